Background: an optimization exercise with open tools, aiming at small area, a short achievable clock period and few clock cycles. Do not read the settings as production practice.
In this exercise RTL edits were held to simulation tests only and were not proved equivalent to the original.
The runs stand in the order in which they began. Some may have run side by side, so a run need not build on the results above it, and the first need not be the original design.
The series may have gaps, and a smaller design here may also do less where the tests do not look.
Power is estimated from default activity; no workload was simulated.

## config.mk

```make
export PLATFORM = sky130hd
export DESIGN_NAME = LASER
export DESIGN_NICKNAME = LASER
export VERILOG_FILES = /design/flow/design.v
export SDC_FILE = /design/flow/constraint.sdc
export NUM_CORES = 4
export LEC_CHECK = 0
export CAP_MARGIN = 20
export CORE_MARGIN = 2
export CORE_UTILIZATION = 45
export GPL_ROUTABILITY_DRIVEN = 0
export GPL_TIMING_DRIVEN = 0
export SLEW_MARGIN = 20
```

## constraint.sdc

```tcl
create_clock -name core_clock -period 22.0 [get_ports {CLK}]
set_input_delay 4.4000 -clock core_clock [delete_from_list [all_inputs] [get_ports {CLK}]]
set_output_delay 4.4000 -clock core_clock [all_outputs]
set_load 0.01 [all_outputs]
```

## design.v

```verilog
module LASER (
    input CLK,
    input RST,
    input [3:0] X,
    input [3:0] Y,
    output reg [3:0] C1X,
    output reg [3:0] C1Y,
    output reg [3:0] C2X,
    output reg [3:0] C2Y,
    output reg DONE
);
    parameter READ = 'b0000_0001;
    parameter C0_LOOP = 'b0000_0010;
    parameter C1_LOOP = 'b0000_0100;
    parameter C0C1_LOOP = 'b0000_1000;
    parameter C1C0_LOOP = 'b0001_0000;
    parameter CHECK = 'b0010_0000;
    reg [5:0] read_cnt;
    reg [7:0] CurrState;
    reg [7:0] NextState;
    reg [7:0] PrevState;
    reg [3:0] x_pos[0:39];
    reg [3:0] y_pos[0:39];
    reg [3:0] C0_x;
    reg [3:0] C0_y;
    reg [3:0] C1_x;
    reg [3:0] C1_y;
    wire C0_LOOP_DONE;
    wire C1_LOOP_DONE;
    integer i;
    wire [5:0] C0_points;
    wire [5:0] C1_points;
    wire [5:0] Re_points;
    reg [5:0] Coverage;
    wire [39:0] IN0;
    wire [39:0] IN1;
    wire [39:0] IN_R;
    reg [5:0] max_Coverage;
    reg [3:0] C0_max_x_pos;
    reg [3:0] C0_max_y_pos;
    reg [3:0] C1_max_x_pos;
    reg [3:0] C1_max_y_pos;
    wire [7:0] C0_x_diff[0:39];
    wire [7:0] C0_y_diff[0:39];
    wire [8:0] C0_dis[0:39];
    wire [7:0] C1_x_diff[0:39];
    wire [7:0] C1_y_diff[0:39];
    wire [8:0] C1_dis[0:39];
    reg [3:0] C0_last_x;
    reg [3:0] C0_last_y;
    reg [3:0] C1_last_x;
    reg [3:0] C1_last_y;
    reg [3:0] last_x, last_y;
    always @(posedge CLK) begin
        if (RST) CurrState <= RST;
        else CurrState <= NextState;
    end
    always @(posedge CLK) PrevState <= CurrState;
    wire C0C1_DONE;
    wire C1C0_DONE;
    assign C0C1_DONE = (C0_last_x == C0_max_x_pos) && (C0_max_y_pos == C0_last_y) &&(C0_x==15)&&(C0_y==15);
    assign C1C0_DONE = (C1_last_x == C1_max_x_pos) && (C1_max_y_pos == C1_last_y) &&(C1_x==15)&&(C1_y==15);
    always @(*) begin
        case (CurrState)
            READ: begin
                if (read_cnt == 40) NextState <= C0_LOOP;
                else NextState <= READ;
            end
            C0_LOOP: begin
                if (C0_LOOP_DONE) NextState <= C1_LOOP;
                else NextState <= C0_LOOP;
            end
            C1_LOOP: begin
                if (C1_LOOP_DONE) NextState <= C0C1_LOOP;
                else NextState <= C1_LOOP;
            end
            C0C1_LOOP: begin
                if (C0C1_DONE) begin
                    NextState <= CHECK;
                end else begin
                    if (C0_LOOP_DONE) NextState <= C1C0_LOOP;
                    else NextState <= C0C1_LOOP;
                end
            end
            C1C0_LOOP: begin
                if (C1C0_DONE) begin
                    NextState <= CHECK;
                end else begin
                    if (C1_LOOP_DONE) NextState <= C0C1_LOOP;
                    else NextState <= C1C0_LOOP;
                end
            end
            CHECK: begin
                NextState <= READ;
            end
            default: NextState <= READ;
        endcase
    end
    always @(posedge CLK) begin
        if (RST | DONE) begin
            read_cnt <= 0;
        end else begin
            if (CurrState == CHECK) read_cnt <= 0;
            else begin
                if (read_cnt < 40) read_cnt <= read_cnt + 1;
            end
        end
    end
    assign C0_LOOP_DONE = (C0_x == 15) && (C0_y == 15);
    assign C1_LOOP_DONE = (C1_x == 15) && (C1_y == 15);
    always @(posedge CLK) begin
        case (CurrState)
            READ: begin
                DONE <= 0;
                C0_x <= 0;
                C0_y <= 0;
                C1_x <= 0;
                C1_y <= 0;
                C1X  <= 0;
                C1Y  <= 0;
                C2X  <= 0;
                C2Y  <= 0;
            end
            C0_LOOP: begin
                if (C0_x == 15) begin
                    C0_x <= 0;
                end else begin
                    C0_x <= C0_x + 1;
                end
                if ((C0_y == 15) && (C0_x == 15)) begin
                    C0_y <= 0;
                end else begin
                    if (C0_x == 15) C0_y <= C0_y + 1;
                end
            end
            C1_LOOP: begin
                C0_x <= C0_max_x_pos;
                C0_y <= C0_max_y_pos;
                if (C1_x == 15) begin
                    C1_x <= 0;
                end else begin
                    C1_x <= C1_x + 1;
                end
                if ((C1_y == 15) && (C1_x == 15)) begin
                    C1_y <= 0;
                end else begin
                    if (C1_x == 15) C1_y <= C1_y + 1;
                end
            end
            C0C1_LOOP: begin
                C1_x <= C1_max_x_pos;
                C1_y <= C1_max_y_pos;
                if (PrevState != C0C1_LOOP) begin
                    C0_x <= 0;
                    C0_y <= 0;
                end else begin
                    if (C0_x == 15) begin
                        C0_x <= 0;
                    end else begin
                        C0_x <= C0_x + 1;
                    end
                    if ((C0_y == 15) && (C0_x == 15)) begin
                        C0_y <= 0;
                    end else begin
                        if (C0_x == 15) C0_y <= C0_y + 1;
                    end
                end
            end
            C1C0_LOOP: begin
                C0_x <= C0_max_x_pos;
                C0_y <= C0_max_y_pos;
                if (PrevState != C1C0_LOOP) begin
                    C1_x <= 0;
                    C1_y <= 0;
                end else begin
                    if (C1_x == 15) begin
                        C1_x <= 0;
                    end else begin
                        C1_x <= C1_x + 1;
                    end
                    if ((C1_y == 15) && (C1_x == 15)) begin
                        C1_y <= 0;
                    end else begin
                        if (C1_x == 15) C1_y <= C1_y + 1;
                    end
                end
            end
            CHECK: begin
                DONE <= 1;
                C1X  <= C0_max_x_pos;
                C1Y  <= C0_max_y_pos;
                C2X  <= C1_max_x_pos;
                C2Y  <= C1_max_y_pos;
            end
            default: begin
                DONE <= 0;
                C0_x <= 0;
                C0_y <= 0;
                C1_x <= 0;
                C1_y <= 0;
                C1X  <= 0;
                C1Y  <= 0;
                C2X  <= 0;
                C2Y  <= 0;
            end
        endcase
    end
    integer k;
    always @(posedge CLK) begin
        if ((CurrState == READ) && (read_cnt < 40)) begin
            for (k = 0; k < 39; k = k + 1) begin
                x_pos[k] <= x_pos[k+1];
                y_pos[k] <= y_pos[k+1];
            end
            x_pos[39] <= X;
            y_pos[39] <= Y;
        end
    end
    genvar idx;
    generate
        for (idx = 0; idx < 40; idx = idx + 1) begin : distance
            assign C0_x_diff[idx]= (x_pos[idx]>C0_x) ? (x_pos[idx]-C0_x)*(x_pos[idx]-C0_x) :(C0_x-x_pos[idx])*(C0_x-x_pos[idx]);
            assign C0_y_diff[idx]= (y_pos[idx]>C0_y) ? (y_pos[idx]-C0_y)*(y_pos[idx]-C0_y) :(C0_y-y_pos[idx])*(C0_y-y_pos[idx]);
            assign C0_dis[idx] = C0_x_diff[idx] + C0_y_diff[idx];
            assign C1_x_diff[idx]= (x_pos[idx]>C1_x) ? (x_pos[idx]-C1_x)*(x_pos[idx]-C1_x) :(C1_x-x_pos[idx])*(C1_x-x_pos[idx]);
            assign C1_y_diff[idx]= (y_pos[idx]>C1_y) ? (y_pos[idx]-C1_y)*(y_pos[idx]-C1_y) :(C1_y-y_pos[idx])*(C1_y-y_pos[idx]);
            assign C1_dis[idx] = C1_x_diff[idx] + C1_y_diff[idx];
            assign IN0[idx] = (C0_dis[idx] <= 16);
            assign IN1[idx] = (C1_dis[idx] <= 16);
            assign IN_R[idx] = IN0[idx] && IN1[idx];
        end
    endgenerate
    assign Re_points =IN_R[0]+IN_R[1]+IN_R[2]+IN_R[3]+IN_R[4]+IN_R[5]+IN_R[6]+IN_R[7]+IN_R[8]+IN_R[9]+IN_R[10]+IN_R[11]+IN_R[12]+IN_R[13]+IN_R[14]+IN_R[15]+IN_R[16]+IN_R[17]+IN_R[18]+IN_R[19]+IN_R[20]+IN_R[21]+IN_R[22]+IN_R[23]+IN_R[24]+IN_R[25]+IN_R[26]+IN_R[27]+IN_R[28]+IN_R[29]+IN_R[30]+IN_R[31]+IN_R[32]+IN_R[33]+IN_R[34]+IN_R[35]+IN_R[36]+IN_R[37]+IN_R[38]+IN_R[39];
    assign C0_points =IN0[0]+IN0[1]+IN0[2]+IN0[3]+IN0[4]+IN0[5]+IN0[6]+IN0[7]+IN0[8]+IN0[9]+IN0[10]+IN0[11]+IN0[12]+IN0[13]+IN0[14]+IN0[15]+IN0[16]+IN0[17]+IN0[18]+IN0[19]+IN0[20]+IN0[21]+IN0[22]+IN0[23]+IN0[24]+IN0[25]+IN0[26]+IN0[27]+IN0[28]+IN0[29]+IN0[30]+IN0[31]+IN0[32]+IN0[33]+IN0[34]+IN0[35]+IN0[36]+IN0[37]+IN0[38]+IN0[39];
    assign C1_points =IN1[0]+IN1[1]+IN1[2]+IN1[3]+IN1[4]+IN1[5]+IN1[6]+IN1[7]+IN1[8]+IN1[9]+IN1[10]+IN1[11]+IN1[12]+IN1[13]+IN1[14]+IN1[15]+IN1[16]+IN1[17]+IN1[18]+IN1[19]+IN1[20]+IN1[21]+IN1[22]+IN1[23]+IN1[24]+IN1[25]+IN1[26]+IN1[27]+IN1[28]+IN1[29]+IN1[30]+IN1[31]+IN1[32]+IN1[33]+IN1[34]+IN1[35]+IN1[36]+IN1[37]+IN1[38]+IN1[39];
    always @(posedge CLK) begin
        if (RST || DONE) begin
            Coverage <= 0;
            Coverage <= 0;
            max_Coverage <= 0;
            C0_max_x_pos <= 0;
            C0_max_y_pos <= 0;
            C1_max_x_pos <= 0;
            C1_max_y_pos <= 0;
            last_x <= 0;
            last_y <= 0;
            C0_last_x <= 0;
            C0_last_y <= 0;
            C1_last_x <= 0;
            C1_last_y <= 0;
        end else begin
            case (CurrState)
                C0_LOOP, C0C1_LOOP: begin
                    last_x <= C0_x;
                    last_y <= C0_y;
                end
                C1_LOOP, C1C0_LOOP: begin
                    last_x <= C1_x;
                    last_y <= C1_y;
                end
            endcase
            Coverage <= C1_points + C0_points - Re_points;
            if ((CurrState != READ) && (Coverage > max_Coverage)) begin
                max_Coverage <= Coverage;
                case (CurrState)
                    C0_LOOP, C0C1_LOOP: begin
                        C0_max_x_pos <= last_x;
                        C0_max_y_pos <= last_y;
                        C0_last_x <= last_x;
                        C0_last_y <= last_y;
                    end
                    C1_LOOP, C1C0_LOOP: begin
                        C1_max_x_pos <= last_x;
                        C1_max_y_pos <= last_y;
                        C1_last_x <= last_x;
                        C1_last_y <= last_y;
                    end
                endcase
            end
        end
    end
endmodule
```

## run.sh

```bash
#!/bin/bash
# synth_recipe.tcl (not shown) runs the flow's synth.tcl, then flattens the netlist and writes it again
# the make line also repeats each setting of config.mk as NAME=value (left out here)
make -C /OpenROAD-flow-scripts/flow DESIGN_CONFIG=/design/flow/config.mk WORK_HOME=/design/flow/orfs CLKGATE_MAP_FILE= SYNTH_SCRIPT=/design/flow/synth_recipe.tcl finish
```

==> out/metrics.yaml, run 1 <==
status: "finished clean"
via_per_inst: 5.02
clock_sinks: 407
dp_hpwl_um: 519000
maxCapViolations: 0
cts_inserted_buffers: 74
syn_area_um2: 250000
criticalPathCategory: "reg2reg"
skew_ns: 0.0855
synth_ff_type: "edfxtp_1"
initial_core_util_pct: 45.2
io_pins: 27
post_drt_wl_per_cell_um: 17.0
num-fill-cells: 52988
cp-end-kind: "flip-flop"
slew_viol_final: 0
core_area_um2: 553000
yosysSeqAreaShare_pct: 4.67
start_kind: "flip-flop"
chipWidth_um: 750
vias: 180526
finalSetupTns_ns: 0
portBuffers: 26
clk_latency_ns: 0.86
path_buf_inv: 18
synth_top_area_share_pct: 29.7
final_nets: 36344
clockBufferDepth: 4
synthTopCellsByArea: "fa_1 (30%), ha_1 (20%), inv_1 (9.7%)"
cts_tree: "yes"
rows: 273
drt_iter0_drc: 8882
critPathMaxFanout: 30
synth-edff-count: 353
hold_buffers: 0
cellLeakagePower_nw: 137
synth-seq-cells: 407
final_layout_size_suffix_gt1_share_pct: 4.09
hold_path.class: "reg2reg"
rsz0062_at_grt: "false"
p_total_mw: 26.2
clk_pin_slew_worst_paths_ns: 0.07
grt_max_degree: 47
hold_viol_final: 0
max_stage_delay_ns: 0.80
fin_crit_ns: 15.50
cp.depth: 52
path_delay_family: "adder cells"
reg2regPathDepth: 52
critical_path_arrival_ns: 16.14
cts-resized-gates: 0
drt_first_pass_iters: 5
htree_levels: 3
worst_slew_pin_slew_ns: 1.04
synth.net_count: 36006
syn_area_per_cell_um2: 8.85
synthCells: 28257
regArea_um2: 11700
p_per_area_nw_per_um2: 98.5
grt_pass1_vias: 187688
slowest_stage: "fa_1"
synthDistinctLibCells: 72
min_period_over_period_pct: 70.5
syn2layout_area_growth_pct: 6.47
hold_depth: 0
whs_ns: 0.367
antenna_left: 0
multi_input_area_um2: 213000
fmax_ghz: 0.0645
synth.largest_area_cell: "fa_1"
cp.required_ns: 22.64
layoutNonFillerInstCount: 35939
drc: 0
grt_use_total_pct: 22.1
postCtsSetupBuffers: 0
grt_overflow_total: 0
peakVddDrop_mv: 1.21
wl_um: 610000
finalSetupViolations: 0
crit_top_cell: "fa_1"
relSlewSlack_pct: 30.4
die_area_um2: 562000
async_flop_share_pct: 0
die_h_um: 750
cts_root_buf: "clkbuf_16"
place_inst: 35806
grt_antenna_before_repair: 30
ys.warnings.count: 3
grt_pass1_wl_um: 1000000
-- power breakdown --
part	internal [mW]	switching, mW	total, mW
clock	0.690	0.538	1.23
combinational	10.4	13.6	24.0
sequential	0.918	0.0899	1.01
total	12.0	14.2	26.2
-- metrics by stage --
stage | utilization [%] | instance area, µm² | setup slack [ns]
after global routing | 48.1 | 266000 | 5.96
after detailed placement | 47.7 | 264000 | 6.56
after global placement | 46.9 | 260000 | -16.42
final | 48.1 | 266000 | 6.50
after CTS | 48.1 | 266000 | 6.45
after floorplan | - | 250000 | 4.33
-- worst paths after layout --
| kind | start | endpoint | slack, ns |
|---|---|---|---|
| max | C1_y[1] | Coverage[5] | 6.50 |
| min | CurrState[3] | PrevState[3] | 0.37 |
| max reg2reg | C1_y[1] | Coverage[5] | 6.50 |
| min reg2reg | CurrState[3] | PrevState[3] | 0.37 |
-- metal layers --
layer / wire (µm) / part of all wire [%] / vias to the layer above / track usage [%]
li1: - / - / 89084 / -
met1: 280000 / 46 / 88439 / 30.6
met2: 287000 / 47 / 2495 / 37.5
met3: 25900 / 4.3 / 508 / 2.01
met4: 16900 / 2.8 / 0 / 5.11
met5: 0 / 0 / - / 0
-- registers in the layout, indices dropped and copies added (netlist names) --
register      count
CurrState         6
DONE              1
C0_y              4
Coverage          6
C2Y               4
y_pos           160
PrevState         6
C1_y              4
C2X               4
last_x            4
last_y            4
C1_max_x_pos      4
read_cnt          6
C1X               4
x_pos           160
max_Coverage      6
C0_max_x_pos      4
C1_x              4
C1Y               4
C1_max_y_pos      4
C0_max_y_pos      4
C0_x              4
-- cell usage in the layout, fill, tap and decap left out, drive strengths merged, types with 353 or more instances in the layout --
cell type | synthesis | layout
xnor2 | 2144 | 2144
xor2 | 951 | 951
nor3 | 477 | 477
inv | 6536 | 6544
o21ai | 601 | 601
a21oi | 1287 | 1287
edfxtp | 353 | 353
nand2b | 496 | 496
nand2 | 1259 | 1259
and2 | 1171 | 1171
nor2 | 1396 | 1396
nor2b | 636 | 636
fa | 3707 | 3707
mux2i | 423 | 423
ha | 4032 | 4032
a21o | 991 | 991
-- synth_stat cells (all sizes together) (496+ instances only) --
master  number
a21o       991
a21oi     1287
and2      1171
fa        3707
ha        4032
inv       6536
nand2     1259
nand2b     496
nor2      1396
nor2b      636
o21ai      601
xnor2     2144
xor2       951
-- kinds of logic (layout without fill, tap and decap cells) --
group	after synthesis	after routing	synth area share [%]
and+or+nand+nor	6243	6243	13.0
other	0	6	0
AOI/OAI and AO/OA	3288	3288	8.66
DFF	407	407	4.67
xor gates and xnor gates	3095	3095	10.8
buffers and inverters	6837	7226	10.3
muxes	648	648	2.71
adders and majority gates	7739	7739	49.8
-- worst reg2reg max path, delay by kind of cell, from the launching register on --
| kind | cells | cell delay, ns |
|---|---|---|
| fa+ha+maj | 16 | 7.98 |
| xor+xnor | 4 | 0.94 |
| compound gates | 7 | 1.18 |
| buf+inv | 18 | 2.53 |
| mux | 1 | 0.22 |
| flops | 1 | 0.75 |
| simple gates | 6 | 1.69 |
-- area by class of cell --
type	count	share of cell area [%]
buffer	301	0.479
inverter	6536	9.26
clock buffer	94	0.747
sequential	407	4.39
antenna	6	0.00564
multi-input combinational	21013	79.9
tap	7287	3.42
timing repair buffer	262	1.67
clock inverter	33	0.126
Testbench counts, summed over its fixed seeds: cycles 103,928.
==> run 2: changes to the inputs <==
==> design.v (replaced) <==
module LASER (
    input CLK,
    input RST,
    input [3:0] X,
    input [3:0] Y,
    output reg [3:0] C1X,
    output reg [3:0] C1Y,
    output reg [3:0] C2X,
    output reg [3:0] C2Y,
    output reg DONE
);
    localparam P  = 16;               
    localparam NG = 256 / P;         
    localparam GW = 4;
    reg        loading;
    reg [5:0]  lcnt;
    reg        fc;                   
    reg        ev;                   
    reg        dr;                   
    reg [1:0]  sweep;
    reg [GW-1:0] g;
    reg          s1v;
    reg [GW-1:0] s1g;
    reg [5:0]    cnt [0:P-1];
    reg [5:0]    best;
    reg [3:0] px [0:39];
    reg [3:0] py [0:39];
    reg       fm [0:39];
    wire [3:0] fx = (sweep == 2'd1) ? 4'd0 : (sweep == 2'd2) ? C1X : C2X;
    wire [3:0] fy = (sweep == 2'd1) ? 4'd0 : (sweep == 2'd2) ? C1Y : C2Y;
    wire [7:0] gbase = {g, 4'd0};
    wire [3:0] cy = fc ? fy : g;
    wire [39:0] fnew;
    wire [15:0] hit [0:39];
    genvar i, j;
    generate
        for (i = 0; i < 40; i = i + 1) begin : pt
            lpt u (.px(px[i]), .py(py[i]), .fm(fm[i]), .cy(cy), .fx(fx), .hit(hit[i]), .fnew(fnew[i]));
        end
    endgenerate
    integer k;
    always @(posedge CLK) begin
        for (k = 0; k < 39; k = k + 1) begin
            px[k] <= px[k+1];
            py[k] <= py[k+1];
            fm[k] <= fc ? fnew[k+1] : fm[k+1];
        end
        px[39] <= loading ? X : px[0];
        py[39] <= loading ? Y : py[0];
        fm[39] <= fc ? fnew[0] : fm[0];
    end
    generate
        for (j = 0; j < P; j = j + 1) begin : pc
            wire [39:0] col;
            for (i = 0; i < 40; i = i + 1) begin : cb
                assign col[i] = hit[i][j];
            end
            wire [5:0] s;
            lpc u (.v(col), .s(s));
            always @(posedge CLK) cnt[j] <= s;
        end
    endgenerate
    wire [7:0] s1base = s1g * P;
    wire       lastg  = (s1g == NG - 1);
    reg        tv [0:2*P-2];
    reg [5:0]  tc [0:2*P-2];
    reg [7:0]  tp [0:2*P-2];
    integer n;
    always @(*) begin
        for (n = 0; n < P; n = n + 1) begin
            tc[P-1+n] = cnt[n];
            tp[P-1+n] = s1base + n;
            tv[P-1+n] = !((sweep == 2'd2) && (s1base + n == 0)) && !(s1base + n == 255);
        end
        for (n = P - 2; n >= 0; n = n - 1) begin
            if (tv[2*n+2] && (!tv[2*n+1] || tc[2*n+2] > tc[2*n+1])) begin
                tv[n] = 1'b1; tc[n] = tc[2*n+2]; tp[n] = tp[2*n+2];
            end else begin
                tv[n] = tv[2*n+1]; tc[n] = tc[2*n+1]; tp[n] = tp[2*n+1];
            end
        end
    end
    wire [5:0] c255 = cnt[P-1];
    wire wupd = s1v && tv[0] && (tc[0] > best);
    wire supd = s1v && lastg && (sweep != 2'd3) && (c255 > best) && (!tv[0] || c255 > tc[0]);
    always @(posedge CLK) begin
        if (RST) begin
            loading <= 1'b1;
            lcnt <= 6'd0;
            fc <= 1'b0; ev <= 1'b0; dr <= 1'b0; s1v <= 1'b0;
            DONE <= 1'b0;
        end else if (DONE) begin
            loading <= 1'b1;
            lcnt <= 6'd0;
            DONE <= 1'b0;
        end else begin
            if (loading) begin
                lcnt <= lcnt + 6'd1;
                if (lcnt == 6'd39) begin
                    loading <= 1'b0;
                    fc <= 1'b1;
                    sweep <= 2'd1;
                end
            end
            if (fc) begin
                fc <= 1'b0;
                ev <= 1'b1;
                g <= 0;
            end
            if (ev) begin
                g <= g + 1'b1;
                if (g == NG - 1) begin
                    ev <= 1'b0;
                    dr <= 1'b1;
                end
            end
            s1v <= ev;
            s1g <= g;
            if (dr) begin
                dr <= 1'b0;
                if (sweep == 2'd3) DONE <= 1'b1;
                else begin
                    sweep <= sweep + 2'd1;
                    fc <= 1'b1;
                end
            end
        end
    end
    always @(posedge CLK) begin
        if (fc && sweep == 2'd1) begin
            best <= 6'd0;
            C1X <= 4'd0; C1Y <= 4'd0; C2X <= 4'd0; C2Y <= 4'd0;
        end else begin
            if (wupd) begin
                best <= tc[0];
                if (sweep == 2'd2) begin C2X <= tp[0][3:0]; C2Y <= tp[0][7:4]; end
                else begin C1X <= tp[0][3:0]; C1Y <= tp[0][7:4]; end
            end
            if (supd) begin
                best <= c255;
                if (sweep == 2'd1) begin C2X <= 4'd15; C2Y <= 4'd15; end
                else begin C1X <= 4'd15; C1Y <= 4'd15; end
            end
        end
    end
endmodule
module lpc(input [39:0] v, output reg [5:0] s);
    integer m;
    always @(*) begin
        s = 6'd0;
        for (m = 0; m < 40; m = m + 1) s = s + v[m];
    end
endmodule
module lpt(input [3:0] px, input [3:0] py, input fm, input [3:0] cy, input [3:0] fx, output [15:0] hit, output fnew);
    genvar j;
    wire [4:0] d = {1'b0, py} - {1'b0, cy};
    reg v;
    reg [2:0] r;
    always @(*) begin
        v = 1'b1;
        case (d)
            5'd0: r = 3'd4;
            5'd1, 5'd2, 5'd31, 5'd30: r = 3'd3;
            5'd3, 5'd29: r = 3'd2;
            5'd4, 5'd28: r = 3'd0;
            default: begin r = 3'd0; v = 1'b0; end
        endcase
    end
    wire [4:0] hs = {1'b0, px} + {2'b00, r};
    wire [4:0] ls = {1'b0, px} - {2'b00, r};
    wire [3:0] hi = hs[4] ? 4'd15 : hs[3:0];
    wire [3:0] lo = ls[4] ? 4'd0 : ls[3:0];
    wire [15:0] th, tl;
    therm t0 (.x(hi), .t(th));
    therm t1 (.x(lo), .t(tl));
    wire [16:0] tl1 = {1'b0, tl};
    for (j = 0; j < 16; j = j + 1) begin : sl
        assign hit[j] = fm | (v & th[j] & ~tl1[j + 1]);
    end
    assign fnew = v & (fx <= hi) & (fx >= lo);
endmodule
module therm(input [3:0] x, output [15:0] t);
    genvar j;
    wire [1:0] a = x[3:2];
    wire [1:0] b = x[1:0];
    wire [3:0] bge = {b[1] & b[0], b[1], b[1] | b[0], 1'b1};
    wire [3:0] agt = {1'b0, a[1] & a[0], a[1], a[1] | a[0]};
    wire [3:0] aeq = {a[1] & a[0], a[1] & ~a[0], ~a[1] & a[0], ~a[1] & ~a[0]};
    for (j = 0; j < 16; j = j + 1) begin : tb
        assign t[j] = agt[j / 4] | (aeq[j / 4] & bge[j % 4]);
    end
endmodule
==> out/metrics.yaml, run 2 <==
status: "finished clean"
fin_crit_ns: 12.97
synthDistinctLibCells: 93
async_flop_share_pct: 0
worst_slack_ns: 9.03
grt_antenna_before_repair: 14
wl_um: 241000
io_pins: 27
grt_max_degree: 37
synth-edff-count: 10
dp_hpwl_um: 205000
grt_pass1_wl_um: 356000
initial_core_util_pct: 45.2
syn_area_um2: 67400
rows: 142
postCtsSetupBuffers: 0
cp-end-kind: "flip-flop"
synth.largest_area_cell: "ha_1"
drt_first_pass_iters: 6
syn_area_per_cell_um2: 8.32
cts_root_buf: "clkbuf_16"
min_period_over_period_pct: 59.0
slew_viol_final: 0
portBuffers: 26
fmax_ghz: 0.0771
die_area_um2: 153000
chipWidth_um: 391
finalSetupViolations: 0
synthCells: 8103
clock_sinks: 500
cts-resized-gates: 0
ys_top_cells_by_count: "inv_1 (1154), ha_1 (1106), a21oi_1 (877)"
rsz0062_at_grt: "false"
worst_slew_pin_slew_ns: 1.23
hold_viol_final: 0
clk_pin_slew_worst_paths_ns: 0.07
whs_ns: 0.351
final_layout_size_suffix_gt1_share_pct: 4.75
htree_levels: 3
post_drt_wl_per_cell_um: 23.6
ys.warnings.count: 17
clockBufferDepth: 3
syn2layout_area_growth_pct: 9.12
hold_path.class: "reg2reg"
via_per_inst: 5.80
synth-seq-cells: 500
yosysSeqAreaShare_pct: 15.0
dpl_cell_area_um2: 71200
crit_top_cell: "fa_1"
mostFrequentLayoutCells: "inv_1 (1154), ha_1 (1106), a21oi_1 (873)"
hold_buffers: 0
dp_worst_setup_slack_ns: 9.00
die_h_um: 391
cp.required_ns: 22.60
slowest_stage: "fa_1"
synth.net_count: 9795
critical_path_arrival_ns: 13.58
final_nets: 9931
cts_tree: "yes"
maxCapViolations: 0
max_stage_delay_ns: 0.68
criticalPathCategory: "reg2reg"
antenna_left: 0
vias: 59396
final_common_cell: "inv_1"
synth_top_area_share_pct: 20.5
finalSetupTns_ns: 0
drc: 0
synth_ff_type: "dfxtp_1"
skew_ns: 0.0471
synthTopCellsByArea: "ha_1 (21%), fa_1 (17%), dfxtp_1 (15%)"
start_kind: "flip-flop"
grt_overflow_total: 0
synth.most_common_cell: "inv_1"
clk_latency_ns: 0.70
grt_use_total_pct: 31.2
cts_inserted_buffers: 68
drt_iter0_drc: 6097
relSlewSlack_pct: 18.3
core_area_um2: 149000
grt_pass1_vias: 57146
critPathMaxFanout: 10
postLayoutCellArea_um2: 73600
[run 2: cell types whose count changed in the layout (fill, tap and decap cells not counted), sizes merged, moves of 436 or more]
cell,previous run,this run
ha,4032,1106
nor2b,636,152
dfxtp,54,490
nor2,1396,652
nand2,1259,496
inv,6544,1161
a21o,991,339
and2,1171,46
xor2,951,92
fa,3707,576
xnor2,2144,172
[run 2: cell type report]
cell class	instances	area (µm²)
fillers	14255	75600
multi-input cells	6252	52400
flip-flops and latches	500	10100
inverters	1155	4340
well taps	1944	2430
clock buffers	79	1830
repair buffers	66	1220
plain buffers	196	766
clock inverters	45	539
diodes	2	5.00
[run 2: worst max-delay path, delay by kind of cell (launching register included)]
family	cells	cell delay, ns
adders and majority gates	12	5.75
buffers and inverters	12	2.66
AOI/OAI and AO/OA	8	2.04
and+or+nand+nor	5	1.00
xor gates and xnor gates	3	0.49
DFF	1	0.47
muxes	1	0.33
[run 2: kinds of logic after synthesis]
logic type,share of synthesized area (%)
flops,15.0
xor+xnor,3.43
simple gates,13.6
buf+inv,7.53
fa+ha+maj,38.2
compound gates,20.9
mux,1.42
[run 2: through the flow]
step	std cells	util, %
3_5_place_dp	10113	47.7
4_1_cts	10237	49.3
6_report	10239	49.3
2_1_floorplan	8103	-
5_1_grt	10237	49.3
3_3_place_gp	10073	47.0
[run 2: worst paths after layout]
kind                                start         to  depth (start not counted)  slack (ns)
worst max-delay path            flip-flop  cnt[3][4]                         41        9.03
worst min-delay path            px[31][2]  px[30][2]                          0        0.35
worst min register to register  px[31][2]  px[30][2]                          0        0.35
worst max register to register  flip-flop  cnt[3][4]                         41        9.03
[run 2: per-layer routing]
layer	part of all wire, %	track usage [%]	up-vias	wire length [µm]
li1	-	-	27912	-
met1	41	40.0	28239	100000
met2	42	47.6	2637	102000
met3	9.2	6.88	604	22200
met4	7.1	19.4	4	17200
met5	0.0095	0.159	-	23
Testbench counts for the RTL of run 2, summed over its fixed seeds: cycles 12,152.
Power of run 2 is not shown: the default activity estimate is doubtful for this run.
==> run 3: changes to the inputs <==
==> design.v (replaced) <==
module LASER (
    input CLK,
    input RST,
    input [3:0] X,
    input [3:0] Y,
    output reg [3:0] C1X,
    output reg [3:0] C1Y,
    output reg [3:0] C2X,
    output reg [3:0] C2Y,
    output reg DONE
);
    reg        loading;
    reg [5:0]  lcnt;
    reg        fc;           
    reg        ev;           
    reg        dr;           
    reg        dr2;          
    reg [1:0]  sweep;
    reg [3:0]  g;
    reg [3:0]  off;
    reg        s1v;
    reg [3:0]  s1g;
    reg [5:0]  cnt [0:15];
    reg [5:0]  best;
    reg [3:0] px [0:39];
    reg [4:0] yr [0:39];
    reg       fm [0:39];
    wire [3:0] fx = (sweep == 2'd1) ? 4'd0 : (sweep == 2'd2) ? C1X : C2X;
    wire [3:0] fy = (sweep == 2'd2) ? C1Y : C2Y;
    wire [3:0] nrow = ev ? ((g == 4'd15) ? 4'd15 : g + 4'd1) :
                      dr2 ? fy :
                      (dr ? off : 4'd0);
    wire [4:0] delta = {1'b0, nrow} - {1'b0, off};
    wire [39:0] fnew;
    wire [15:0] hit [0:39];
    genvar i, j;
    generate
        for (i = 0; i < 40; i = i + 1) begin : pt
            lpt u (.px(px[i]), .d(yr[i]), .fm(fm[i]), .fx(fx), .hit(hit[i]), .fnew(fnew[i]));
        end
    endgenerate
    integer k;
    always @(posedge CLK) begin
        for (k = 0; k < 39; k = k + 1) begin
            px[k] <= px[k+1];
            yr[k] <= yr[k+1] - delta;
            fm[k] <= fc ? fnew[k+1] : fm[k+1];
        end
        px[39] <= loading ? X : px[0];
        yr[39] <= loading ? {1'b0, Y} : yr[0] - delta;
        fm[39] <= fc ? fnew[0] : fm[0];
    end
    generate
        for (j = 0; j < 16; j = j + 1) begin : pc
            wire [39:0] col;
            for (i = 0; i < 40; i = i + 1) begin : cb
                assign col[i] = hit[i][j];
            end
            wire [5:0] s;
            lpc u (.v(col), .s(s));
            always @(posedge CLK) cnt[j] <= s;
        end
    endgenerate
    reg        tv [0:30];
    reg [5:0]  tc [0:30];
    reg [3:0]  tp [0:30];
    integer n;
    always @(*) begin
        for (n = 0; n < 16; n = n + 1) begin
            tc[15+n] = cnt[n];
            tp[15+n] = n;
            tv[15+n] = !((sweep == 2'd2) && (s1g == 4'd0) && (n == 0)) && !((s1g == 4'd15) && (n == 15));
        end
        for (n = 14; n >= 0; n = n - 1) begin
            if (tv[2*n+2] && (!tv[2*n+1] || tc[2*n+2] > tc[2*n+1])) begin
                tv[n] = 1'b1; tc[n] = tc[2*n+2]; tp[n] = tp[2*n+2];
            end else begin
                tv[n] = tv[2*n+1]; tc[n] = tc[2*n+1]; tp[n] = tp[2*n+1];
            end
        end
    end
    wire [5:0] c255 = cnt[15];
    wire wupd = s1v && tv[0] && (tc[0] > best);
    wire supd = s1v && (s1g == 4'd15) && (sweep != 2'd3) && (c255 > best) && (!tv[0] || c255 > tc[0]);
    always @(posedge CLK) begin
        if (RST) begin
            loading <= 1'b1;
            lcnt <= 6'd0;
            fc <= 1'b0; ev <= 1'b0; dr <= 1'b0; dr2 <= 1'b0; s1v <= 1'b0;
            off <= 4'd0;
            DONE <= 1'b0;
        end else if (DONE) begin
            loading <= 1'b1;
            lcnt <= 6'd0;
            off <= 4'd0;
            DONE <= 1'b0;
        end else begin
            off <= nrow;
            if (loading) begin
                lcnt <= lcnt + 6'd1;
                if (lcnt == 6'd39) begin
                    loading <= 1'b0;
                    fc <= 1'b1;
                    sweep <= 2'd1;
                end
            end
            if (fc) begin
                fc <= 1'b0;
                ev <= 1'b1;
                g <= 4'd0;
            end
            if (ev) begin
                g <= g + 4'd1;
                if (g == 4'd15) begin
                    ev <= 1'b0;
                    dr <= 1'b1;
                end
            end
            s1v <= ev;
            s1g <= g;
            if (dr) begin
                dr <= 1'b0;
                if (sweep == 2'd3) DONE <= 1'b1;
                else begin
                    sweep <= sweep + 2'd1;
                    dr2 <= 1'b1;
                end
            end
            if (dr2) begin
                dr2 <= 1'b0;
                fc <= 1'b1;
            end
        end
    end
    always @(posedge CLK) begin
        if (fc && sweep == 2'd1) begin
            best <= 6'd0;
            C1X <= 4'd0; C1Y <= 4'd0; C2X <= 4'd0; C2Y <= 4'd0;
        end else begin
            if (wupd) begin
                best <= tc[0];
                if (sweep == 2'd2) begin C2X <= tp[0]; C2Y <= s1g; end
                else begin C1X <= tp[0]; C1Y <= s1g; end
            end
            if (supd) begin
                best <= c255;
                if (sweep == 2'd1) begin C2X <= 4'd15; C2Y <= 4'd15; end
                else begin C1X <= 4'd15; C1Y <= 4'd15; end
            end
        end
    end
endmodule
module lpt(input [3:0] px, input [4:0] d, input fm, input [3:0] fx, output [15:0] hit, output fnew);
    genvar j;
    reg v;
    reg [2:0] r;
    always @(*) begin
        v = 1'b1;
        case (d)
            5'd0: r = 3'd4;
            5'd1, 5'd2, 5'd31, 5'd30: r = 3'd3;
            5'd3, 5'd29: r = 3'd2;
            5'd4, 5'd28: r = 3'd0;
            default: begin r = 3'd0; v = 1'b0; end
        endcase
    end
    wire [4:0] hs = {1'b0, px} + {2'b00, r};
    wire [4:0] ls = {1'b0, px} - {2'b00, r};
    wire [3:0] hi = hs[4] ? 4'd15 : hs[3:0];
    wire [3:0] lo = ls[4] ? 4'd0 : ls[3:0];
    wire [15:0] th, tl;
    therm t0 (.x(hi), .t(th));
    therm t1 (.x(lo), .t(tl));
    wire [16:0] tl1 = {1'b0, tl};
    for (j = 0; j < 16; j = j + 1) begin : sl
        assign hit[j] = fm | (v & th[j] & ~tl1[j + 1]);
    end
    assign fnew = v & (fx <= hi) & (fx >= lo);
endmodule
module therm(input [3:0] x, output [15:0] t);
    genvar j;
    wire [1:0] a = x[3:2];
    wire [1:0] b = x[1:0];
    wire [3:0] bge = {b[1] & b[0], b[1], b[1] | b[0], 1'b1};
    wire [3:0] agt = {1'b0, a[1] & a[0], a[1], a[1] | a[0]};
    wire [3:0] aeq = {a[1] & a[0], a[1] & ~a[0], ~a[1] & a[0], ~a[1] & ~a[0]};
    for (j = 0; j < 16; j = j + 1) begin : tb
        assign t[j] = agt[j / 4] | (aeq[j / 4] & bge[j % 4]);
    end
endmodule
module lpc(input [39:0] v, output [5:0] s);
    wire w1 = v[0] ^ v[1] ^ v[2];
    wire w2 = (v[0] & v[1]) | (v[0] & v[2]) | (v[1] & v[2]);
    wire w3 = v[3] ^ v[4] ^ v[5];
    wire w4 = (v[3] & v[4]) | (v[3] & v[5]) | (v[4] & v[5]);
    wire w5 = v[6] ^ v[7] ^ v[8];
    wire w6 = (v[6] & v[7]) | (v[6] & v[8]) | (v[7] & v[8]);
    wire w7 = v[9] ^ v[10] ^ v[11];
    wire w8 = (v[9] & v[10]) | (v[9] & v[11]) | (v[10] & v[11]);
    wire w9 = v[12] ^ v[13] ^ v[14];
    wire w10 = (v[12] & v[13]) | (v[12] & v[14]) | (v[13] & v[14]);
    wire w11 = v[15] ^ v[16] ^ v[17];
    wire w12 = (v[15] & v[16]) | (v[15] & v[17]) | (v[16] & v[17]);
    wire w13 = v[18] ^ v[19] ^ v[20];
    wire w14 = (v[18] & v[19]) | (v[18] & v[20]) | (v[19] & v[20]);
    wire w15 = v[21] ^ v[22] ^ v[23];
    wire w16 = (v[21] & v[22]) | (v[21] & v[23]) | (v[22] & v[23]);
    wire w17 = v[24] ^ v[25] ^ v[26];
    wire w18 = (v[24] & v[25]) | (v[24] & v[26]) | (v[25] & v[26]);
    wire w19 = v[27] ^ v[28] ^ v[29];
    wire w20 = (v[27] & v[28]) | (v[27] & v[29]) | (v[28] & v[29]);
    wire w21 = v[30] ^ v[31] ^ v[32];
    wire w22 = (v[30] & v[31]) | (v[30] & v[32]) | (v[31] & v[32]);
    wire w23 = v[33] ^ v[34] ^ v[35];
    wire w24 = (v[33] & v[34]) | (v[33] & v[35]) | (v[34] & v[35]);
    wire w25 = v[36] ^ v[37] ^ v[38];
    wire w26 = (v[36] & v[37]) | (v[36] & v[38]) | (v[37] & v[38]);
    wire w27 = w1 ^ w3 ^ w5;
    wire w28 = (w1 & w3) | (w1 & w5) | (w3 & w5);
    wire w29 = w7 ^ w9 ^ w11;
    wire w30 = (w7 & w9) | (w7 & w11) | (w9 & w11);
    wire w31 = w13 ^ w15 ^ w17;
    wire w32 = (w13 & w15) | (w13 & w17) | (w15 & w17);
    wire w33 = w19 ^ w21 ^ w23;
    wire w34 = (w19 & w21) | (w19 & w23) | (w21 & w23);
    wire w35 = w2 ^ w4 ^ w6;
    wire w36 = (w2 & w4) | (w2 & w6) | (w4 & w6);
    wire w37 = w8 ^ w10 ^ w12;
    wire w38 = (w8 & w10) | (w8 & w12) | (w10 & w12);
    wire w39 = w14 ^ w16 ^ w18;
    wire w40 = (w14 & w16) | (w14 & w18) | (w16 & w18);
    wire w41 = w20 ^ w22 ^ w24;
    wire w42 = (w20 & w22) | (w20 & w24) | (w22 & w24);
    wire w43 = w27 ^ w29 ^ w31;
    wire w44 = (w27 & w29) | (w27 & w31) | (w29 & w31);
    wire w45 = w33 ^ w25 ^ v[39];
    wire w46 = (w33 & w25) | (w33 & v[39]) | (w25 & v[39]);
    wire w47 = w28 ^ w30 ^ w32;
    wire w48 = (w28 & w30) | (w28 & w32) | (w30 & w32);
    wire w49 = w34 ^ w35 ^ w37;
    wire w50 = (w34 & w35) | (w34 & w37) | (w35 & w37);
    wire w51 = w39 ^ w41 ^ w26;
    wire w52 = (w39 & w41) | (w39 & w26) | (w41 & w26);
    wire w53 = w36 ^ w38 ^ w40;
    wire w54 = (w36 & w38) | (w36 & w40) | (w38 & w40);
    wire w55 = w44 ^ w46 ^ w47;
    wire w56 = (w44 & w46) | (w44 & w47) | (w46 & w47);
    wire w57 = w48 ^ w50 ^ w52;
    wire w58 = (w48 & w50) | (w48 & w52) | (w50 & w52);
    wire w59 = w55 ^ w49 ^ w51;
    wire w60 = (w55 & w49) | (w55 & w51) | (w49 & w51);
    wire w61 = w56 ^ w57 ^ w53;
    wire w62 = (w56 & w57) | (w56 & w53) | (w57 & w53);
    wire w63 = w60 ^ w61 ^ w42;
    wire w64 = (w60 & w61) | (w60 & w42) | (w61 & w42);
    wire w65 = w62 ^ w58 ^ w54;
    wire w66 = (w62 & w58) | (w62 & w54) | (w58 & w54);
    wire [5:0] ra = {1'b0, w66, w64, w63, w59, w43};
    wire [5:0] rb = {1'b0, 1'b0, w65, 1'b0, 1'b0, w45};
    assign s = ra + rb;
endmodule
==> out/metrics.yaml, run 3 <==
status: "finished clean"
relSlewSlack_pct: 18.5
drt_iter0_drc: 5845
crit_top_cell: "o21a_1"
wl_um: 228000
largest_reg_flops: 200
finalSetupViolations: 0
syn_area_um2: 71400
synth_compound_area_share_pct: 16.8
io_pins: 27
async_flop_share_pct: 0
grt_antenna_before_repair: 7
syn2layout_area_growth_pct: 9.15
final_nets: 10327
clock_sinks: 701
fin_crit_ns: 11.34
post_drt_wl_per_cell_um: 21.0
clockBufferDepth: 3
ys.warnings.count: 16
chipWidth_um: 402
synth_ff_type: "dfxtp_1"
mostFrequentLayoutCells: "inv_1 (1414), ha_1 (942), nand2_1 (878)"
criticalPathCategory: "reg2reg"
synthDistinctLibCells: 95
critPathMaxFanout: 10
final_common_cell: "inv_1"
synthTopCellsByArea: "dfxtp_1 (19%), fa_1 (18%), ha_1 (17%)"
synthMuxAreaShare_pct: 1.36
cts_root_buf: "clkbuf_16"
critical_path_arrival_ns: 12.00
die_area_um2: 162000
grt_max_degree: 41
hold_viol_final: 0
htree_levels: 3
postCtsSetupBuffers: 0
max_stage_delay_ns: 0.72
clk_latency_ns: 0.73
wl_met3_um: 18100
cp-end-kind: "flip-flop"
die_h_um: 402
finalSetupTns_ns: 0
min_period_over_period_pct: 51.5
clk_pin_slew_worst_paths_ns: 0.07
routedLengthMet1_um: 99600
hold_buffers: 0
regMostFlops: "yr"
fmax_ghz: 0.0882
start_kind: "flip-flop"
synthAdderAreaFrac_pct: 34.7
routed.top_layer: "met5"
syn_area_per_cell_um2: 8.32
via_per_inst: 5.56
worst_slew_pin_slew_ns: 1.22
hold_path.class: "reg2reg"
synthCells: 8584
synth_simple_gate_area_share_pct: 15.1
grt_pass1_wl_um: 349000
synth_top_area_share_pct: 19.4
cts_inserted_buffers: 84
skew_ns: 0.0512
vias: 60420
synth.largest_area_cell: "dfxtp_1"
cts-resized-gates: 0
core_area_um2: 158000
cts_tree: "yes"
synth.net_count: 10185
final_layout_size_suffix_gt1_share_pct: 3.25
rsz0062_at_grt: "false"
rows: 146
yosysSeqAreaShare_pct: 19.8
antenna_left: 0
ys_top_cells_by_count: "inv_1 (1416), ha_1 (942), nand2_1 (878)"
synth.most_common_cell: "inv_1"
wl_met2_um: 99800
portBuffers: 26
synth_xor_area_share_pct: 3.89
grt_overflow_total: 0
initial_core_util_pct: 45.2
slew_viol_final: 0
maxCapViolations: 0
drt_first_pass_iters: 9
cp.required_ns: 22.66
slowest_stage: "o221ai_1"
synth-seq-cells: 701
synth_top_family_by_area: "adder cells"
grt_pass1_vias: 59448
drc: 0
synth-edff-count: 10
grt_use_total_pct: 28.0
dp_hpwl_um: 192000
## run 3: cell types whose count changed after synthesis, moves of 127 or more
cell | before | now
o21ai_0 | 299 | 441
a21oi_1 | 877 | 660
dfxtp_1 | 490 | 691
ha_1 | 1106 | 942
inv_1 | 1154 | 1416
a21o_1 | 339 | 209
nand3_1 | 96 | 223
nand2_1 | 495 | 878
## run 3: critical path, delay by kind of cell, from the launching register on
family | cells | cell delay, ns
muxes | 3 | 1.27
and+or+nand+nor | 5 | 0.84
adders and majority gates | 4 | 1.22
DFF | 1 | 0.35
AOI/OAI and AO/OA | 28 | 6.14
buffers and inverters | 7 | 1.47
## run 3: worst paths after layout
kind / startpoint / end / slack, ns / depth (start not counted)
setup / recovery: cnt[10][1] / best[5] / 10.66 / 47
hold / removal: px[16][3] / px[15][3] / 0.37 / 0
setup reg to reg: cnt[10][1] / best[5] / 10.66 / 47
hold reg to reg: px[16][3] / px[15][3] / 0.37 / 0
## run 3: cells by family after synthesis
| family | after synthesis |
|---|---|
| AND/OR/NAND/NOR | 2354 |
| AO/OA/AOI/OAI | 1945 |
| adder cells (fa/ha/maj) | 1593 |
| buffers and inverters | 1582 |
| flip-flops | 701 |
| XOR/XNOR | 316 |
| multiplexers | 93 |
## run 3: routing by layer
metal  GRT usage (%)  vias up
li1                -    28827
met1            37.7    28855
met2            44.0     2286
met3            5.40      444
met4            11.5        8
met5               0        -
## run 3: area by class of cell
class / count / area (µm²)
antenna: 1 / 2.50
buffer: 165 / 647
fill: 15038 / 80100
clock inverter: 44 / 427
clock buffer: 112 / 2440
sequential: 701 / 14100
inverter: 1417 / 5330
multi-input combinational: 6301 / 51400
tap: 2072 / 2590
timing repair buffer: 56 / 980
## run 3: metrics by stage
step           setup WS [ns]  utilization, %  hold slack (ns)  cell area [µm²]  std cells
6_report               10.66            49.3            0.369            77900      10869
3_5_place_dp           10.98            47.5            0.355            75100      10712
2_1_floorplan          12.92               -            0.329            71400       8584
5_1_grt                 9.84            49.3            0.374            77900      10868
3_3_place_gp            9.89            47.0            0.363            74300      10682
4_1_cts                10.96            49.3            0.373            77900      10868
Testbench counts for the RTL of run 3, summed over its fixed seeds: cycles 12,408.
Power of run 3 is not shown: default switching activity piles up to over one toggle a cycle in this logic, so the estimate is an artifact.
==> run 4: changes to the inputs <==
--- a/design.v
+++ b/design.v
@@ -32,11 +32,12 @@
                       (dr ? off : 4'd0);
     wire [4:0] delta = {1'b0, nrow} - {1'b0, off};
     wire [39:0] fnew;
+    wire [15:0] fxoh = 16'd1 << fx;
     wire [15:0] hit [0:39];
     genvar i, j;
     generate
         for (i = 0; i < 40; i = i + 1) begin : pt
-            lpt u (.px(px[i]), .d(yr[i]), .fm(fm[i]), .fx(fx), .hit(hit[i]), .fnew(fnew[i]));
+            lpt u (.px(px[i]), .d(yr[i]), .fm(fm[i]), .fxoh(fxoh), .hit(hit[i]), .fnew(fnew[i]));
         end
     endgenerate
     integer k;
@@ -61,32 +62,64 @@
             always @(posedge CLK) cnt[j] <= s;
         end
     endgenerate
-    reg        tv [0:30];
-    reg [5:0]  tc [0:30];
-    reg [3:0]  tp [0:30];
-    integer n;
-    always @(*) begin
-        for (n = 0; n < 16; n = n + 1) begin
-            tc[15+n] = cnt[n];
-            tp[15+n] = n;
-            tv[15+n] = !((sweep == 2'd2) && (s1g == 4'd0) && (n == 0)) && !((s1g == 4'd15) && (n == 15));
-        end
-        for (n = 14; n >= 0; n = n - 1) begin
-            if (tv[2*n+2] && (!tv[2*n+1] || tc[2*n+2] > tc[2*n+1])) begin
-                tv[n] = 1'b1; tc[n] = tc[2*n+2]; tp[n] = tp[2*n+2];
-            end else begin
-                tv[n] = tv[2*n+1]; tc[n] = tc[2*n+1]; tp[n] = tp[2*n+1];
-            end
-        end
-    end
-    wire [5:0] c255 = cnt[15];
-    wire wupd = s1v && tv[0] && (tc[0] > best);
-    wire supd = s1v && (s1g == 4'd15) && (sweep != 2'd3) && (c255 > best) && (!tv[0] || c255 > tc[0]);
+    function gt6(input [5:0] a, input [5:0] b);
+        reg [5:0] e, g;
+        begin
+            e = ~(a ^ b);
+            g = a & ~b;
+            gt6 = g[5] | (e[5] & g[4]) | (e[5] & e[4] & g[3]) | (e[5] & e[4] & e[3] & g[2]) |
+                  (e[5] & e[4] & e[3] & e[2] & g[1]) | (e[5] & e[4] & e[3] & e[2] & e[1] & g[0]);
+        end
+    endfunction
+    wire [15:0] cv;
+    genvar q;
+    generate
+        for (q = 0; q < 16; q = q + 1) begin : cvb
+            assign cv[q] = !((q == 0) && (sweep == 2'd2) && (s1g == 4'd0)) && !((q == 15) && (s1g == 4'd15));
+        end
+    endgenerate
+    function [3:0] first4(input [23:0] c, input [3:0] v);
+        reg [5:0] c0, c1, c2, c3;
+        reg g10, g20, g30, g21, g31, g32;
+        begin
+            c0 = c[5:0]; c1 = c[11:6]; c2 = c[17:12]; c3 = c[23:18];
+            g10 = gt6(c1, c0); g20 = gt6(c2, c0); g30 = gt6(c3, c0);
+            g21 = gt6(c2, c1); g31 = gt6(c3, c1); g32 = gt6(c3, c2);
+            first4[0] = v[0] & (~v[1] | ~g10) & (~v[2] | ~g20) & (~v[3] | ~g30);
+            first4[1] = v[1] & (~v[0] | g10) & (~v[2] | ~g21) & (~v[3] | ~g31);
+            first4[2] = v[2] & (~v[0] | g20) & (~v[1] | g21) & (~v[3] | ~g32);
+            first4[3] = v[3] & (~v[0] | g30) & (~v[1] | g31) & (~v[2] | g32);
+        end
+    endfunction
+    wire [3:0]  l1s [0:3];
+    wire [23:0] l2c;
+    wire [3:0]  l2v;
+    wire [7:0]  l2p;
+    generate
+        for (q = 0; q < 4; q = q + 1) begin : l1
+            assign l1s[q] = first4({cnt[4*q+3], cnt[4*q+2], cnt[4*q+1], cnt[4*q]}, cv[4*q+3:4*q]);
+            assign l2v[q] = |l1s[q];
+            assign l2c[6*q+5:6*q] = ({6{l1s[q][0]}} & cnt[4*q]) | ({6{l1s[q][1]}} & cnt[4*q+1]) |
+                                    ({6{l1s[q][2]}} & cnt[4*q+2]) | ({6{l1s[q][3]}} & cnt[4*q+3]);
+            assign l2p[2*q+1:2*q] = {l1s[q][3] | l1s[q][2], l1s[q][3] | l1s[q][1]};
+        end
+    endgenerate
+    wire [3:0] l2s = first4(l2c, l2v);
+    wire [3:0] wpos = {l2s[3] | l2s[2], l2s[3] | l2s[1],
+                       |(l2s & {l2p[7], l2p[5], l2p[3], l2p[1]}),
+                       |(l2s & {l2p[6], l2p[4], l2p[2], l2p[0]})};
+    wire [5:0] wcnt = ({6{l2s[0]}} & l2c[5:0]) | ({6{l2s[1]}} & l2c[11:6]) |
+                      ({6{l2s[2]}} & l2c[17:12]) | ({6{l2s[3]}} & l2c[23:18]);
+    wire wupd = s1v && (|l2v) && gt6(wcnt, best);
+    reg  [5:0] c255;
+    reg        s2v;
+    always @(posedge CLK) if (s1v && s1g == 4'd15) c255 <= cnt[15];
+    wire supd = s2v && gt6(c255, best);
     always @(posedge CLK) begin
         if (RST) begin
             loading <= 1'b1;
             lcnt <= 6'd0;
-            fc <= 1'b0; ev <= 1'b0; dr <= 1'b0; dr2 <= 1'b0; s1v <= 1'b0;
+            fc <= 1'b0; ev <= 1'b0; dr <= 1'b0; dr2 <= 1'b0; s1v <= 1'b0; s2v <= 1'b0;
             off <= 4'd0;
             DONE <= 1'b0;
         end else if (DONE) begin
@@ -117,6 +150,7 @@
                 end
             end
             s1v <= ev;
+            s2v <= dr && (sweep != 2'd3);
             s1g <= g;
             if (dr) begin
                 dr <= 1'b0;
@@ -138,32 +172,26 @@
             C1X <= 4'd0; C1Y <= 4'd0; C2X <= 4'd0; C2Y <= 4'd0;
         end else begin
             if (wupd) begin
-                best <= tc[0];
-                if (sweep == 2'd2) begin C2X <= tp[0]; C2Y <= s1g; end
-                else begin C1X <= tp[0]; C1Y <= s1g; end
+                best <= wcnt;
+                if (sweep == 2'd2) begin C2X <= wpos; C2Y <= s1g; end
+                else begin C1X <= wpos; C1Y <= s1g; end
             end
             if (supd) begin
                 best <= c255;
-                if (sweep == 2'd1) begin C2X <= 4'd15; C2Y <= 4'd15; end
+                if (sweep == 2'd2) begin C2X <= 4'd15; C2Y <= 4'd15; end
                 else begin C1X <= 4'd15; C1Y <= 4'd15; end
             end
         end
     end
 endmodule
-module lpt(input [3:0] px, input [4:0] d, input fm, input [3:0] fx, output [15:0] hit, output fnew);
+module lpt(input [3:0] px, input [4:0] d, input fm, input [15:0] fxoh, output [15:0] hit, output fnew);
     genvar j;
-    reg v;
-    reg [2:0] r;
-    always @(*) begin
-        v = 1'b1;
-        case (d)
-            5'd0: r = 3'd4;
-            5'd1, 5'd2, 5'd31, 5'd30: r = 3'd3;
-            5'd3, 5'd29: r = 3'd2;
-            5'd4, 5'd28: r = 3'd0;
-            default: begin r = 3'd0; v = 1'b0; end
-        endcase
-    end
+    wire a0 = (d == 5'd0);
+    wire a1 = (d == 5'd1) | (d == 5'd2) | (d == 5'd31) | (d == 5'd30);
+    wire a2 = (d == 5'd3) | (d == 5'd29);
+    wire a3 = (d == 5'd4) | (d == 5'd28);
+    wire v = a0 | a1 | a2 | a3;
+    wire [2:0] r = {a0, a1 | a2, a1};
     wire [4:0] hs = {1'b0, px} + {2'b00, r};
     wire [4:0] ls = {1'b0, px} - {2'b00, r};
     wire [3:0] hi = hs[4] ? 4'd15 : hs[3:0];
@@ -172,10 +200,12 @@
     therm t0 (.x(hi), .t(th));
     therm t1 (.x(lo), .t(tl));
     wire [16:0] tl1 = {1'b0, tl};
+    wire [15:0] win;
     for (j = 0; j < 16; j = j + 1) begin : sl
-        assign hit[j] = fm | (v & th[j] & ~tl1[j + 1]);
-    end
-    assign fnew = v & (fx <= hi) & (fx >= lo);
+        assign win[j] = v & th[j] & ~tl1[j + 1];
+        assign hit[j] = fm | win[j];
+    end
+    assign fnew = |(win & fxoh);
 endmodule
 module therm(input [3:0] x, output [15:0] t);
     genvar j;
==> out/metrics.yaml, run 4 <==
syn2layout_area_growth_pct: 9.18
clock_sinks: 552
grt_pass1_wl_um: 397000
antenna_left: 0
reg2regPathDepth: 21
hold_path.class: "reg2reg"
yosysSeqAreaShare_pct: 16.9
hold_end: "px[7][3]"
chipWidth_um: 388
cp.required_ns: 22.55
syn_area_per_cell_um2: 8.11
die_area_um2: 151000
criticalPathCategory: "reg2reg"
slew_viol_final: 0
regMostFlops: "yr"
rows: 141
cts_tree: "yes"
clk_pin_slew_worst_paths_ns: 0.06
initial_core_util_pct: 45.2
clk_latency_ns: 0.75
portBuffers: 26
dp_hpwl_um: 221000
clockBufferDepth: 3
synth_ff_type: "dfxtp_1"
status: "finished clean"
synth_top_area_share_pct: 19.5
drt_iter0_drc: 9220
finalSetupViolations: 0
grt_antenna_before_repair: 23
htree_levels: 3
fin_crit_ns: 7.69
ys_top_cells_by_count: "inv_1 (995), nor2_1 (875), fa_1 (649)"
critical_path_arrival_ns: 8.24
finalSetupTns_ns: 0
synthCells: 8203
rsz0062_at_grt: "false"
maxCapViolations: 0
drc: 0
largest_reg_flops: 200
synthDistinctLibCells: 98
ys.warnings.count: 9
fmax_ghz: 0.130
post_drt_wl_per_cell_um: 26.8
synth-edff-count: 16
syn_area_um2: 66500
final_common_cell: "inv_1"
synth.most_common_cell: "inv_1"
skew_ns: 0.0550
num-fill-cells: 14222
grt_pass1_vias: 59908
vias: 64344
final_nets: 9605
grt_overflow_total: 0
via_per_inst: 6.21
hold_buffers: 0
mostFrequentLayoutCells: "inv_1 (993), nor2_1 (867), fa_1 (648)"
grt_max_degree: 41
relSlewSlack_pct: 5.13
die_h_um: 388
wl_um: 277000
cp-end-kind: "flip-flop"
cts_root_buf: "clkbuf_16"
synth.largest_area_cell: "fa_1"
grt_use_total_pct: 35.9
hp-start: "px[8][3]"
cts_inserted_buffers: 71
reg2reg_to: "cnt[5][4]"
final_layout_size_suffix_gt1_share_pct: 5.56
hold_viol_final: 0
min_period_over_period_pct: 35.0
postCtsSetupBuffers: 0
start_kind: "flip-flop"
synthTopCellsByArea: "fa_1 (20%), dfxtp_1 (16%), ha_1 (12%)"
r2r_start: "yr[18][1]"
hold_depth: 0
async_flop_share_pct: 0
io_pins: 27
cts-resized-gates: 0
synth.net_count: 9478
worst_slew_pin_slew_ns: 1.42
critPathMaxFanout: 6
rrSetupSlack_ns: 14.31
drt_first_pass_iters: 10
core_area_um2: 147000
synth-seq-cells: 552
run 4: changes by cell type in the layout (fill, tap and decap cells not counted), sizes merged, moves of 70 or more:
cell / change
a21oi: -83
dfxtp: -155
ha: -326
inv: -427
nand2: -238
nor2: +336
nor3: +115
o21ai: -70
o21bai: +86
o31ai: -70
or2: +120
run 4: per-layer routing:
metal	wire length [µm]	vias up	part of all wire, %	GRT usage, %
li1	-	28454	-	-
met1	104000	30180	37	43.0
met2	110000	4377	40	50.9
met3	37800	1311	14	16.0
met4	25600	22	9.2	25.5
met5	327	-	0.12	0.606
run 4: worst max-delay path by stage:
stage               startpoint          to  slack [ns]  depth (start not counted)
floorplan             yr[0][4]  cnt[14][4]       15.55                         22
global route          yr[7][1]  cnt[11][4]       14.15                         21
detailed placement    yr[9][4]   cnt[1][5]       14.58                         24
finish               yr[18][1]   cnt[5][4]       14.31                         21
CTS                   yr[9][4]   cnt[1][5]       14.58                         24
global placement     flip-flop   yr[10][4]       12.30                         16
run 4: through the flow:
step / cell area (µm²) / std cells / util (%) / hold WS [ns] / setup slack [ns]
2_1_floorplan: 66500 / 8203 / - / 0.329 / 15.55
3_3_place_gp: 69200 / 10159 / 47.0 / 0.347 / 12.30
3_5_place_dp: 70000 / 10185 / 47.5 / 0.347 / 14.58
4_1_cts: 72400 / 10313 / 49.2 / 0.341 / 14.58
5_1_grt: 72500 / 10318 / 49.3 / 0.348 / 14.15
6_report: 72600 / 10359 / 49.3 / 0.343 / 14.31
run 4: cells by family after synthesis:
group           count (synthesis)  share of synthesized area [%]
compound gates               2040                           20.3
xor+xnor                      339                           4.47
fa+ha+maj                    1268                           31.2
buf+inv                      1196                           6.77
flops                         552                           16.9
mux                            24                          0.378
simple gates                 2784                           20.1
run 4: cell type report:
class	instances	area [µm²]	area share, %
diodes	44	110	0.152
plain buffers	201	840	1.16
clock buffers	92	1970	2.71
clock inverters	36	495	0.682
inverters	995	3740	5.15
multi-input cells	6455	51000	70.2
flip-flops and latches	552	11200	15.4
well taps	1930	2410	3.33
repair buffers	54	863	1.19
run 4: worst max-delay path, cell delays in order, from the launching register on:
cell and delay (ns):
dfxtp_1 0.49, xor2_1 0.12, a22o_1 0.30, ha_1 0.25
fa_1 0.43, nand2b_1 0.18, o41ai_1 0.84, nor2_1 0.30
o21ai_0 0.16, nor2_1 0.10, or2_2 0.31, fa_1 0.57
inv_1 0.07, fa_1 0.53, inv_1 0.05, fa_1 0.44
fa_1 0.54, fa_1 0.46, fa_1 0.50, ha_1 0.38
a31oi_1 0.12, xnor2_1 0.42
Testbench counts for the RTL of run 4, summed over its fixed seeds: cycles 12,408.
Power of run 4 is left out for the same reason.
==> run 5: changes to the inputs <==
--- a/design.v
+++ b/design.v
@@ -11,45 +11,58 @@
 );
     reg        loading;
     reg [5:0]  lcnt;
+    reg        pre;          
     reg        fc;           
     reg        ev;           
     reg        dr;           
     reg        dr2;          
     reg [1:0]  sweep;
     reg [3:0]  g;
-    reg [3:0]  off;
     reg        s1v;
     reg [3:0]  s1g;
     reg [5:0]  cnt [0:15];
     reg [5:0]  best;
     reg [3:0] px [0:39];
-    reg [4:0] yr [0:39];
+    reg [3:0] py [0:39];
+    reg [3:0] rh [0:39];
+    reg [3:0] rl [0:39];
     reg       fm [0:39];
     wire [3:0] fx = (sweep == 2'd1) ? 4'd0 : (sweep == 2'd2) ? C1X : C2X;
     wire [3:0] fy = (sweep == 2'd2) ? C1Y : C2Y;
     wire [3:0] nrow = ev ? ((g == 4'd15) ? 4'd15 : g + 4'd1) :
-                      dr2 ? fy :
-                      (dr ? off : 4'd0);
-    wire [4:0] delta = {1'b0, nrow} - {1'b0, off};
+                      dr2 ? fy : 4'd0;
     wire [39:0] fnew;
     wire [15:0] fxoh = 16'd1 << fx;
     wire [15:0] hit [0:39];
+    wire [3:0]  nh [0:39];
+    wire [3:0]  nl [0:39];
     genvar i, j;
     generate
         for (i = 0; i < 40; i = i + 1) begin : pt
-            lpt u (.px(px[i]), .d(yr[i]), .fm(fm[i]), .fxoh(fxoh), .hit(hit[i]), .fnew(fnew[i]));
+            lpt u (.hi(rh[i]), .lo(rl[i]), .fxoh(fxoh), .hit(hit[i]), .fnew(fnew[i]));
+            lpre w (.px(px[(i + 1) % 40]), .py(py[(i + 1) % 40]), .cy(nrow), .hi(nh[i]), .lo(nl[i]));
+        end
+    endgenerate
+    wire [39:0] fmn;
+    wire        fen = fc | ev;       
+    generate
+        for (i = 0; i < 40; i = i + 1) begin : fmb
+            assign fmn[i] = fc ? fnew[(i + 1) % 40] : fm[(i + 1) % 40];
         end
     endgenerate
     integer k;
     always @(posedge CLK) begin
         for (k = 0; k < 39; k = k + 1) begin
             px[k] <= px[k+1];
-            yr[k] <= yr[k+1] - delta;
-            fm[k] <= fc ? fnew[k+1] : fm[k+1];
+            py[k] <= py[k+1];
         end
         px[39] <= loading ? X : px[0];
-        yr[39] <= loading ? {1'b0, Y} : yr[0] - delta;
-        fm[39] <= fc ? fnew[0] : fm[0];
+        py[39] <= loading ? Y : py[0];
+        for (k = 0; k < 40; k = k + 1) fm[k] <= fmn[k];
+        for (k = 0; k < 40; k = k + 1) begin
+            rh[k] <= (fen && fmn[k]) ? 4'd15 : nh[k];
+            rl[k] <= (fen && fmn[k]) ? 4'd0 : nl[k];
+        end
     end
     generate
         for (j = 0; j < 16; j = j + 1) begin : pc
@@ -72,10 +85,12 @@
         end
     endfunction
     wire [15:0] cv;
+    wire [15:0] cgb;         
     genvar q;
     generate
         for (q = 0; q < 16; q = q + 1) begin : cvb
             assign cv[q] = !((q == 0) && (sweep == 2'd2) && (s1g == 4'd0)) && !((q == 15) && (s1g == 4'd15));
+            assign cgb[q] = gt6(cnt[q], best);
         end
     endgenerate
     function [3:0] first4(input [23:0] c, input [3:0] v);
@@ -95,6 +110,7 @@
     wire [23:0] l2c;
     wire [3:0]  l2v;
     wire [7:0]  l2p;
+    wire [3:0]  l2g;
     generate
         for (q = 0; q < 4; q = q + 1) begin : l1
             assign l1s[q] = first4({cnt[4*q+3], cnt[4*q+2], cnt[4*q+1], cnt[4*q]}, cv[4*q+3:4*q]);
@@ -102,6 +118,7 @@
             assign l2c[6*q+5:6*q] = ({6{l1s[q][0]}} & cnt[4*q]) | ({6{l1s[q][1]}} & cnt[4*q+1]) |
                                     ({6{l1s[q][2]}} & cnt[4*q+2]) | ({6{l1s[q][3]}} & cnt[4*q+3]);
             assign l2p[2*q+1:2*q] = {l1s[q][3] | l1s[q][2], l1s[q][3] | l1s[q][1]};
+            assign l2g[q] = |(l1s[q] & cgb[4*q+3:4*q]);
         end
     endgenerate
     wire [3:0] l2s = first4(l2c, l2v);
@@ -110,7 +127,7 @@
                        |(l2s & {l2p[6], l2p[4], l2p[2], l2p[0]})};
     wire [5:0] wcnt = ({6{l2s[0]}} & l2c[5:0]) | ({6{l2s[1]}} & l2c[11:6]) |
                       ({6{l2s[2]}} & l2c[17:12]) | ({6{l2s[3]}} & l2c[23:18]);
-    wire wupd = s1v && (|l2v) && gt6(wcnt, best);
+    wire wupd = s1v && |(l2s & l2g);
     reg  [5:0] c255;
     reg        s2v;
     always @(posedge CLK) if (s1v && s1g == 4'd15) c255 <= cnt[15];
@@ -119,24 +136,25 @@
         if (RST) begin
             loading <= 1'b1;
             lcnt <= 6'd0;
-            fc <= 1'b0; ev <= 1'b0; dr <= 1'b0; dr2 <= 1'b0; s1v <= 1'b0; s2v <= 1'b0;
-            off <= 4'd0;
+            pre <= 1'b0; fc <= 1'b0; ev <= 1'b0; dr <= 1'b0; dr2 <= 1'b0; s1v <= 1'b0; s2v <= 1'b0;
             DONE <= 1'b0;
         end else if (DONE) begin
             loading <= 1'b1;
             lcnt <= 6'd0;
-            off <= 4'd0;
             DONE <= 1'b0;
         end else begin
-            off <= nrow;
             if (loading) begin
                 lcnt <= lcnt + 6'd1;
                 if (lcnt == 6'd39) begin
                     loading <= 1'b0;
-                    fc <= 1'b1;
+                    pre <= 1'b1;
                     sweep <= 2'd1;
                 end
             end
+            if (pre) begin
+                pre <= 1'b0;
+                fc <= 1'b1;
+            end
             if (fc) begin
                 fc <= 1'b0;
                 ev <= 1'b1;
@@ -184,8 +202,8 @@
         end
     end
 endmodule
-module lpt(input [3:0] px, input [4:0] d, input fm, input [15:0] fxoh, output [15:0] hit, output fnew);
-    genvar j;
+module lpre(input [3:0] px, input [3:0] py, input [3:0] cy, output [3:0] hi, output [3:0] lo);
+    wire [4:0] d = {1'b0, py} - {1'b0, cy};
     wire a0 = (d == 5'd0);
     wire a1 = (d == 5'd1) | (d == 5'd2) | (d == 5'd31) | (d == 5'd30);
     wire a2 = (d == 5'd3) | (d == 5'd29);
@@ -194,17 +212,20 @@
     wire [2:0] r = {a0, a1 | a2, a1};
     wire [4:0] hs = {1'b0, px} + {2'b00, r};
     wire [4:0] ls = {1'b0, px} - {2'b00, r};
-    wire [3:0] hi = hs[4] ? 4'd15 : hs[3:0];
-    wire [3:0] lo = ls[4] ? 4'd0 : ls[3:0];
+    assign hi = !v ? 4'd0 : hs[4] ? 4'd15 : hs[3:0];
+    assign lo = !v ? 4'd15 : ls[4] ? 4'd0 : ls[3:0];
+endmodule
+module lpt(input [3:0] hi, input [3:0] lo, input [15:0] fxoh, output [15:0] hit, output fnew);
+    genvar j;
     wire [15:0] th, tl;
     therm t0 (.x(hi), .t(th));
     therm t1 (.x(lo), .t(tl));
     wire [16:0] tl1 = {1'b0, tl};
     wire [15:0] win;
     for (j = 0; j < 16; j = j + 1) begin : sl
-        assign win[j] = v & th[j] & ~tl1[j + 1];
-        assign hit[j] = fm | win[j];
+        assign win[j] = th[j] & ~tl1[j + 1];
     end
+    assign hit = win;
     assign fnew = |(win & fxoh);
 endmodule
 module therm(input [3:0] x, output [15:0] t);
--- a/config.mk
+++ b/config.mk
@@ -7,7 +7,7 @@
 export LEC_CHECK = 0
 export CAP_MARGIN = 20
 export CORE_MARGIN = 2
-export CORE_UTILIZATION = 45
-export GPL_ROUTABILITY_DRIVEN = 0
+export CORE_UTILIZATION = 30
+export GPL_ROUTABILITY_DRIVEN = 1
 export GPL_TIMING_DRIVEN = 0
 export SLEW_MARGIN = 20
==> out/metrics.yaml, run 5 <==
cp.required_ns: 22.63
grt_overflow_total: 0
die_area_um2: 243000
grt_pass1_vias: 62488
syn2layout_area_growth_pct: 13.0
relSlewSlack_pct: 9.57
core_area_um2: 238000
status: "finished clean"
cts_inserted_buffers: 95
grt_use_total_pct: 25.4
final_core_utilization_pct: 34.1
maxCapViolations: 0
cts_root_buf: "clkbuf_16"
drt_iter0_drc: 6937
htree_levels: 3
synth.most_common_cell: "inv_1"
die_h_um: 493
async_flop_share_pct: 0
synthCells: 8266
cellLeakagePower_nw: 34.7
syn_area_per_cell_um2: 8.69
final_common_cell: "inv_1"
final_layout_size_suffix_gt1_share_pct: 4.55
synth-edff-count: 16
portBuffers: 25
clk_latency_ns: 0.81
criticalPathCategory: "reg2reg"
critPathMaxFanout: 34
grt_pass1_wl_um: 446000
hold_buffers: 0
synthDistinctLibCells: 86
synth.net_count: 9612
crit_chain: "inv_1 -> ha_1 -> clkbuf_1 -> clkbuf_1 -> buf_1 -> mux2i_1 -> o21ai_4 -> buf_16 -> inv_4 -> buf_16 -> ha_1 -> a21o_1 -> a21oi_1 -> xnor2_1 -> and3_1 -> nor2_1 -> a21oi_1 -> inv_1 -> ha_1 -> inv_1 -> a21oi_1 -> or4b_2 -> a21oi_1 -> o21ai_0"
grt_max_degree: 35
fmax_ghz: 0.144
syn_area_um2: 71800
clockBufferDepth: 3
critical_path_arrival_ns: 7.58
post_drt_wl_per_cell_um: 27.0
grt_antenna_before_repair: 21
dp_hpwl_um: 267000
final_nets: 9792
clock_sinks: 829
drc: 0
ys_top_cells_by_count: "inv_1 (1030), dfxtp_1 (813), a21oi_1 (747)"
postCtsSetupBuffers: 0
max_stage_delay_ns: 0.67
via_per_inst: 5.50
rows: 179
finalSetupTns_ns: 0
peakVddDrop_mv: 0.0685
hold_path.class: "reg2reg"
cts_tree: "yes"
mostFrequentLayoutCells: "inv_1 (1029), dfxtp_1 (813), a21oi_1 (746)"
crit_top_cell: "a21oi_1"
cp-end-kind: "flip-flop"
synth_ff_type: "dfxtp_1"
cts-resized-gates: 0
yosysSeqAreaShare_pct: 23.3
drt_first_pass_iters: 10
synthTopCellsByArea: "dfxtp_1 (23%), fa_1 (18%), ha_1 (12%)"
slowest_stage: "o21ai_4"
skew_ns: 0.0496
initial_core_util_pct: 30.2
antenna_left: 0
rsz0062_at_grt: "false"
min_period_over_period_pct: 31.6
chipWidth_um: 493
wl_um: 316000
hold_viol_final: 0
io_pins: 27
slew_viol_final: 0
finalSetupViolations: 0
vias: 64450
p_per_area_nw_per_um2: 63.6
fin_crit_ns: 6.96
worst_slew_pin_slew_ns: 1.36
synth_top_area_share_pct: 22.7
synth-seq-cells: 829
clk_pin_slew_worst_paths_ns: 0.06
synth.largest_area_cell: "dfxtp_1"
gp_congestion: 1.10
ys.warnings.count: 13
start_kind: "flip-flop"
-- run 5: through the flow --
step | hold slack (ns) | cells | instance area (µm²) | setup WS (ns) | power (mW)
after floorplan | 0.331 | 8266 | 71800 | 13.52 | 2.78
after global placement | 0.338 | 11458 | 76000 | 3.18 | 3.30
after detailed placement | 0.345 | 11513 | 77500 | 15.14 | 3.36
after CTS | 0.350 | 11690 | 81100 | 15.09 | 5.17
after global routing | 0.362 | 11695 | 81100 | 14.60 | 5.41
final | 0.351 | 11710 | 81200 | 15.04 | 5.16
-- run 5: area by class of cell --
| class | count | area [µm²] |
|---|---|---|
| Buffer | 344 | 1380 |
| Sequential cell | 829 | 16800 |
| Antenna cell | 17 | 42.5 |
| Clock inverter | 57 | 888 |
| Clock buffer | 120 | 2640 |
| Fill cell | 24346 | 157000 |
| Inverter | 1030 | 3870 |
| Multi-Input combinational cell | 6063 | 50000 |
| Timing Repair Buffer | 83 | 1570 |
| Tap cell | 3167 | 3960 |
-- run 5: kinds of logic after synthesis --
family | synth area share [%]
AND/OR/NAND/NOR | 13.5
AO/OA/AOI/OAI | 23.1
multiplexers | 0.470
XOR/XNOR | 2.33
flip-flops | 23.3
adder cells (fa/ha/maj) | 30.1
buffers and inverters | 7.20
-- run 5: per-layer routing --
metal / track usage [%] / up-vias / routed length [µm]
met2: 39.3 / 2778 / 137000
met4: 12.5 / 14 / 17800
met3: 5.18 / 632 / 24900
li1: - / 29266 / -
met5: 0 / - / 225
met1: 33.5 / 31760 / 136000
-- run 5: final timing paths --
check                 start        end  slack (ns)  cells past startpoint
hold / removal    py[38][0]  py[37][0]        0.35                      0
hold reg to reg   py[38][0]  py[37][0]        0.35                      0
setup reg to reg  flip-flop  rh[14][3]       15.04                     24
setup / recovery  flip-flop  rh[14][3]       15.04                     24
-- run 5: critical path: cells and delay by family, from the launching register on --
| family | cells | cell delay (ns) |
|---|---|---|
| muxes | 1 | 0.29 |
| and+or+nand+nor | 3 | 0.92 |
| xor gates and xnor gates | 1 | 0.18 |
| adders and majority gates | 3 | 0.83 |
| buffers and inverters | 9 | 2.28 |
| AOI/OAI and AO/OA | 7 | 1.69 |
| DFF | 1 | 0.45 |
-- run 5: where the power goes --
part           switching (mW)  leakage (nW)  internal (mW)
clock                   0.712          1.73           1.07
sequential              0.163          6.90           1.65
combinational            1.02          26.1          0.545
total                    1.90          34.7           3.27
Testbench counts for the RTL of run 5, summed over its fixed seeds: cycles 12,536.
==> run 6: changes to the inputs <==
--- a/design.v
+++ b/design.v
@@ -20,6 +20,7 @@
     reg [3:0]  g;
     reg        s1v;
     reg [3:0]  s1g;
+    reg        s1z, s1l;     
     reg [5:0]  cnt [0:15];
     reg [5:0]  best;
     reg [3:0] px [0:39];
@@ -27,12 +28,13 @@
     reg [3:0] rh [0:39];
     reg [3:0] rl [0:39];
     reg       fm [0:39];
-    wire [3:0] fx = (sweep == 2'd1) ? 4'd0 : (sweep == 2'd2) ? C1X : C2X;
+    wire [3:0] fx = (sweep == 2'd2) ? C1X : C2X;
     wire [3:0] fy = (sweep == 2'd2) ? C1Y : C2Y;
-    wire [3:0] nrow = ev ? ((g == 4'd15) ? 4'd15 : g + 4'd1) :
-                      dr2 ? fy : 4'd0;
+    reg  [3:0] nr;
+    wire [3:0] nrow = dr2 ? fy : nr;
     wire [39:0] fnew;
-    wire [15:0] fxoh = 16'd1 << fx;
+    reg  [15:0] fxoh;        
+    always @(posedge CLK) fxoh <= 16'd1 << fx;
     wire [15:0] hit [0:39];
     wire [3:0]  nh [0:39];
     wire [3:0]  nl [0:39];
@@ -44,10 +46,10 @@
         end
     endgenerate
     wire [39:0] fmn;
-    wire        fen = fc | ev;       
+    wire        fen = pre | fc | ev;       
     generate
         for (i = 0; i < 40; i = i + 1) begin : fmb
-            assign fmn[i] = fc ? fnew[(i + 1) % 40] : fm[(i + 1) % 40];
+            assign fmn[i] = fc ? fnew[(i + 1) % 40] : pre ? (nl[i] == 4'd0) : fm[(i + 1) % 40];
         end
     endgenerate
     integer k;
@@ -89,7 +91,7 @@
     genvar q;
     generate
         for (q = 0; q < 16; q = q + 1) begin : cvb
-            assign cv[q] = !((q == 0) && (sweep == 2'd2) && (s1g == 4'd0)) && !((q == 15) && (s1g == 4'd15));
+            assign cv[q] = !((q == 0) && s1z) && !((q == 15) && s1l);
             assign cgb[q] = gt6(cnt[q], best);
         end
     endgenerate
@@ -153,8 +155,10 @@
             end
             if (pre) begin
                 pre <= 1'b0;
-                fc <= 1'b1;
+                ev <= 1'b1;
+                g <= 4'd0;
             end
+            nr <= (pre | fc | ev) ? nr + 4'd1 : 4'd0;
             if (fc) begin
                 fc <= 1'b0;
                 ev <= 1'b1;
@@ -170,6 +174,8 @@
             s1v <= ev;
             s2v <= dr && (sweep != 2'd3);
             s1g <= g;
+            s1z <= (sweep == 2'd2) && (g == 4'd0);
+            s1l <= (g == 4'd15);
             if (dr) begin
                 dr <= 1'b0;
                 if (sweep == 2'd3) DONE <= 1'b1;
@@ -185,7 +191,7 @@
         end
     end
     always @(posedge CLK) begin
-        if (fc && sweep == 2'd1) begin
+        if (pre) begin
             best <= 6'd0;
             C1X <= 4'd0; C1Y <= 4'd0; C2X <= 4'd0; C2Y <= 4'd0;
         end else begin
==> out/metrics.yaml, run 6 <==
status: "finished clean"
min_period_over_period_pct: 33.6
path_delay_family: "compound AO/OA/AOI/OAI gates"
rsz0062_at_grt: "false"
drc: 0
peakVddDrop_mv: 0.0588
syn_area_per_cell_um2: 8.76
clk_latency_ns: 0.81
via_per_inst: 5.54
grt_pass1_vias: 63786
slew_viol_final: 0
final_layout_size_suffix_gt1_share_pct: 5.90
whs_ns: 0.335
final_common_cell: "inv_1"
die_area_um2: 250000
cts_inserted_buffers: 101
mostFrequentLayoutCells: "inv_1 (1031), dfxtp_1 (828), ha_1 (690)"
cp.required_ns: 22.64
synthTopCellsByArea: "dfxtp_1 (22%), fa_1 (18%), ha_1 (12%)"
drt_iter0_drc: 7353
synthDistinctLibCells: 97
drt_first_pass_iters: 9
dpl_cell_area_um2: 79500
relSlewSlack_pct: 9.72
grt_pass1_wl_um: 463000
clk_pin_slew_worst_paths_ns: 0.06
yosysSeqAreaShare_pct: 23.4
syn_area_um2: 73800
hold_buffers: 0
synth_top_area_share_pct: 22.5
maxCapViolations: 0
cellLeakagePower_nw: 34.4
regArea_um2: 17300
synthCells: 8421
grt_use_total_pct: 25.7
syn2layout_area_growth_pct: 12.8
final_nets: 9951
p_total_mw: 6.07
max_stage_delay_ns: 0.57
gp_congestion: 1.07
rrSetupSlack_ns: 14.60
synth-edff-count: 22
finalSetupViolations: 0
synth-seq-cells: 851
cts_root_buf: "clkbuf_16"
hold_depth: 0
path_buf_inv: 7
reg2reg_to: "rl[8][1]"
postCtsSetupBuffers: 0
die_h_um: 500
postLayoutCellArea_um2: 83200
hp-start: "py[7][0]"
synth.net_count: 9769
reg2regPathDepth: 26
fin_crit_ns: 7.40
critPathMaxFanout: 13
grt_antenna_before_repair: 17
synth_ff_type: "dfxtp_1"
synth.most_common_cell: "inv_1"
async_flop_share_pct: 0
post_drt_wl_per_cell_um: 27.6
cts_tree: "yes"
skew_ns: 0.0398
wl_um: 329000
htree_levels: 3
rows: 182
cts-resized-gates: 0
dp_hpwl_um: 274000
criticalPathCategory: "reg2reg"
finalSetupTns_ns: 0
antenna_left: 0
clock_sinks: 851
grt_max_degree: 19
synth.largest_area_cell: "dfxtp_1"
fmax_ghz: 0.135
cp-end-kind: "flip-flop"
grt_overflow_total: 0
num-fill-cells: 24940
hold_path.class: "reg2reg"
critical_path_arrival_ns: 8.04
slowest_stage: "a21oi_4"
core_area_um2: 245000
start_kind: "flip-flop"
ys.warnings.count: 13
p_per_area_nw_per_um2: 72.9
hold_end: "py[6][0]"
portBuffers: 25
clockBufferDepth: 3
hold_viol_final: 0
multi_input_area_um2: 51400
vias: 66064
ys_top_cells_by_count: "inv_1 (1031), dfxtp_1 (829), a21oi_1 (690), ha_1 (690), fa_1 (648)"
chipWidth_um: 500
io_pins: 27
initial_core_util_pct: 30.1
worst_slew_pin_slew_ns: 1.35
## run 6: logic make-up after synthesis
| group | after synthesis | share of synthesized area, % |
|---|---|---|
| buffers and inverters | 1387 | 7.06 |
| DFF | 851 | 23.4 |
| muxes | 31 | 0.431 |
| and+or+nand+nor | 2005 | 13.5 |
| xor gates and xnor gates | 183 | 2.17 |
| AOI/OAI and AO/OA | 2626 | 24.2 |
| adders and majority gates | 1338 | 29.3 |
## run 6: how the worst max path moves through the flow
stage / endpoint / slack [ns] / cells after the start
final: rl[8][1] / 14.60 / 26
after global routing: rl[8][0] / 14.05 / 26
after CTS: rl[8][0] / 14.57 / 26
after detailed placement: rl[8][0] / 14.65 / 27
after global placement: rl[8][0] / 2.72 / 19
after floorplan: rl[10][0] / 11.20 / 19
## run 6: layout make-up
cell class              instances  area share [%]
clock inverters                59            1.03
repair buffers                 79            1.77
well taps                    3220            4.84
flip-flops and latches        851            20.7
inverters                    1038            4.68
multi-input cells            6183            61.8
clock buffers                 131            3.42
plain buffers                 349            1.70
diodes                          8          0.0241
## run 6: per-stage QoR
stage,util [%],std cells,setup slack (ns)
floorplan,-,8421,11.20
global placement,31.8,11666,2.72
detailed placement,32.4,11718,14.65
CTS,33.9,11908,14.57
global route,33.9,11911,14.05
finish,33.9,11918,14.60
## run 6: layer usage
layer	part of all wire (%)	routed length [µm]	track usage (%)	vias to the layer above
met1	44	144000	34.7	32660
met5	0.017	55	0	-
met2	43	143000	39.9	2729
met3	7.9	26100	4.83	503
met4	4.8	15700	10.9	8
li1	-	-	-	30164
## run 6: where the power goes
group	leakage, nW	total (mW)	internal, mW	switching, mW
clock	1.77	1.85	1.10	0.754
sequential	7.10	1.97	1.74	0.228
combinational	25.5	2.24	0.778	1.47
Testbench counts for the RTL of run 6, summed over its fixed seeds: cycles 12,408.
==> run 7: changes to the inputs <==
==> flow/run.sh (new file) <==
#!/bin/bash
# Layout flow: the standard flow (standard.sh, unchanged synthesis and
# steps) with two changes to how the layout is made:
#  - the port buffers are buf_4 cells instead of the smallest buffer, so the
#    fixed input and output delays leave more of the period to the design;
#  - timing repair aims at a setup slack margin, so that the resizer also
#    works on paths that meet the 22 ns clock easily; the clock period and
#    the constraints are the design's.
# make's full output goes to standard.log; each ORFS step keeps its own log
# under orfs/logs.
set -euo pipefail
bash standard.sh \
  "BUFFER_PORTS_ARGS=-buffer_cell sky130_fd_sc_hd__buf_4" \
  SETUP_SLACK_MARGIN=16.3 \
  finish > standard.log 2>&1
==> standard.sh (new file) <==
#!/bin/bash
# synth_recipe.tcl (not shown) runs the flow's synth.tcl, then flattens the netlist and writes it again
# the make line also repeats each setting of config.mk as NAME=value (left out here)
make -C /OpenROAD-flow-scripts/flow DESIGN_CONFIG=/design/flow/config.mk WORK_HOME=/design/flow/orfs CLKGATE_MAP_FILE= SYNTH_SCRIPT=/design/flow/synth_recipe.tcl "${@:-finish}"
removed: run.sh
==> out/metrics.yaml, run 7 <==
synthTopCellsByArea: "dfxtp_1 (22%), fa_1 (18%), ha_1 (12%)"
grt_pass1_vias: 65139
mostFrequentLayoutCells: "inv_1 (1021), dfxtp_1 (812), ha_1 (653)"
yosysSeqAreaShare_pct: 23.4
async_flop_share_pct: 0
synth.largest_area_cell: "dfxtp_1"
p_per_area_nw_per_um2: 71.7
ys.warnings.count: 13
final_nets: 10119
criticalPathCategory: "reg2out"
htree_levels: 3
cp.required_ns: 17.60
gp_congestion: 1.11
start_kind: "flip-flop"
cts_root_buf: "clkbuf_16"
synth-seq-cells: 851
via_per_inst: 5.63
rows: 182
path_delay_family: "flip-flops"
maxCapViolations: 0
worst_slew_pin_slew_ns: 1.37
antenna_left: 0
relSlewSlack_pct: 8.96
die_area_um2: 250000
finalSetupViolations: 0
portBuffers: 25
grt_use_total_pct: 25.3
hold_buffers: 0
rsz0062_at_grt: "true"
finalSetupTns_ns: 0
fin_crit_ns: 5.71
max_stage_delay_ns: 0.36
cellLeakagePower_nw: 35.9
final_common_cell: "inv_1"
dp_hpwl_um: 264000
clockBufferDepth: 3
drt_iter0_drc: 7944
crit_chain: "buf_6"
grt_pass1_wl_um: 459000
skew_ns: 0.0746
initial_core_util_pct: 30.1
chipWidth_um: 500
synth.most_common_cell: "inv_1"
path_buf_inv: 1
drt_first_pass_iters: 10
hold_path.class: "reg2reg"
clk_latency_ns: 0.84
synth_ff_type: "dfxtp_1"
post_drt_wl_per_cell_um: 27.3
synth.net_count: 9769
slew_viol_final: 0
status: "finished clean"
io_pins: 27
wl_um: 330000
cts_inserted_buffers: 100
core_area_um2: 245000
syn2layout_area_growth_pct: 18.1
fmax_ghz: 0.175
clock_sinks: 851
slowest_stage: "dfxtp_4"
syn_area_per_cell_um2: 8.76
cts_tree: "yes"
grt_max_degree: 18
vias: 68108
whs_ns: 0.321
peakVddDrop_mv: 0.0604
clk_pin_slew_worst_paths_ns: 0.07
grt_overflow_total: 0
grt_antenna_before_repair: 28
p_total_mw: 6.25
min_period_over_period_pct: 25.9
drc: 0
ys_top_cells_by_count: "inv_1 (1031), dfxtp_1 (829), a21oi_1 (690), ha_1 (690), fa_1 (648)"
critPathMaxFanout: 2
synth_top_area_share_pct: 22.5
hold_viol_final: 0
final_layout_size_suffix_gt1_share_pct: 13.3
synth-edff-count: 22
synthDistinctLibCells: 97
die_h_um: 500
critical_path_arrival_ns: 1.31
synthCells: 8421
cp-end-kind: "primary output"
syn_area_um2: 73800
[run 7: cell counts after synthesis]
Identical to the previous run, type by type.
[run 7: kinds of logic after synthesis]
logic type | count (synthesis) | share of synthesized area [%]
AO/OA/AOI/OAI | 2626 | 24.2
AND/OR/NAND/NOR | 2005 | 13.5
buffers and inverters | 1387 | 7.06
adder cells (fa/ha/maj) | 1338 | 29.3
flip-flops | 851 | 23.4
XOR/XNOR | 183 | 2.17
multiplexers | 31 | 0.431
[run 7: layout make-up]
| type | instances | area (µm²) |
|---|---|---|
| fillers | 24657 | 158000 |
| multi-input cells | 6183 | 53900 |
| flip-flops and latches | 851 | 17300 |
| well taps | 3220 | 4030 |
| inverters | 1038 | 3900 |
| repair buffers | 248 | 2910 |
| clock buffers | 129 | 2810 |
| plain buffers | 349 | 1460 |
| clock inverters | 58 | 806 |
| diodes | 14 | 35.0 |
[run 7: worst paths after layout]
path                   from         to  slack (ns)  depth (start not counted)
setup / recovery     C2X[2]     C2X[2]       16.29                          1
hold / removal     py[8][0]   py[7][0]        0.32                          0
setup reg to reg  flip-flop  rl[17][1]       16.29                         30
hold reg to reg    py[8][0]   py[7][0]        0.32                          0
[run 7: timing repair]
item | 4_1_cts | 5_1_grt
resized for setup | 224 | 468
endpoints found under the setup margin | 398 | 364
cloned | 4 | 4
endpoints found under the hold margin | 0 | 0
pin swaps | 38 | 157
buffers inserted | 71 | 104
[run 7: layer usage]
metal | share of wire [%] | global-route usage (%) | routed length (µm) | up-vias
li1 | - | - | - | 30483
met1 | 42 | 33.1 | 138000 | 33565
met2 | 43 | 38.5 | 141000 | 3307
met3 | 9.4 | 6.07 | 30900 | 747
met4 | 6.1 | 13.0 | 20000 | 6
met5 | 0.012 | 0 | 38 | -
[run 7: metrics by stage]
| step | utilization (%) | cell area, µm² | cells | setup slack [ns] |
|---|---|---|---|---|
| finish | 35.5 | 87100 | 12090 | 16.29 |
| global route | 35.5 | 87100 | 12078 | 16.12 |
| CTS | 34.4 | 84300 | 11967 | 16.26 |
| detailed placement | 32.3 | 79100 | 11705 | 14.65 |
| global placement | 31.8 | 78000 | 11666 | 13.35 |
| floorplan | - | 73800 | 8421 | 16.29 |
[run 7: where the power goes]
part           switching (mW)  internal (mW)  total, mW
sequential              0.236           1.75       1.98
combinational            1.54          0.877       2.42
clock                   0.765           1.08       1.84
==> run 8: changes to the inputs <==
--- a/design.v
+++ b/design.v
@@ -31,7 +31,8 @@
     wire [3:0] fx = (sweep == 2'd2) ? C1X : C2X;
     wire [3:0] fy = (sweep == 2'd2) ? C1Y : C2Y;
     reg  [3:0] nr;
-    wire [3:0] nrow = dr2 ? fy : nr;
+    reg        rs1, rs2, rsn;    
+    wire [3:0] nrow = ({4{rs1}} & C1Y) | ({4{rs2}} & C2Y) | ({4{rsn}} & nr);
     wire [39:0] fnew;
     reg  [15:0] fxoh;        
     always @(posedge CLK) fxoh <= 16'd1 << fx;
@@ -139,6 +140,7 @@
             loading <= 1'b1;
             lcnt <= 6'd0;
             pre <= 1'b0; fc <= 1'b0; ev <= 1'b0; dr <= 1'b0; dr2 <= 1'b0; s1v <= 1'b0; s2v <= 1'b0;
+            rs1 <= 1'b0; rs2 <= 1'b0; rsn <= 1'b1;
             DONE <= 1'b0;
         end else if (DONE) begin
             loading <= 1'b1;
@@ -159,6 +161,9 @@
                 g <= 4'd0;
             end
             nr <= (pre | fc | ev) ? nr + 4'd1 : 4'd0;
+            rs1 <= dr && (sweep == 2'd1);
+            rs2 <= dr && (sweep == 2'd2);
+            rsn <= !(dr && (sweep != 2'd3));
             if (fc) begin
                 fc <= 1'b0;
                 ev <= 1'b1;
==> out/metrics.yaml, run 8 <==
grt_pass1_wl_um: 487000
io_pins: 27
critPathMaxFanout: 6
cellLeakagePower_nw: 36.1
synth.most_common_cell: "inv_1"
synth-seq-cells: 854
drt_iter0_drc: 6194
dpl_cell_area_um2: 80400
htree_levels: 3
cts_inserted_buffers: 104
relSlewSlack_pct: 12.9
synth-edff-count: 22
syn_area_per_cell_um2: 8.71
final_nets: 10224
clockBufferDepth: 3
vias: 67729
synthTopCellsByArea: "dfxtp_1 (23%), fa_1 (18%), ha_1 (12%)"
cp.required_ns: 22.66
synth_top_area_share_pct: 22.5
worst_slew_pin_slew_ns: 1.31
gp_congestion: 1.09
grt_pass1_vias: 66162
clock_sinks: 854
p_per_area_nw_per_um2: 71.1
hold_path.class: "reg2reg"
postLayoutCellArea_um2: 87900
dp_hpwl_um: 293000
max_stage_delay_ns: 0.40
synth.largest_area_cell: "dfxtp_1"
clk_latency_ns: 0.79
grt_use_total_pct: 27.2
die_area_um2: 251000
via_per_inst: 5.55
rsz0062_at_grt: "true"
cts_tree: "yes"
cts_root_buf: "clkbuf_16"
finalSetupViolations: 0
hold_viol_final: 0
slowest_stage: "dfxtp_1"
criticalPathCategory: "reg2reg"
grt_overflow_total: 0
post_drt_wl_per_cell_um: 28.8
ys_top_cells_by_count: "inv_1 (1041), dfxtp_1 (832), ha_1 (690)"
die_h_um: 501
antenna_left: 0
yosysSeqAreaShare_pct: 23.4
core_area_um2: 246000
synthDistinctLibCells: 95
critical_path_arrival_ns: 6.46
crit_top_cell: "buf_6"
grt_max_degree: 31
cp-end-kind: "flip-flop"
rrSetupSlack_ns: 16.20
finalSetupTns_ns: 0
start_kind: "flip-flop"
final_layout_size_suffix_gt1_share_pct: 14.6
synth_ff_type: "dfxtp_1"
drc: 0
skew_ns: 0.0381
status: "finished clean"
fin_crit_ns: 5.80
wl_um: 351000
peakVddDrop_mv: 0.0784
fmax_ghz: 0.172
initial_core_util_pct: 30.1
whs_ns: 0.350
synth.net_count: 9844
async_flop_share_pct: 0
min_period_over_period_pct: 26.4
slew_viol_final: 0
synthCells: 8496
rows: 182
portBuffers: 26
grt_antenna_before_repair: 30
chipWidth_um: 501
clk_pin_slew_worst_paths_ns: 0.06
final_common_cell: "inv_1"
mostFrequentLayoutCells: "inv_1 (1005), dfxtp_1 (816), ha_1 (636)"
hold_buffers: 0
syn_area_um2: 74000
drt_first_pass_iters: 8
maxCapViolations: 0
ys.warnings.count: 13
syn2layout_area_growth_pct: 18.8
==> run 8: worst paths after layout <==
check | from | end | cells after the start
worst max-delay path | rsn | rl[15][2] | 35
worst min-delay path | py[17][0] | py[16][0] | 0
worst max register to register | rsn | rl[15][2] | 35
worst min register to register | py[17][0] | py[16][0] | 0
==> run 8: final cells by class <==
| cell class | count | area, µm² |
|---|---|---|
| Clock buffer | 142 | 3020 |
| Tap cell | 3220 | 4030 |
| Inverter | 1049 | 3960 |
| Multi-Input combinational cell | 6239 | 54500 |
| Buffer | 354 | 1460 |
| Clock inverter | 55 | 617 |
| Antenna cell | 12 | 30.0 |
| Fill cell | 24784 | 158000 |
| Sequential cell | 854 | 17400 |
| Timing Repair Buffer | 274 | 2920 |
==> run 8: critical path, delay by kind of cell, from the launching register on <==
| kind | cells | cell delay, ns |
|---|---|---|
| simple gates | 4 | 0.39 |
| fa+ha+maj | 3 | 0.86 |
| flops | 1 | 0.40 |
| compound gates | 10 | 1.76 |
| buf+inv | 18 | 2.23 |
==> run 8: routing by layer <==
layer / GRT usage (%) / vias to the layer above / share of wire [%]
met2: 43.6 / 2457 / 45
met3: 5.39 / 575 / 7.0
met5: 0 / - / 0.027
met1: 36.1 / 33838 / 44
met4: 9.98 / 16 / 4.6
li1: - / 30843 / -
==> run 8: logic make-up after synthesis <==
logic type / after synthesis / synth area share (%)
muxes: 26 / 0.360
and+or+nand+nor: 2153 / 14.7
xor gates and xnor gates: 142 / 1.68
buffers and inverters: 1403 / 7.15
DFF: 854 / 23.4
adders and majority gates: 1338 / 29.2
AOI/OAI and AO/OA: 2580 / 23.5
==> run 8: where the power goes <==
group / internal [mW] / leakage (nW) / switching [mW]
combinational: 0.901 / 27.2 / 1.56
clock: 1.07 / 1.79 / 0.758
sequential: 1.75 / 7.13 / 0.216
total: 3.71 / 36.1 / 2.54
==> run 8: timing repair <==
item	4_1_cts	5_1_grt
pin swaps	60	142
endpoints found under the setup margin	401	328
resized for setup	286	350
gates cloned	1	0
setup buffers	70	90
==> run 8: stage by stage <==
stage	std cells	setup WS [ns]	total power, mW	util [%]
floorplan	8496	13.25	3.36	-
global placement	11742	0.308	4.13	32.2
detailed placement	11828	14.14	4.22	32.7
CTS	12096	16.21	6.14	34.9
global route	12187	15.98	6.58	35.8
finish	12199	16.20	6.25	35.8
Testbench counts for the RTL of run 8, summed over its fixed seeds: cycles 12,408.
==> run 9: changes to the inputs <==
--- a/config.mk
+++ b/config.mk
@@ -7,7 +7,7 @@
 export LEC_CHECK = 0
 export CAP_MARGIN = 20
 export CORE_MARGIN = 2
-export CORE_UTILIZATION = 30
+export CORE_UTILIZATION = 45
 export GPL_ROUTABILITY_DRIVEN = 1
 export GPL_TIMING_DRIVEN = 0
 export SLEW_MARGIN = 20
==> out/metrics.yaml, run 9 <==
status: "finished clean"
clk_latency_ns: 0.76
grt_pass1_vias: 63803
synthDistinctLibCells: 95
dp_hpwl_um: 271000
critical_path_arrival_ns: 6.36
cp.required_ns: 22.67
slowest_stage: "a2111oi_1"
hold_depth: 0
p_sw_share_pct: 40.2
cellLeakagePower_nw: 34.9
grt_overflow_total: 0
ys_top_cells_by_count: "inv_1 (1041), dfxtp_1 (832), ha_1 (690)"
htree_levels: 3
skew_ns: 0.0533
reg2regPathDepth: 14
synth_top_area_share_pct: 22.5
final_core_utilization_pct: 51.5
ys.warnings.count: 13
initial_core_util_pct: 45.4
post_drt_wl_per_cell_um: 29.8
async_flop_share_pct: 0
cts_tree: "yes"
p_per_area_nw_per_um2: 71.9
cp-end-kind: "flip-flop"
clock_sinks: 854
path_delay_family: "adder cells"
reg2reg_to: "cnt[2][4]"
hold_end: "py[22][0]"
mostFrequentLayoutCells: "inv_1 (1006), dfxtp_1 (816), ha_1 (651)"
cts_inserted_buffers: 97
synth_ff_type: "dfxtp_1"
r2r_start: "rh[18][1]"
worst_slew_pin_slew_ns: 1.30
synth-edff-count: 22
via_per_inst: 6.16
maxCapViolations: 0
hold_viol_final: 0
vias: 67869
relSlewSlack_pct: 13.3
grt_pass1_wl_um: 460000
synth-seq-cells: 854
critPathMaxFanout: 10
synth.most_common_cell: "inv_1"
path_buf_inv: 3
p_clk_share_pct: 29.1
finalSetupViolations: 0
peakVddDrop_mv: 0.0933
syn2layout_area_growth_pct: 13.4
drc: 0
hp-start: "py[23][0]"
syn_area_um2: 74000
p_total_mw: 6.04
crit_chain: "clkbuf_1 -> nor3_1 -> a2111oi_1 -> fa_1 -> inv_1 -> fa_1 -> fa_1 -> fa_1 -> fa_1 -> inv_1 -> fa_1 -> ha_1 -> a31oi_1 -> xnor2_1"
p_sw_mw: 2.43
hold_path.class: "reg2reg"
final_layout_size_suffix_gt1_share_pct: 11.3
antenna_left: 0
final_nets: 10101
drt_iter0_drc: 7690
crit_top_cell: "fa_1"
portBuffers: 26
yosysSeqAreaShare_pct: 23.4
internal-power_mw: 3.61
rows: 148
syn_area_per_cell_um2: 8.71
cts_root_buf: "clkbuf_16"
io_pins: 27
synthCells: 8496
fmax_ghz: 0.176
clk_pin_slew_worst_paths_ns: 0.06
rsz0062_at_grt: "false"
chipWidth_um: 410
die_area_um2: 168000
synthTopCellsByArea: "dfxtp_1 (23%), fa_1 (18%), ha_1 (12%)"
max_stage_delay_ns: 1.00
p_comb_share_pct: 38.4
die_h_um: 410
pwr-share-seq_pct: 32.6
layoutNonFillerInstCount: 11021
min_period_over_period_pct: 25.8
synth.net_count: 9844
drt_first_pass_iters: 9
grt_max_degree: 29
rrSetupSlack_ns: 16.32
fin_crit_ns: 5.68
gp_congestion: 1.15
final_common_cell: "inv_1"
core_area_um2: 163000
slew_viol_final: 0
synth.largest_area_cell: "dfxtp_1"
grt_antenna_before_repair: 21
grt_use_total_pct: 38.1
start_kind: "flip-flop"
clockBufferDepth: 3
place_inst: 10773
criticalPathCategory: "reg2reg"
wl_um: 328000
whs_ns: 0.352
[run 9: cell count changes in the layout (fill, tap and decap cells not counted), moves of 13 or more]
cell	delta
buf_16	-13
a21oi_2	-24
nand2_1	+13
ha_4	-16
o21ai_1	+21
o21ai_2	-37
a21oi_1	+25
o21ai_0	+17
buf_6	-20
ha_1	+15
buf_4	-94
[run 9: cell families after synthesis]
group,Yosys count,synth area share [%]
AOI/OAI and AO/OA,2580,23.5
and+or+nand+nor,2153,14.7
buffers and inverters,1403,7.15
adders and majority gates,1338,29.2
DFF,854,23.4
xor gates and xnor gates,142,1.68
muxes,26,0.360
[run 9: worst max-delay path by stage]
stage / slack [ns] / start / cells after the start / to
CTS: 16.27 / nr[1] / 25 / rl[8][3]
global route: 16.25 / nr[1] / 29 / rl[23][3]
detailed placement: 14.98 / nr[2] / 23 / rl[8][3]
finish: 16.32 / rh[18][1] / 14 / cnt[2][4]
global placement: -0.77 / nr[1] / 18 / rl[8][3]
floorplan: 13.25 / nr[1] / 20 / rl[0][0]
[run 9: repair_timing]
item                       CTS  global route
setup buffers               22            33
pin swaps                   16            35
setup endpoints to repair  312           312
cloned                       0             1
hold buffers                 0             0
resized for setup          116           218
[run 9: power by group through the flow]
| stage | combinational (mW) | sequential [mW] | clock (mW) |
|---|---|---|---|
| floorplan | 1.47 | 1.89 | 0 |
| global placement | 2.11 | 1.98 | 0 |
| detailed placement | 2.16 | 1.98 | 0 |
| CTS | 2.20 | 1.95 | 1.79 |
| global route | 2.51 | 1.98 | 1.85 |
| finish | 2.32 | 1.97 | 1.75 |
[run 9: final cells by class]
type                    count  area, µm²
multi-input cells        6239      53300
flip-flops and latches    854      17400
plain buffers             354       1450
well taps                2175       2720
clock inverters            56        713
repair buffers            158       1650
fillers                 15318      79000
clock buffers             123       2740
inverters                1049       3960
diodes                     13       32.5
[run 9: metrics by stage]
step	cell area [µm²]	TNS, ns	worst slack [ns]
after floorplan	74900	0	13.25
after global placement	77800	-10.35	-0.767
after detailed placement	78800	0	14.98
after CTS	82800	0	16.27
after global routing	83900	0	16.25
final	83900	0	16.32
[run 9: routing by layer]
metal	global-route usage [%]	wire, µm	vias up
met4	20.3	20900	18
li1	-	-	30575
met1	51.9	142000	33367
met5	1.81	579	-
met3	9.76	30400	741
met2	55.0	134000	3168
==> run 10: changes to the inputs <==
--- a/design.v
+++ b/design.v
@@ -28,7 +28,7 @@
     reg [3:0] rh [0:39];
     reg [3:0] rl [0:39];
     reg       fm [0:39];
-    wire [3:0] fx = (sweep == 2'd2) ? C1X : C2X;
+    wire [3:0] fx = (dr ? (sweep == 2'd1) : (sweep == 2'd2)) ? C1X : C2X;
     wire [3:0] fy = (sweep == 2'd2) ? C1Y : C2Y;
     reg  [3:0] nr;
     reg        rs1, rs2, rsn;    
@@ -161,9 +161,9 @@
                 g <= 4'd0;
             end
             nr <= (pre | fc | ev) ? nr + 4'd1 : 4'd0;
-            rs1 <= dr && (sweep == 2'd1);
-            rs2 <= dr && (sweep == 2'd2);
-            rsn <= !(dr && (sweep != 2'd3));
+            rs1 <= ((ev && g == 4'd15) || (dr && wupd)) && (sweep == 2'd1);
+            rs2 <= ((ev && g == 4'd15) || (dr && wupd)) && (sweep == 2'd2);
+            rsn <= !(((ev && g == 4'd15) || (dr && wupd)) && (sweep != 2'd3));
             if (fc) begin
                 fc <= 1'b0;
                 ev <= 1'b1;
@@ -186,7 +186,8 @@
                 if (sweep == 2'd3) DONE <= 1'b1;
                 else begin
                     sweep <= sweep + 2'd1;
-                    dr2 <= 1'b1;
+                    if (wupd) dr2 <= 1'b1;
+                    else fc <= 1'b1;
                 end
             end
             if (dr2) begin
--- a/config.mk
+++ b/config.mk
@@ -7,7 +7,7 @@
 export LEC_CHECK = 0
 export CAP_MARGIN = 20
 export CORE_MARGIN = 2
-export CORE_UTILIZATION = 45
+export CORE_UTILIZATION = 55
 export GPL_ROUTABILITY_DRIVEN = 1
 export GPL_TIMING_DRIVEN = 0
 export SLEW_MARGIN = 20
==> out/metrics.yaml, run 10 <==
async_flop_share_pct: 0
critPathMaxFanout: 10
ys_top_cells_by_count: "inv_1 (1098), dfxtp_1 (832), ha_1 (691)"
relSlewSlack_pct: 8.40
die_area_um2: 138000
synth-edff-count: 22
grt_use_total_pct: 45.2
synthDistinctLibCells: 105
die_h_um: 371
cp-end-kind: "flip-flop"
place_inst: 10334
synthAdderAreaFrac_pct: 29.1
synth.most_common_cell: "inv_1"
syn2layout_area_growth_pct: 12.8
portBuffers: 25
start_kind: "flip-flop"
synth_top_area_share_pct: 22.5
slowest_stage: "fa_1"
htree_levels: 3
post_drt_wl_per_cell_um: 30.1
hold_viol_final: 0
clk_pin_slew_worst_paths_ns: 0.06
grt_pass1_wl_um: 447000
dp_hpwl_um: 252000
initial_core_util_pct: 55.5
drc: 0
worst_slew_pin_slew_ns: 1.37
grt_max_degree: 31
drt_first_pass_iters: 11
ys.warnings.count: 13
wl_um: 319000
antenna_left: 0
max_stage_delay_ns: 0.68
synth.largest_area_cell: "dfxtp_1"
num-fill-cells: 11194
maxCapViolations: 0
rows: 134
hold_buffers: 0
cts_root_buf: "clkbuf_16"
synthTopCellsByArea: "dfxtp_1 (22%), fa_1 (17%), ha_1 (12%)"
criticalPathCategory: "reg2reg"
path_buf_inv: 3
skew_ns: 0.0400
path_delay_family: "adder cells"
critical_path_arrival_ns: 6.33
fmax_ghz: 0.175
drt_iter0_drc: 9034
grt_pass1_vias: 65823
clockBufferDepth: 3
synth_simple_gate_area_share_pct: 14.0
grt_antenna_before_repair: 24
synth_top_family_by_area: "adder cells"
layoutNonFillerInstCount: 10595
yosysSeqAreaShare_pct: 23.3
gp_congestion: 1.16
status: "finished clean"
slew_viol_final: 0
p_per_area_nw_per_um2: 70.4
clk_latency_ns: 0.74
p_total_mw: 5.89
synth_ff_type: "dfxtp_1"
io_pins: 27
crit_top_cell: "fa_1"
cp.required_ns: 22.63
cts_tree: "yes"
chipWidth_um: 371
grt_overflow_total: 0
cts_inserted_buffers: 93
clock_sinks: 854
cellLeakagePower_nw: 35.2
peakVddDrop_mv: 0.0644
core_area_um2: 134000
syn_area_per_cell_um2: 8.76
via_per_inst: 6.60
hold_path.class: "reg2reg"
synth-seq-cells: 854
final_nets: 10080
vias: 69888
synthMuxAreaShare_pct: 0.184
syn_area_um2: 74200
crit_chain: "clkbuf_1 -> nand2_1 -> a311oi_1 -> fa_1 -> fa_1 -> fa_1 -> inv_1 -> fa_1 -> fa_1 -> fa_1 -> inv_1 -> ha_1 -> a31oi_1 -> xnor2_1"
finalSetupViolations: 0
rsz0062_at_grt: "true"
synth.net_count: 9818
final_common_cell: "inv_1"
synth_xor_area_share_pct: 1.61
min_period_over_period_pct: 25.9
fin_crit_ns: 5.70
synthCells: 8469
final_layout_size_suffix_gt1_share_pct: 11.5
synth_compound_area_share_pct: 24.3
mostFrequentLayoutCells: "inv_1 (1061), dfxtp_1 (829), ha_1 (651)"
## run 10: changes by cell type in the layout (fill, tap and decap cells not counted), moves of 19 or more
| cell | previous run | this run |
|---|---|---|
| nand2_1 | 529 | 448 |
| a221oi_2 | 16 | 36 |
| a211o_1 | 37 | 56 |
| a211oi_1 | 85 | 66 |
| a22o_1 | 24 | 43 |
| nor2b_1 | 186 | 139 |
| a221oi_1 | 50 | 71 |
| inv_1 | 1006 | 1061 |
| a31oi_1 | 131 | 103 |
## run 10: worst paths after layout
check / start / to / slack [ns] / cells past startpoint
hold reg to reg: py[17][0] / py[16][0] / 0.35 / 0
hold / removal: py[17][0] / py[16][0] / 0.35 / 0
setup / recovery: rh[33][2] / cnt[13][4] / 16.30 / 14
setup reg to reg: rh[33][2] / cnt[13][4] / 16.30 / 14
## run 10: layout make-up
cell class              instances  area, µm²  area share [%]
diodes                         18       45.0          0.0538
plain buffers                 354       1460            1.75
clock buffers                 132       2750            3.28
clock inverters                41        601           0.718
inverters                    1104       4160            4.97
multi-input cells            6157      53400            63.8
flip-flops and latches        854      17300            20.7
well taps                    1768       2210            2.64
repair buffers                166       1730            2.06
repair inverters                1       8.76          0.0105
## run 10: logic make-up after synthesis
kind of cell / after synthesis
adders and majority gates: 1339
xor gates and xnor gates: 136
DFF: 854
AOI/OAI and AO/OA: 2616
and+or+nand+nor: 2053
buffers and inverters: 1458
muxes: 13
## run 10: per-layer routing
metal  vias to the layer above  wire, µm  GRT usage [%]  share of wire, %
li1                      30562         -              -                 -
met1                     34041    123000           56.5                39
met2                      4241    131000           65.0                41
met3                      1022     39600           16.4                12
met4                        22     25300           29.9               7.9
met5                         -       737           1.96              0.23
## run 10: worst reg2reg max path: stages (launching register included)
cell      delay [ns]
dfxtp_1         0.33
clkbuf_1        0.33
nand2_1         0.20
a311oi_1        0.56
fa_1            0.56
fa_1            0.68
fa_1            0.45
inv_1           0.19
fa_1            0.48
fa_1            0.46
fa_1            0.60
inv_1           0.13
ha_1            0.27
a31oi_1         0.21
xnor2_1         0.14
## run 10: metrics by stage
step                setup TNS [ns]  hold WS (ns)  cell area (µm²)  utilization, %  setup WS, ns
finish                           0         0.351            83700            62.6         16.30
global route                     0         0.356            83700            62.6         16.15
CTS                              0         0.352            82500            61.8         16.30
detailed placement               0         0.341            78600            58.8         14.73
global placement            -16.10         0.335            77600            58.1         -1.03
floorplan                        0         0.329            75200               -         13.35
## run 10: timing repair
action | CTS | global route
gates resized for setup | 86 | 175
setup endpoints to repair | 378 | 266
pin swaps | 14 | 53
setup buffers | 32 | 35
cloned | 1 | 0
## run 10: power by group
part / switching [mW] / internal, mW / total, mW / leakage, nW
clock network: 0.709 / 1.01 / 1.72 / 1.62
registers: 0.203 / 1.74 / 1.94 / 7.12
logic: 1.45 / 0.788 / 2.24 / 26.4
total: 2.36 / 3.53 / 5.89 / 35.2
Testbench counts for the RTL of run 10, summed over its fixed seeds: cycles 12,152.
==> run 11: changes to the inputs <==
--- a/design.v
+++ b/design.v
@@ -88,12 +88,10 @@
         end
     endfunction
     wire [15:0] cv;
-    wire [15:0] cgb;         
     genvar q;
     generate
         for (q = 0; q < 16; q = q + 1) begin : cvb
             assign cv[q] = !((q == 0) && s1z) && !((q == 15) && s1l);
-            assign cgb[q] = gt6(cnt[q], best);
         end
     endgenerate
     function [3:0] first4(input [23:0] c, input [3:0] v);
@@ -113,7 +111,6 @@
     wire [23:0] l2c;
     wire [3:0]  l2v;
     wire [7:0]  l2p;
-    wire [3:0]  l2g;
     generate
         for (q = 0; q < 4; q = q + 1) begin : l1
             assign l1s[q] = first4({cnt[4*q+3], cnt[4*q+2], cnt[4*q+1], cnt[4*q]}, cv[4*q+3:4*q]);
@@ -121,7 +118,6 @@
             assign l2c[6*q+5:6*q] = ({6{l1s[q][0]}} & cnt[4*q]) | ({6{l1s[q][1]}} & cnt[4*q+1]) |
                                     ({6{l1s[q][2]}} & cnt[4*q+2]) | ({6{l1s[q][3]}} & cnt[4*q+3]);
             assign l2p[2*q+1:2*q] = {l1s[q][3] | l1s[q][2], l1s[q][3] | l1s[q][1]};
-            assign l2g[q] = |(l1s[q] & cgb[4*q+3:4*q]);
         end
     endgenerate
     wire [3:0] l2s = first4(l2c, l2v);
@@ -130,7 +126,7 @@
                        |(l2s & {l2p[6], l2p[4], l2p[2], l2p[0]})};
     wire [5:0] wcnt = ({6{l2s[0]}} & l2c[5:0]) | ({6{l2s[1]}} & l2c[11:6]) |
                       ({6{l2s[2]}} & l2c[17:12]) | ({6{l2s[3]}} & l2c[23:18]);
-    wire wupd = s1v && |(l2s & l2g);
+    wire wupd = s1v && (|l2v) && gt6(wcnt, best);
     reg  [5:0] c255;
     reg        s2v;
     always @(posedge CLK) if (s1v && s1g == 4'd15) c255 <= cnt[15];
--- a/config.mk
+++ b/config.mk
@@ -7,7 +7,7 @@
 export LEC_CHECK = 0
 export CAP_MARGIN = 20
 export CORE_MARGIN = 2
-export CORE_UTILIZATION = 55
+export CORE_UTILIZATION = 45
 export GPL_ROUTABILITY_DRIVEN = 1
 export GPL_TIMING_DRIVEN = 0
 export SLEW_MARGIN = 20
==> out/metrics.yaml, run 11 <==
status: "finished clean"
p_sw_mw: 2.71
synth_top_family_by_area: "adder cells"
drt_first_pass_iters: 9
vias: 66171
worst_slew_pin_slew_ns: 1.39
yosysSeqAreaShare_pct: 24.0
finalSetupTns_ns: 0
synth.most_common_cell: "inv_1"
whs_ns: 0.340
crit_start: "cnt[10][4]"
reg2regPathDepth: 28
relSlewSlack_pct: 7.45
initial_core_util_pct: 45.1
rrSetupSlack_ns: 16.15
gp_congestion: 1.11
drt_iter0_drc: 7958
grt_pass1_vias: 62398
criticalPathCategory: "reg2reg"
grt_max_degree: 29
grt_antenna_before_repair: 12
rsz0062_at_grt: "true"
die_area_um2: 164000
grt_use_total_pct: 37.3
synthCells: 8342
start_kind: "flip-flop"
slew_viol_final: 0
synth.largest_area_cell: "dfxtp_1"
core_area_um2: 160000
peakVddDrop_mv: 0.110
final_core_utilization_pct: 52.1
pwr-share-seq_pct: 30.4
critical_path_arrival_ns: 6.48
dp_worst_setup_slack_ns: 14.91
drc: 0
r2r_start: "cnt[10][4]"
post_drt_wl_per_cell_um: 28.7
synthDistinctLibCells: 95
num-fill-cells: 14913
crit_path_end: "C1Y[1]"
cp.required_ns: 22.63
max_stage_delay_ns: 0.44
synth_ff_type: "dfxtp_1"
p_clk_share_pct: 27.6
min_period_over_period_pct: 26.6
synth_simple_gate_area_share_pct: 13.6
synthMuxAreaShare_pct: 0.147
io_pins: 27
hold_path.class: "reg2reg"
reg2reg_to: "C1Y[1]"
final_nets: 9943
wl_um: 312000
clk_latency_ns: 0.77
p_comb_share_pct: 42.0
ys.warnings.count: 13
dp_hpwl_um: 256000
maxCapViolations: 0
finalSetupViolations: 0
final_layout_size_suffix_gt1_share_pct: 13.3
fmax_ghz: 0.171
die_h_um: 405
clk_pin_slew_worst_paths_ns: 0.06
postLayoutCellArea_um2: 83400
cp-end-kind: "flip-flop"
cts_root_buf: "clkbuf_16"
final_common_cell: "inv_1"
cts_inserted_buffers: 97
p_sw_share_pct: 41.4
via_per_inst: 6.10
fin_crit_ns: 5.85
clock_sinks: 854
synthTopCellsByArea: "dfxtp_1 (23%), fa_1 (18%), ha_1 (11%)"
slowest_stage: "a221o_1"
dpl_cell_area_um2: 77000
synth_xor_area_share_pct: 2.57
ys_top_cells_by_count: "inv_1 (1125), dfxtp_1 (832), a21oi_1 (713)"
rows: 147
syn_area_per_cell_um2: 8.66
syn_area_um2: 72200
portBuffers: 26
async_flop_share_pct: 0
synth.net_count: 9610
synth_compound_area_share_pct: 23.5
internal-power_mw: 3.84
worst_slack_ns: 16.15
cts_tree: "yes"
chipWidth_um: 405
syn2layout_area_growth_pct: 15.4
critPathMaxFanout: 6
hold_viol_final: 0
cellLeakagePower_nw: 35.0
grt_overflow_total: 0
antenna_left: 0
synthAdderAreaFrac_pct: 28.6
synth_top_area_share_pct: 23.1
p_per_area_nw_per_um2: 78.6
clockBufferDepth: 3
skew_ns: 0.0482
synth-seq-cells: 854
synth-edff-count: 22
htree_levels: 3
hold_buffers: 0
mostFrequentLayoutCells: "inv_1 (1070), dfxtp_1 (782), a21oi_1 (666)"
grt_pass1_wl_um: 440000
run 11: kinds of logic after synthesis:
family	after synthesis
AO/OA/AOI/OAI	2511
XOR/XNOR	212
adder cells (fa/ha/maj)	1260
buffers and inverters	1476
flip-flops	854
multiplexers	10
AND/OR/NAND/NOR	2019
run 11: layer usage:
| metal | up-vias | share of wire (%) | track usage, % | routed length (µm) |
|---|---|---|---|---|
| li1 | 29914 | - | - | - |
| met5 | - | 0.14 | 0 | 446 |
| met2 | 3253 | 41 | 53.8 | 127000 |
| met3 | 700 | 9.3 | 9.77 | 29000 |
| met4 | 16 | 6.6 | 19.3 | 20500 |
| met1 | 32288 | 43 | 51.1 | 135000 |
run 11: layout make-up:
class	instances	area, µm²	share of cell area (%)
clock inverters	66	941	1.13
well taps	2086	2610	3.13
clock buffers	116	2630	3.15
repair buffers	234	2250	2.70
diodes	10	25.0	0.0300
plain buffers	345	1470	1.77
multi-input cells	6012	51800	62.1
flip-flops and latches	854	17400	20.9
inverters	1131	4260	5.11
run 11: stage by stage:
| stage | total power [mW] | std cells |
|---|---|---|
| floorplan | 3.51 | 8342 |
| global placement | 4.32 | 10454 |
| detailed placement | 4.37 | 10526 |
| CTS | 6.37 | 10783 |
| global route | 6.86 | 10844 |
| finish | 6.55 | 10854 |
run 11: what timing repair did:
action | 4_1_cts | 5_1_grt
buffers inserted | 75 | 61
pin swaps | 86 | 114
setup endpoints to repair | 388 | 266
resized for setup | 211 | 241
run 11: power groups by stage:
stage / combinational (mW) / sequential (mW) / clock, mW
floorplan: 1.60 / 1.91 / 0
global placement: 2.31 / 2.01 / 0
detailed placement: 2.36 / 2.01 / 0
CTS: 2.55 / 1.98 / 1.84
global route: 2.96 / 2.01 / 1.90
finish: 2.75 / 1.99 / 1.81
run 11: critical path: cells and delay by family, from the launching register on:
family          cells  cell delay [ns]
compound gates     17             3.37
fa+ha+maj           3             0.85
buf+inv             4             0.52
flops               1             0.38
mux                 1             0.20
simple gates        3             0.40
run 11: worst min path at each step:
stage                   start         to  slack, ns  cells after the start
detailed placement  py[35][0]  py[34][0]       0.34                      0
CTS                  py[1][0]   py[0][0]       0.34                      0
finish               py[1][0]   py[0][0]       0.34                      0
global route         py[1][0]   py[0][0]       0.35                      0
floorplan            px[1][3]   px[0][3]       0.33                      0
global placement    py[38][0]  py[37][0]       0.34                      0
Testbench counts for the RTL of run 11, summed over its fixed seeds: cycles 12,152.
==> run 12: changes to the inputs <==
--- a/design.v
+++ b/design.v
@@ -88,10 +88,12 @@
         end
     endfunction
     wire [15:0] cv;
+    wire [15:0] cgb;         
     genvar q;
     generate
         for (q = 0; q < 16; q = q + 1) begin : cvb
             assign cv[q] = !((q == 0) && s1z) && !((q == 15) && s1l);
+            assign cgb[q] = gt6(cnt[q], best);
         end
     endgenerate
     function [3:0] first4(input [23:0] c, input [3:0] v);
@@ -111,6 +113,7 @@
     wire [23:0] l2c;
     wire [3:0]  l2v;
     wire [7:0]  l2p;
+    wire [3:0]  l2g;
     generate
         for (q = 0; q < 4; q = q + 1) begin : l1
             assign l1s[q] = first4({cnt[4*q+3], cnt[4*q+2], cnt[4*q+1], cnt[4*q]}, cv[4*q+3:4*q]);
@@ -118,6 +121,7 @@
             assign l2c[6*q+5:6*q] = ({6{l1s[q][0]}} & cnt[4*q]) | ({6{l1s[q][1]}} & cnt[4*q+1]) |
                                     ({6{l1s[q][2]}} & cnt[4*q+2]) | ({6{l1s[q][3]}} & cnt[4*q+3]);
             assign l2p[2*q+1:2*q] = {l1s[q][3] | l1s[q][2], l1s[q][3] | l1s[q][1]};
+            assign l2g[q] = |(l1s[q] & cgb[4*q+3:4*q]);
         end
     endgenerate
     wire [3:0] l2s = first4(l2c, l2v);
@@ -126,7 +130,7 @@
                        |(l2s & {l2p[6], l2p[4], l2p[2], l2p[0]})};
     wire [5:0] wcnt = ({6{l2s[0]}} & l2c[5:0]) | ({6{l2s[1]}} & l2c[11:6]) |
                       ({6{l2s[2]}} & l2c[17:12]) | ({6{l2s[3]}} & l2c[23:18]);
-    wire wupd = s1v && (|l2v) && gt6(wcnt, best);
+    wire wupd = s1v && |(l2s & l2g);
     reg  [5:0] c255;
     reg        s2v;
     always @(posedge CLK) if (s1v && s1g == 4'd15) c255 <= cnt[15];
--- a/config.mk
+++ b/config.mk
@@ -7,7 +7,8 @@
 export LEC_CHECK = 0
 export CAP_MARGIN = 20
 export CORE_MARGIN = 2
-export CORE_UTILIZATION = 45
+export CORE_UTILIZATION = 55
+export CTS_CLUSTER_SIZE = 30
 export GPL_ROUTABILITY_DRIVEN = 1
 export GPL_TIMING_DRIVEN = 0
 export SLEW_MARGIN = 20
==> out/metrics.yaml, run 12 <==
drc: 0
die_h_um: 371
core_area_um2: 134000
cts_inserted_buffers: 93
synth-seq-cells: 854
final_core_utilization_pct: 62.6
cp.required_ns: 22.63
internal-power_mw: 3.53
critical_path_arrival_ns: 6.33
maxCapViolations: 0
vias: 69888
cts_tree: "yes"
fin_crit_ns: 5.70
worst_slack_ns: 16.30
post_drt_wl_per_cell_um: 30.1
clk_latency_ns: 0.74
via_per_inst: 6.60
hold_viol_final: 0
grt_max_degree: 31
clockBufferDepth: 3
p_clk_share_pct: 29.1
syn_area_per_cell_um2: 8.76
p_sw_mw: 2.36
ys_top_cells_by_count: "inv_1 (1098), dfxtp_1 (832), ha_1 (691)"
die_area_um2: 138000
hold_path.class: "reg2reg"
criticalPathCategory: "reg2reg"
skew_ns: 0.0400
finalSetupViolations: 0
rows: 134
slew_viol_final: 0
synth.largest_area_cell: "dfxtp_1"
status: "finished clean"
rsz0062_at_grt: "true"
crit_path_end: "cnt[13][4]"
reg2regPathDepth: 14
initial_core_util_pct: 55.5
min_period_over_period_pct: 25.9
yosysSeqAreaShare_pct: 23.3
async_flop_share_pct: 0
grt_pass1_wl_um: 447000
grt_use_total_pct: 45.2
synthCells: 8469
synthDistinctLibCells: 105
synthTopCellsByArea: "dfxtp_1 (22%), fa_1 (17%), ha_1 (12%)"
synth_ff_type: "dfxtp_1"
r2r_start: "rh[33][2]"
grt_overflow_total: 0
rrSetupSlack_ns: 16.30
gp_congestion: 1.16
pwr-share-seq_pct: 32.9
synth-edff-count: 22
cts_root_buf: "clkbuf_16"
crit_start: "rh[33][2]"
final_nets: 10080
ys.warnings.count: 13
synth.most_common_cell: "inv_1"
syn_area_um2: 74200
synth_top_area_share_pct: 22.5
io_pins: 27
peakVddDrop_mv: 0.0644
final_layout_size_suffix_gt1_share_pct: 11.5
grt_antenna_before_repair: 24
portBuffers: 25
fmax_ghz: 0.175
p_total_mw: 5.89
cp-end-kind: "flip-flop"
cellLeakagePower_nw: 35.2
start_kind: "flip-flop"
chipWidth_um: 371
p_per_area_nw_per_um2: 70.4
dp_worst_setup_slack_ns: 14.73
relSlewSlack_pct: 8.40
antenna_left: 0
clock_sinks: 854
wl_um: 319000
worst_slew_pin_slew_ns: 1.37
syn2layout_area_growth_pct: 12.8
p_sw_share_pct: 40.1
final_common_cell: "inv_1"
synth.net_count: 9818
mostFrequentLayoutCells: "inv_1 (1061), dfxtp_1 (829), ha_1 (651)"
drt_iter0_drc: 9034
clk_pin_slew_worst_paths_ns: 0.06
htree_levels: 3
critPathMaxFanout: 10
p_comb_share_pct: 38.0
grt_pass1_vias: 65823
reg2reg_to: "cnt[13][4]"
dp_hpwl_um: 252000
drt_first_pass_iters: 11
run 12: changes by cell type after synthesis, moves of 36 or more:
cell,previous run,this run
o22ai_1,24,60
nand2b_1,38,159
xnor2_1,198,121
a21boi_0,21,84
nor2_1,615,463
ha_1,610,691
a21oi_1,713,622
o221ai_1,60,24
nand3_1,159,200
o21ai_0,419,484
a21o_1,170,122
run 12: kinds of logic after synthesis:
logic type / Yosys count / share of synthesized area, %
buf+inv: 1458 / 7.41
mux: 13 / 0.184
xor+xnor: 136 / 1.61
simple gates: 2053 / 14.0
flops: 854 / 23.3
fa+ha+maj: 1339 / 29.1
compound gates: 2616 / 24.3
run 12: critical path, stage by stage, from the launching register on:
cell and delay [ns]:
dfxtp_1 0.33, clkbuf_1 0.33, nand2_1 0.20, a311oi_1 0.56, fa_1 0.56, fa_1 0.68
fa_1 0.44, inv_1 0.19, fa_1 0.48, fa_1 0.46, fa_1 0.60, inv_1 0.13
ha_1 0.27, a31oi_1 0.21, xnor2_1 0.14
run 12: through the flow:
| step | std cells | setup TNS (ns) | hold WS (ns) | area [µm²] |
|---|---|---|---|---|
| after floorplan | 8469 | 0 | 0.329 | 75200 |
| after global placement | 10262 | -16.10 | 0.335 | 77600 |
| after detailed placement | 10334 | 0 | 0.341 | 78600 |
| after CTS | 10540 | 0 | 0.352 | 82500 |
| after global routing | 10578 | 0 | 0.356 | 83700 |
| final | 10595 | 0 | 0.351 | 83700 |
run 12: layer usage:
metal,GRT usage (%),up-vias,wire (µm)
met4,29.9,22,25300
met1,56.5,34041,123000
met5,1.96,-,737
met2,65.0,4241,131000
met3,16.4,1022,39600
li1,-,30562,-
run 12: how the worst min path moves through the flow:
stage                         start   endpoint  slack [ns]  cells past startpoint
after detailed placement  py[17][0]  py[16][0]        0.34                      0
after global placement    py[17][0]  py[16][0]        0.34                      0
after global routing      py[15][0]  py[14][0]        0.36                      0
final                     py[17][0]  py[16][0]        0.35                      0
after CTS                 py[15][0]  py[14][0]        0.35                      0
after floorplan           px[11][3]  px[10][3]        0.33                      0
run 12: layout make-up:
cell class	instances	area (µm²)
Buffer	354	1460
Tap cell	1768	2210
Timing Repair Buffer	166	1730
Clock buffer	132	2750
Fill cell	11194	49900
Inverter	1104	4160
Timing Repair inverter	1	8.76
Sequential cell	854	17300
Clock inverter	41	601
Multi-Input combinational cell	6157	53400
Antenna cell	18	45.0
run 12: timing repair:
item,in CTS,in global routing
resized for setup,86,175
endpoints found under the setup margin,378,266
buffers inserted,32,35
hold buffers,0,0
pin swaps,14,53
gates cloned,1,0
run 12: power groups by stage:
stage,clock network [mW],registers (mW),logic [mW]
after global routing,1.78,1.95,2.40
after CTS,1.72,1.92,2.09
after detailed placement,0,1.95,2.05
after global placement,0,1.95,1.98
after floorplan,0,1.88,1.43
final,1.72,1.94,2.24
Testbench counts for the RTL of run 12, summed over its fixed seeds: cycles 12,152.
==> run 13: changes to the inputs <==
--- a/flow/run.sh
+++ b/flow/run.sh
@@ -11,5 +11,5 @@
 set -euo pipefail
 bash standard.sh \
   "BUFFER_PORTS_ARGS=-buffer_cell sky130_fd_sc_hd__buf_4" \
-  SETUP_SLACK_MARGIN=16.3 \
+  SETUP_SLACK_MARGIN=16.0 \
   finish > standard.log 2>&1
--- a/config.mk
+++ b/config.mk
@@ -8,7 +8,6 @@
 export CAP_MARGIN = 20
 export CORE_MARGIN = 2
 export CORE_UTILIZATION = 55
-export CTS_CLUSTER_SIZE = 30
 export GPL_ROUTABILITY_DRIVEN = 1
 export GPL_TIMING_DRIVEN = 0
 export SLEW_MARGIN = 20
==> out/metrics.yaml, run 13 <==
status: "finished clean"
critical_path_arrival_ns: 6.54
synth-seq-cells: 854
worst_slack_ns: 16.06
grt_max_degree: 31
dp_worst_setup_slack_ns: 14.73
clockBufferDepth: 3
synth.net_count: 9818
cellLeakagePower_nw: 34.9
initial_core_util_pct: 55.5
ys_top_cells_by_count: "inv_1 (1098), dfxtp_1 (832), ha_1 (691)"
hold_buffers: 0
clk_latency_ns: 0.74
fmax_ghz: 0.168
drt_iter0_drc: 8929
syn_area_per_cell_um2: 8.76
grt_overflow_total: 0
p_sw_mw: 2.34
io_pins: 27
p_sw_share_pct: 40.0
via_per_inst: 6.58
async_flop_share_pct: 0
fin_crit_ns: 5.94
skew_ns: 0.0412
worst_slew_pin_slew_ns: 1.39
synth_top_area_share_pct: 22.5
criticalPathCategory: "reg2reg"
synthDistinctLibCells: 105
hold_path.class: "reg2reg"
chipWidth_um: 371
maxCapViolations: 0
internal-power_mw: 3.51
rsz0062_at_grt: "false"
cts_inserted_buffers: 93
whs_ns: 0.352
relSlewSlack_pct: 7.27
start_kind: "flip-flop"
synthCells: 8469
die_h_um: 371
synth.most_common_cell: "inv_1"
htree_levels: 3
mostFrequentLayoutCells: "inv_1 (1061), dfxtp_1 (829), ha_1 (649)"
layoutNonFillerInstCount: 10562
syn_area_um2: 74200
rows: 134
final_core_utilization_pct: 62.0
yosysSeqAreaShare_pct: 23.3
slew_viol_final: 0
dp_hpwl_um: 252000
core_area_um2: 134000
final_common_cell: "inv_1"
hold_viol_final: 0
cts_tree: "yes"
peakVddDrop_mv: 0.0650
vias: 69526
ys.warnings.count: 13
cp-end-kind: "flip-flop"
gp_congestion: 1.16
cts_root_buf: "clkbuf_16"
p_per_area_nw_per_um2: 70.5
syn2layout_area_growth_pct: 11.8
cp.required_ns: 22.60
r2r_start: "rh[33][2]"
clk_pin_slew_worst_paths_ns: 0.07
wl_um: 316000
synth.largest_area_cell: "dfxtp_1"
p_comb_share_pct: 37.5
portBuffers: 25
clock_sinks: 854
drt_first_pass_iters: 10
post_drt_wl_per_cell_um: 29.9
p_clk_share_pct: 29.3
critPathMaxFanout: 10
min_period_over_period_pct: 27.0
synthTopCellsByArea: "dfxtp_1 (22%), fa_1 (17%), ha_1 (12%)"
final_nets: 10043
pwr-share-seq_pct: 33.1
synth_ff_type: "dfxtp_1"
finalSetupViolations: 0
synth-edff-count: 22
crit_start: "rh[33][2]"
hp-start: "py[17][0]"
grt_antenna_before_repair: 21
drc: 0
grt_pass1_wl_um: 445000
place_inst: 10334
die_area_um2: 138000
grt_pass1_vias: 65664
grt_use_total_pct: 44.9
antenna_left: 0
final_layout_size_suffix_gt1_share_pct: 10.3
==> run 13: cell types whose count changed in the layout (fill, tap and decap cells not counted), moves of 7 or more <==
cell,before,now
a2111oi_1,28,35
a2111oi_2,15,4
a221oi_1,71,81
a221oi_2,36,28
buf_4,104,71
buf_6,17,10
==> run 13: worst paths after layout <==
check | cells after the start | slack [ns] | endpoint
setup / recovery | 14 | 16.06 | cnt[1][5]
hold / removal | 0 | 0.35 | py[16][0]
setup reg to reg | 14 | 16.06 | cnt[1][5]
hold reg to reg | 0 | 0.35 | py[16][0]
==> run 13: per-layer routing <==
layer	GRT usage [%]	vias up	wire length, µm
met4	29.2	22	24900
li1	-	30505	-
met1	56.3	33927	122000
met2	65.0	4105	129000
met3	16.1	967	38800
met5	2.24	-	556
==> run 13: kinds of logic (layout without fill, tap and decap cells) <==
kind of cell	count (synthesis)	after routing	synth area share, %
multiplexers	13	13	0.184
AO/OA/AOI/OAI	2616	2616	24.3
XOR/XNOR	136	136	1.61
flip-flops	854	854	23.3
other	0	22	0
buffers and inverters	1458	1761	7.41
adder cells (fa/ha/maj)	1339	1339	29.1
AND/OR/NAND/NOR	2053	2053	14.0
==> run 13: timing repair <==
action                                 4_1_cts  5_1_grt
gates cloned                                 0        0
setup buffers                               14       18
endpoints found under the hold margin        0        0
setup endpoints to repair                  303      183
resized for setup                           54      105
pin swaps                                    9       23
==> run 13: critical path, cell delays in order (launching register included) <==
cell and delay, ns:
dfxtp_1 0.34, clkbuf_1 0.34, nor2_1 0.15, a2111oi_0 1.04, fa_1 0.63, fa_1 0.62, fa_1 0.46, fa_1 0.52
inv_1 0.05, fa_1 0.48, fa_1 0.42, inv_1 0.10, ha_1 0.28, and4_1 0.19, o21a_1 0.17
==> run 13: layout make-up <==
type	instances	area [µm²]
plain buffers	354	1460
multi-input cells	6157	53000
repair buffers	130	1390
flip-flops and latches	854	17300
clock inverters	41	601
well taps	1768	2210
clock buffers	132	2750
fillers	11294	50700
diodes	22	55.1
inverters	1104	4160
==> run 13: per-stage QoR <==
step / setup TNS [ns] / total power, mW / instance area (µm²)
after floorplan: 0 / 3.31 / 75200
after global placement: -16.10 / 3.93 / 77600
after detailed placement: 0 / 4.00 / 78600
after CTS: 0 / 5.73 / 82300
after global routing: 0 / 6.09 / 82900
final: 0 / 5.84 / 82900
==> run 13: power by group through the flow <==
stage	combinational (mW)	sequential, mW	clock, mW
CTS	2.08	1.92	1.72
detailed placement	2.05	1.95	0
global placement	1.98	1.95	0
floorplan	1.43	1.88	0
finish	2.19	1.94	1.71
global route	2.36	1.95	1.78

static timing again, ports no longer ideal:
No port has a modelled driver above. Below, the same layouts with a new extraction and two added sets of constraints.
Step 1 (the two cells are an assumption about what drives the block):
set clk [get_ports {CLK}]
set_driving_cell -lib_cell sky130_fd_sc_hd__clkbuf_16 $clk
set_driving_cell -lib_cell sky130_fd_sc_hd__buf_2 [delete_from_list [all_inputs] $clk]
Step 2 adds t to the input delays and takes it off the output delays; t is the mean of the earliest and latest rising clock arrival at the registers after step 1. Input paths then give back, and output paths get back, about the clock's delay inside the block.
Three values: ideal ports, drivers, drivers and shift; two values: the first two.
| run | shift t [ns] | setup WS [ns] | worst setup path after step 2 | pins driven straight from the clock port |
|---|---|---|---|---|
| run 1 | 0.910 | 6.500 / 6.500 / 6.500 | register to register | 1 |
| run 2 | 0.761 | 9.026 / 9.026 / 9.026 | register to register | 1 |
| run 3 | 0.790 | 10.661 / 10.661 / 10.661 | register to register | 1 |
| run 4 | 0.796 | 14.306 / 14.306 / 14.306 | register to register | 1 |
| run 5 | 0.875 | 15.043 / 15.043 / 15.043 | register to register | 1 |
| run 6 | 0.881 | 14.599 / 14.599 / 14.599 | register to register | 1 |
| run 7 | 0.901 | 16.293 / 16.189 / 15.976 | input to register | 1 |
| run 8 | 0.865 | 16.196 / 16.196 / 16.136 | input to register | 1 |
| run 9 | 0.818 | 16.317 / 16.271 / 16.179 | input to register | 1 |
| run 10 | 0.807 | 16.301 / 16.235 / 16.046 | input to register | 1 |
| run 11 | 0.825 | 16.150 / 16.150 / 16.131 | input to register | 1 |
| run 12 | 0.807 | 16.301 / 16.235 / 16.046 | input to register | 1 |
| run 13 | 0.802 | 16.060 / 16.060 / 16.044 | input to register | 1 |
After both steps every run listed still meets setup and hold. The setup slack of run 7, which loses most, moves by -0.104 ns with the drivers and by -0.317 ns with both steps.
